This is an optimization exercise on Yosys and OpenROAD, whose aim is small area and a short achievable clock period, not a production implementation. Only simulation tests tie the RTL to the original design; equivalence was not proved. Order is by start time. A run may have started before the one above it ended, and the first run may already hold edits. The series may have gaps, and a smaller design here may also do less where the tests do not look.

### flow/run.sh
#!/bin/bash
# synth_recipe.tcl (not shown) runs the flow's synth.tcl, then flattens the netlist and writes it again
# the make line also repeats each setting of config.mk as NAME=value (left out here)
make -C /OpenROAD-flow-scripts/flow DESIGN_CONFIG=/design/flow/config.mk WORK_HOME=/design/flow/orfs CLKGATE_MAP_FILE= SYNTH_SCRIPT=/design/flow/synth_recipe.tcl finish
### flow/config.mk
export PLATFORM = sky130hd
export DESIGN_NAME = router
export DESIGN_NICKNAME = router
export VERILOG_FILES = /design/flow/design.v
export SDC_FILE = /design/flow/constraint.sdc
export NUM_CORES = 4
export LEC_CHECK = 0
export CAP_MARGIN = 20
export CORE_MARGIN = 2
export CORE_UTILIZATION = 50
export PLACE_DENSITY = 0.6
export SLEW_MARGIN = 20
### flow/constraint.sdc
create_clock -name core_clock -period 5.0 [get_ports {clk}]
set_input_delay 1.0000 -clock core_clock [delete_from_list [all_inputs] [get_ports {clk}]]
set_output_delay 1.0000 -clock core_clock [all_outputs]
set_load 0.01 [all_outputs]
### flow/design.v
module router (
    input logic clk,
    input logic rst_n,
    input logic [3:0]  req_i,       
    input logic [31:0] data_n_i,
    input logic [31:0] data_s_i,
    input logic [31:0] data_e_i,
    input logic [31:0] data_w_i,
    input logic        yumi_i,     
    output logic [31:0] data_o,
    output logic        valid_o,
    output logic        busy_o
);
    logic [31:0] buffer [0:63];      
    logic [5:0]  write_ptr, read_ptr; 
    logic [6:0]  count;              
    logic write_en;
    logic read_en;
    assign write_en = (|req_i) && (count < 64);
    assign read_en  = (count > 0) && yumi_i;
    always_ff @(posedge clk or negedge rst_n) begin
        if (!rst_n) begin
            write_ptr <= 0;
            read_ptr  <= 0;
            count     <= 0;
            busy_o    <= 0;
            valid_o   <= 0;
            data_o    <= 0;
        end else begin
            if (write_en) begin
                if (req_i[0])      buffer[write_ptr] <= data_n_i;
                else if (req_i[1]) buffer[write_ptr] <= data_s_i;
                else if (req_i[2]) buffer[write_ptr] <= data_e_i;
                else if (req_i[3]) buffer[write_ptr] <= data_w_i;
                write_ptr <= write_ptr + 1;
            end
            if (read_en) begin
                data_o    <= buffer[read_ptr];
                valid_o   <= 1;
                read_ptr  <= read_ptr + 1;
            end else begin
                valid_o <= 0;
            end
            if (write_en && !read_en) begin
                count <= count + 1;           
            end 
            else if (!write_en && read_en) begin
                count <= count - 1;           
            end
            if (count >= 60) busy_o <= 1; 
            else             busy_o <= 0;
        end
    end
endmodule
==> results of run 1 <==
## cell usage after synthesis (53+ instances only)
library cell	number	area share
nand2_1	191	0.0092
mux2i_1	78	0.010
o21ai_0	58	0.0037
edfxtp_1	2048	0.79
a21oi_1	95	0.0061
and3_1	57	0.0046
nand4_1	167	0.013
buf_2	53	0.0034
clkbuf_1	209	0.010
nor2_1	164	0.0079
a22oi_1	802	0.077
dfrtp_1	53	0.017
## how the worst max path moves through the flow
stage / from / to / depth (start not counted)
after global placement: req_i[3] / buffer[60][17]$_DFFE_PP_ / 7
final: read_ptr[2]$_DFFE_PN0P_ / data_o[4]$_DFFE_PN0P_ / 9
after detailed placement: req_i[3] / buffer[14][10]$_DFFE_PP_ / 7
after CTS: read_ptr[2]$_DFFE_PN0P_ / data_o[28]$_DFFE_PN0P_ / 9
after floorplan: req_i[2] / buffer[0][23]$_DFFE_PP_ / 6
after global routing: read_ptr[4]$_DFFE_PN0P_ / data_o[11]$_DFFE_PN0P_ / 9
## state kept, by name, indices dropped and copies added (netlist names)
| signal | flops |
|---|---|
| count | 7 |
| buffer | 2048 |
| read_ptr | 6 |
| write_ptr | 6 |
| valid_o | 1 |
| busy_o | 1 |
| data_o | 32 |
## layer usage
| layer | vias up | wire length, µm | share of wire | global-route usage |
|---|---|---|---|---|
| li1 | 19058 | - | - | - |
| met1 | 24333 | 99000 | 0.36 | 0.465 |
| met2 | 3642 | 121000 | 0.45 | 0.513 |
| met3 | 794 | 35000 | 0.13 | 0.0873 |
| met4 | 2 | 16600 | 0.061 | 0.174 |
| met5 | - | 13 | 0.000048 | 0 |
## cell families (layout without fill, tap and decap cells)
kind of cell,Yosys count,count (layout),share of synthesized area
xor gates and xnor gates,16,16,0.00180
DFF,2101,2101,0.807
AOI/OAI and AO/OA,1144,1144,0.108
buffers and inverters,317,790,0.0163
other,0,8,0
adders and majority gates,16,16,0.00267
and+or+nand+nor,808,808,0.0539
muxes,79,79,0.0102
## per-stage QoR
step           hold WS [ps]  instance area (µm²)  setup TNS [ps]  setup WS (ps)
2_1_floorplan           488                77900         -103570           -203
3_3_place_gp            520                84000               0            643
3_5_place_dp            539                84100               0            596
4_1_cts                99.3                90600               0            762
5_1_grt                 124                90600               0            381
6_report                117                90600               0            563
## area by class of cell
class                           count  area [µm²]  area share
Timing Repair Buffer              392        3900      0.0430
Multi-Input combinational cell   2063       14800       0.163
Antenna cell                        8        20.0    0.000221
Sequential cell                  2101       62800       0.693
Tap cell                         2044        2560      0.0282
Clock inverter                    113        1030      0.0113
Inverter                           19        71.3    0.000787
Clock buffer                      266        5480      0.0605
==> results.yml, run 1 <==
clock_tree:
  clk_transition_reported_paths_ps: 60
  cts_tree: "yes"
  htree_levels: 4
  cts_sinks: 2101
  clkLatencyLatePin_ps: 850
  cts_resized: 0
  cts-root-buf: "clkbuf_16"
  cts_max_path_buffers: 3
  cts_setup_buffers: 0
  hold_buffers: 0
  tritoncts.num_buffers: 203
layout:
  finalNonFillerCells: 7006
  final_common_cell: "edfxtp_1"
  utilization: 0.587
  nFillCells: 11491
  drive_above_1_share: 0.137
  area_delta_synth_final_pct: 16.4
  final_cell_mix: "2048 x edfxtp_1, 802 x a22oi_1, 206 x clkbuf_16"
  finalNetCount: 4931
critical_path:
  crit_family: "simple AND/OR/NAND/NOR gates"
  worstPathCellList: "buf_4 > mux2_2 > nor3b_1 > o221ai_1 > a2111oi_0 > nand3_2 > nand2_1 > buf_4 > o221ai_1"
  path_buf_inv: 2
  rrSetupSlack_ps: 560
  start_kind: "flop"
  worstSetupPathType: "reg2reg"
  worstRegToRegCells: 9
  rr_endpoint: "data_o[4]$_DFFE_PN0P_"
  r2r-start: "read_ptr[2]$_DFFE_PN0P_"
  arrival_ps: 5120
  worst_ep_required_time_ps: 5690
  cp_slowest_cell: "dfrtp_1"
  cp_slowest_stage_delay_ps: 800
  cp-end-kind: "flop"
  crit_fanout: 26
sta:
  tightestPinTransition_ps: 1270
  finalHoldViolations: 0
  rsz0062_at_grt: "no"
  fin_crit_sh: 0.887
  period_minus_slack_ps: 4440
  setup_violations: 0
  finClkSkew_ps: 23.8
  drv_slew: 0
  maxSlewHeadroom: 0.128
  fmax_ghz: 0.225
place:
  hpwl_um: 162000
  port_buffers: 168
  routabilityCongestion: 0.946
  dp.cells: 6618
global_routing:
  grt_pass1_vias: 45297
  antenna_found_initial: 6
  overflow: 0
  grt_max_degree: 65
  grt_usage: 0.342
  grt_pass1_wl_um: 370000
routing:
  routedWlPerCell_um: 38.8
  drt_iter0_drc: 8005
  wirelength_um: 272000
  drc: 0
  final_antenna_net_count: 0
  dr.pass1.iters: 12
  viasPerCell: 6.83
  via_count: 47829
job:
  maxCapViolCount: 0
synthesis:
  ys_warn_count: 2
  synth-async-reset-ratio: 0.0252
  avgSynthCellArea_um2: 17.4
  ys_seq_area_frac: 0.807
  synth_top_flop_cell: "edfxtp_1"
  netlist-cell-type-count: 60
  syn_inst: 4481
  ys_seq_elements: 2101
  synth-edff-count: 2048
  syn_area_um2: 77900
die:
  die_w_um: 399
  num_rows: 144
  die_area_um2: 159000
  initial_core_util: 0.504
  core_area_um2: 154000
  die-height_um: 399
  io_pins: 169
min_path:
  hold_path.class: "in2async"
run_status:
  outcome: "finished clean"
Power of run 1 is not shown: the default activity estimate is doubtful for this run.
==> run 2: changes to the inputs <==
==> flow/design.v (replaced) <==
module router (
    input logic clk,
    input logic rst_n,
    input logic [3:0]  req_i,
    input logic [31:0] data_n_i,
    input logic [31:0] data_s_i,
    input logic [31:0] data_e_i,
    input logic [31:0] data_w_i,
    input logic        yumi_i,
    output logic [31:0] data_o,
    output logic        valid_o,
    output logic        busy_o
);
    logic [31:0] buffer [0:63];
    logic [63:0] rsel;         
    logic [5:0]  write_ptr;
    logic [6:0]  count;
    logic        empty;        
    logic full, write_en, read_en;
    logic [31:0] din, rdata;
    assign full     = count[6];
    assign write_en = (|req_i) && !full;
    assign read_en  = yumi_i && !empty;
    always_comb begin
        if (req_i[0])      din = data_n_i;
        else if (req_i[1]) din = data_s_i;
        else if (req_i[2]) din = data_e_i;
        else               din = data_w_i;
    end
    always_ff @(posedge clk) begin
        if (!full) buffer[write_ptr] <= din;
    end
    logic [31:0] lvl0 [0:63];
    logic [31:0] lvl1 [0:15];
    logic [31:0] lvl2 [0:3];
    always_comb begin
        for (int i = 0; i < 64; i++) lvl0[i] = {32{rsel[i]}} & buffer[i];
        for (int i = 0; i < 16; i++) lvl1[i] = lvl0[4*i] | lvl0[4*i+1] | lvl0[4*i+2] | lvl0[4*i+3];
        for (int i = 0; i < 4; i++)  lvl2[i] = lvl1[4*i] | lvl1[4*i+1] | lvl1[4*i+2] | lvl1[4*i+3];
        rdata = lvl2[0] | lvl2[1] | lvl2[2] | lvl2[3];
    end
    always_ff @(posedge clk) data_o <= rdata;
    logic [6:0] count_next;
    always_comb begin
        if (write_en && !read_en)      count_next = count + 7'd1;
        else if (!write_en && read_en) count_next = count - 7'd1;
        else                           count_next = count;
    end
    always_ff @(posedge clk or negedge rst_n) begin
        if (!rst_n) begin
            rsel      <= 64'd1;
            write_ptr <= 6'd0;
            count     <= 7'd0;
            empty     <= 1'b1;
            valid_o   <= 1'b0;
            busy_o    <= 1'b0;
        end else begin
            valid_o <= read_en;
            busy_o  <= (count >= 7'd60);
            if (read_en)  rsel <= {rsel[62:0], rsel[63]};
            if (write_en) write_ptr <= write_ptr + 6'd1;
            count <= count_next;
            empty <= (count_next == 7'd0);
        end
    end
endmodule
--- a/flow/config.mk
+++ b/flow/config.mk
@@ -5,8 +5,11 @@
 export SDC_FILE = /design/flow/constraint.sdc
 export NUM_CORES = 4
 export LEC_CHECK = 0
+export ABC_CLOCK_PERIOD_IN_PS = 2300
 export CAP_MARGIN = 20
 export CORE_MARGIN = 2
-export CORE_UTILIZATION = 50
-export PLACE_DENSITY = 0.6
+export CORE_UTILIZATION = 60
+export PLACE_DENSITY = 0.7
+export SETUP_SLACK_MARGIN = 2.7
 export SLEW_MARGIN = 20
+export TNS_END_PERCENT = 100
==> run 2 against run 1 <==
Compared with the run above:
- via count is 16% higher
- largest cell class unchanged
- highest routed layer unchanged
- hold slack gained 61 ps
- sequential share of layout area decreased by 1.2 points
- die area is 17% lower
- worst setup slack improved by 1900 ps
- sequential cell count increased by 59
- core utilization up 15 points
- global-route usage increased by 16 points
- maximum frequency is 77% higher
- first-iteration DRC count up 66%
==> results.yml, run 2 <==
run_status:
  outcome: "finished clean"
routing:
  final_antenna_net_count: 0
  routedWlPerCell_um: 51.3
  drt_iter0_drc: 13310
  dr.pass1.iters: 10
  drc: 0
  wirelength_um: 342000
  via_count: 55404
  viasPerCell: 8.31
sta:
  finalHoldViolations: 0
  fin_crit_sh: 0.501
  tns_ps: 0
  drv_slew: 0
  setup_violations: 0
  tightestPinTransition_ps: 911
  finClkSkew_ps: 36.4
  fmax_ghz: 0.399
  period_minus_slack_ps: 2500
  rsz0062_at_grt: "yes"
  maxSlewHeadroom: 0.392
synthesis:
  synth-edff-count: 2048
  yosysMostFrequentCell: "edfxtp_1"
  synth_top_flop_cell: "edfxtp_1"
  yosysTopAreaCellShare: 0.791
  syn_inst: 4143
  ys_seq_elements: 2160
  avgSynthCellArea_um2: 18.8
  synth_largest_area_cell: "edfxtp_1"
  ys_seq_area_frac: 0.826
  syn_area_um2: 77700
  ys_warn_count: 4
  synth-async-reset-ratio: 0.0370
  netlist-cell-type-count: 43
  ys_top_cells_by_area: "edfxtp_1 79%, a221oi_1 5.8%, a22o_1 5.8%"
  synth_common_cells: "2048 x edfxtp_1, 512 x a221oi_1, 512 x a22o_1, 264 x clkbuf_1, 236 x nand2_1"
critical_path:
  r2r-start: "rsel[2]$_DFFE_PN0P_"
  critPathLaunch: "valid_o$_DFF_PN0_"
  crit_fanout: 1
  arrival_ps: 1500
  cp-end-kind: "output pin"
  crit_family: "flip-flops"
  path_buf_inv: 1
  cp_slowest_stage_delay_ps: 480
  start_kind: "flop"
  worstPathCellList: "buf_6"
  worst_ep_required_time_ps: 4000
  cp_num_cells: 1
  cp_slowest_cell: "dfrtp_2"
  worstRegToRegCells: 5
  worstSetupPathType: "reg2out"
die:
  die_area_um2: 132000
  io_pins: 169
  die_w_um: 364
  die-height_um: 364
  initial_core_util: 0.602
  core_area_um2: 129000
  num_rows: 132
clock_tree:
  hold_buffers: 0
  clk_transition_reported_paths_ps: 70
  htree_levels: 4
  cts_tree: "yes"
  cts_sinks: 2160
  cts_max_path_buffers: 3
  cts-root-buf: "clkbuf_16"
  tritoncts.num_buffers: 200
  clkLatencyLatePin_ps: 880
global_routing:
  grt_pass1_wl_um: 432000
  overflow: 0
  grt_pass1_vias: 49617
  antenna_found_initial: 24
  grt_max_degree: 66
  grt_usage: 0.503
layout:
  largestRegisters: "buffer x2048, rsel x64, data_o x32"
  seq_area_um2: 64400
  area_delta_synth_final_pct: 21.7
  drive_above_1_share: 0.229
  regMostFlops: "buffer"
  nFillCells: 7112
  largest_reg_flops: 2048
  final_common_cell: "edfxtp_1"
  finalNetCount: 4868
  multi_input_area_um2: 14100
  final_cell_mix: "2048 x edfxtp_1, 512 x a22o_1, 463 x a221oi_1"
min_path:
  hold_path.class: "in2async"
place:
  routabilityCongestion: 0.885
  port_buffers: 168
  hpwl_um: 162000
job:
  maxCapViolCount: 0
run 2: stage by stage:
step,utilization,hold slack (ps),instances,cell area (µm²),setup WS (ps)
2_1_floorplan,-,508,4143,78200,2180
3_3_place_gp,0.646,537,5956,83300,1470
3_5_place_dp,0.646,550,5958,83400,1450
4_1_cts,0.722,162,6590,93100,2370
5_1_grt,0.733,202,6650,94500,2500
6_report,0.733,178,6669,94500,2500
run 2: final timing paths:
| check | slack, ps | endpoint |
|---|---|---|
| min in group core_clock | 580 | count[4]$_DFF_PN0_ |
| setup / recovery | 2500 | valid_o |
| max in group asynchronous | 3690 | rsel[60]$_DFFE_PN0P_ |
| setup reg to reg | 2520 | data_o[21]$_DFF_P_ |
| hold / removal | 180 | count[0]$_DFF_PN0_ |
| hold reg to reg | 580 | count[4]$_DFF_PN0_ |
run 2: cell families (layout without fill, tap and decap cells):
kind of cell	after synthesis	in the layout	share of synthesized area
DFF	2160	2160	0.826
AOI/OAI and AO/OA	1100	1119	0.121
and+or+nand+nor	533	533	0.0329
buffers and inverters	302	1045	0.0147
muxes	34	34	0.00440
xor gates and xnor gates	10	10	0.00113
adders and majority gates	4	4	0.000644
other	0	22	0
run 2: layout make-up:
class / instances / share of cell area
sequential: 2160 / 0.681
multi-input combinational: 1700 / 0.149
timing repair buffer: 663 / 0.0787
clock buffer: 277 / 0.0584
tap: 1742 / 0.0231
clock inverter: 101 / 0.00891
antenna: 22 / 0.000582
inverter: 4 / 0.000212
run 2: what timing repair did:
| action | CTS | global route |
|---|---|---|
| setup buffers | 248 | 37 |
| gates cloned | 6 | 19 |
| gates resized for setup | 374 | 151 |
| endpoints found under the setup margin | 3140 | 2114 |
| pin swaps | 55 | 33 |
run 2: per-layer routing:
layer | wire length [µm] | GRT usage | vias up | part of all wire
li1 | - | - | 18766 | -
met1 | 95800 | 0.607 | 26395 | 0.28
met4 | 37400 | 0.365 | 49 | 0.11
met3 | 76400 | 0.296 | 2392 | 0.22
met5 | 1720 | 0.0203 | - | 0.0050
met2 | 131000 | 0.664 | 7802 | 0.38
Power of run 2 is not shown: the default activity estimate is doubtful for this run.
==> run 3: changes to the inputs <==
--- a/flow/design.v
+++ b/flow/design.v
@@ -13,7 +13,8 @@
 );
     logic [31:0] buffer [0:63];
     logic [63:0] rsel;         
-    logic [5:0]  write_ptr;
+    logic [7:0]  wlo, whi;     
+    logic [7:0]  wlo_g;        
     logic [6:0]  count;
     logic        empty;        
     logic full, write_en, read_en;
@@ -28,7 +29,9 @@
         else               din = data_w_i;
     end
     always_ff @(posedge clk) begin
-        if (!full) buffer[write_ptr] <= din;
+        for (int h = 0; h < 8; h++)
+            for (int l = 0; l < 8; l++)
+                if (whi[h] && wlo_g[l]) buffer[8*h+l] <= din;
     end
     logic [31:0] lvl0 [0:63];
     logic [31:0] lvl1 [0:15];
@@ -46,19 +49,25 @@
         else if (!write_en && read_en) count_next = count - 7'd1;
         else                           count_next = count;
     end
+    logic [7:0] wlo_next;
+    assign wlo_next = write_en ? {wlo[6:0], wlo[7]} : wlo;
     always_ff @(posedge clk or negedge rst_n) begin
         if (!rst_n) begin
-            rsel      <= 64'd1;
-            write_ptr <= 6'd0;
-            count     <= 7'd0;
-            empty     <= 1'b1;
-            valid_o   <= 1'b0;
-            busy_o    <= 1'b0;
+            rsel    <= 64'd1;
+            wlo     <= 8'd1;
+            wlo_g   <= 8'd1;
+            whi     <= 8'd1;
+            count   <= 7'd0;
+            empty   <= 1'b1;
+            valid_o <= 1'b0;
+            busy_o  <= 1'b0;
         end else begin
             valid_o <= read_en;
             busy_o  <= (count >= 7'd60);
-            if (read_en)  rsel <= {rsel[62:0], rsel[63]};
-            if (write_en) write_ptr <= write_ptr + 6'd1;
+            if (read_en) rsel <= {rsel[62:0], rsel[63]};
+            wlo   <= wlo_next;
+            wlo_g <= count_next[6] ? 8'd0 : wlo_next;
+            if (write_en && wlo[7]) whi <= {whi[6:0], whi[7]};
             count <= count_next;
             empty <= (count_next == 7'd0);
         end
--- a/flow/config.mk
+++ b/flow/config.mk
@@ -9,6 +9,8 @@
 export CAP_MARGIN = 20
 export CORE_MARGIN = 2
 export CORE_UTILIZATION = 60
+export CTS_CLUSTER_DIAMETER = 80
+export CTS_CLUSTER_SIZE = 25
 export PLACE_DENSITY = 0.7
 export SETUP_SLACK_MARGIN = 2.7
 export SLEW_MARGIN = 20
==> run 3 against run 2 <==
Compared with the run above:
- hold slack better by 150 ps
- critical path depth is 1 higher
- non-clock buffer count shrank 153
- sequential share of layout area increased by 4.6 points
==> results.yml, run 3 <==
clock_tree:
  clk_transition_reported_paths_ps: 100
  tritoncts.num_buffers: 99
  cts-root-buf: "clkbuf_16"
  cts_max_path_buffers: 3
  cts_tree: "yes"
  cts_sinks: 2178
  htree_levels: 3
  clkLatencyLatePin_ps: 780
place:
  hpwl_um: 166000
  pre_cts_ws_ps: 1370
  routabilityCongestion: 0.912
  port_buffers: 168
  placed_area_um2: 83200
die:
  initial_core_util: 0.605
  die_area_um2: 134000
  io_pins: 169
  num_rows: 132
  core_area_um2: 130000
  die-height_um: 366
  die_w_um: 366
routing:
  drc: 0
  drt_iter0_drc: 13470
  viasPerCell: 8.36
  dr.pass1.iters: 9
  routedWlPerCell_um: 52.5
  via_count: 53075
  final_antenna_net_count: 0
  wirelength_um: 333000
critical_path:
  crit_fanout: 19
  rr_endpoint: "buffer[9][9]$_DFFE_PP_"
  rrSetupSlack_ps: 2540
  worstSetupPathType: "reg2reg"
  worst_ep_required_time_ps: 5400
  cp-end-kind: "flop"
  start_kind: "flop"
  r2r-start: "whi[1]$_DFFE_PN0P_"
  arrival_ps: 2860
  worstRegToRegCells: 2
global_routing:
  grt_usage: 0.482
  grt_max_degree: 68
  overflow: 0
  grt_pass1_vias: 47296
  antenna_found_initial: 26
  grt_pass1_wl_um: 424000
layout:
  largest_reg_flops: 2048
  multi_input_area_um2: 14000
  largestRegisters: "buffer x2048, rsel x64, data_o x32"
  finalNetCount: 4638
  seq_area_um2: 64800
  utilization: 0.687
  area_delta_synth_final_pct: 13.5
  postLayoutCellArea_um2: 89200
  drive_above_1_share: 0.176
  nFillCells: 8205
  final_cell_mix: "2048 x edfxtp_1, 512 x a22o_1, 469 x a221oi_1"
  regMostFlops: "buffer"
  final_common_cell: "edfxtp_1"
sta:
  finalHoldViolations: 0
  tightestPinTransition_ps: 1240
  fmax_ghz: 0.406
  period_minus_slack_ps: 2460
  fin_ws_ps: 2540
  rsz0062_at_grt: "yes"
  tns_ps: 0
  finClkSkew_ps: 45.8
  maxSlewHeadroom: 0.172
  fin_crit_sh: 0.493
  drv_slew: 0
  setup_violations: 0
synthesis:
  synth_top_flop_cell: "edfxtp_1"
  yosysTopAreaCellShare: 0.783
  yosysMostFrequentCell: "edfxtp_1"
  ys_seq_elements: 2178
  avgSynthCellArea_um2: 18.9
  synth-edff-count: 2048
  syn_inst: 4157
  synth_common_cells: "2048 x edfxtp_1, 512 x a221oi_1, 512 x a22o_1, 225 x nand2_1, 170 x clkbuf_1"
  netlist-cell-type-count: 50
  ys_top_cells_by_area: "edfxtp_1 78%, a221oi_1 5.7%, a22o_1 5.7%"
  synth-async-reset-ratio: 0.0450
  syn_area_um2: 78600
  synth_largest_area_cell: "edfxtp_1"
  ys_warn_count: 5
  ys_seq_area_frac: 0.822
run_status:
  outcome: "finished clean"
job:
  maxCapViolCount: 0
min_path:
  hold_path.class: "in2async"
## run 3: changes by cell type in the layout (fill, tap and decap cells not counted), sizes merged, moves of 14 or more
cell and delta:
buf -158, clkbuf -117, clkinv -72, and2 +64
nor2 -64, dfrtp +15, mux2 +14
## run 3: stage by stage
stage | std cells | hold slack, ps
after floorplan | 4157 | 484
after global placement | 5948 | 503
after detailed placement | 5956 | 509
after CTS | 6275 | 382
after global routing | 6324 | 431
final | 6347 | 327
## run 3: final cells by class
type | count | share of cell area
Timing Repair Buffer | 510 | 0.0588
Sequential cell | 2178 | 0.727
Clock inverter | 16 | 0.00161
Clock buffer | 165 | 0.0310
Tap cell | 1742 | 0.0244
Antenna cell | 25 | 0.000701
Inverter | 4 | 0.000168
Multi-Input combinational cell | 1707 | 0.157
## run 3: cell families after synthesis
group,Yosys count,share of synthesized area
AOI/OAI and AO/OA,1105,0.120
xor gates and xnor gates,5,0.000557
adders and majority gates,3,0.000478
buffers and inverters,298,0.0162
DFF,2178,0.822
muxes,47,0.00661
and+or+nand+nor,521,0.0341
## run 3: how the worst max path moves through the flow
stage	startpoint	endpoint	slack, ps	cells after the start
after floorplan	req_i[2]	buffer[0][10]$_DFFE_PP_	2490	6
after CTS	valid_o$_DFF_PN0_	valid_o	2440	1
after global routing	req_i[2]	buffer[37][31]$_DFFE_PP_	2560	6
after detailed placement	req_i[2]	buffer[38][29]$_DFFE_PP_	1370	6
final	whi[1]$_DFFE_PN0P_	buffer[9][9]$_DFFE_PP_	2540	2
after global placement	req_i[2]	buffer[9][6]$_DFFE_PP_	1410	6
## run 3: critical path: stages, from the launching register on
cell and delay [ps]:
dfrtp_1 560, and2_2 890, buf_4 550
## run 3: layer usage
layer	routed length, µm	GRT usage
met3	72400	0.247
met2	132000	0.645
met4	32600	0.354
met5	1000	0.0146
met1	95400	0.599
## run 3: timing repair
| item | in CTS | in global routing |
|---|---|---|
| setup endpoints to repair | 2254 | 962 |
| gates cloned | 13 | 14 |
| pin swaps | 18 | 23 |
| hold buffers | 0 | 0 |
| setup buffers | 125 | 33 |
| resized for setup | 355 | 97 |
Power of run 3 is not shown: the default activity estimate is doubtful for this run.
==> run 4: changes to the inputs <==
--- a/flow/design.v
+++ b/flow/design.v
@@ -33,15 +33,23 @@
             for (int l = 0; l < 8; l++)
                 if (whi[h] && wlo_g[l]) buffer[8*h+l] <= din;
     end
-    logic [31:0] lvl0 [0:63];
-    logic [31:0] lvl1 [0:15];
-    logic [31:0] lvl2 [0:3];
-    always_comb begin
-        for (int i = 0; i < 64; i++) lvl0[i] = {32{rsel[i]}} & buffer[i];
-        for (int i = 0; i < 16; i++) lvl1[i] = lvl0[4*i] | lvl0[4*i+1] | lvl0[4*i+2] | lvl0[4*i+3];
-        for (int i = 0; i < 4; i++)  lvl2[i] = lvl1[4*i] | lvl1[4*i+1] | lvl1[4*i+2] | lvl1[4*i+3];
-        rdata = lvl2[0] | lvl2[1] | lvl2[2] | lvl2[3];
+    logic [31:0] grp_n [0:21];
+    for (genvar k = 0; k < 21; k++) begin : g_grp
+        router_rd_grp3 u_grp (.d0(buffer[3*k]), .d1(buffer[3*k+1]), .d2(buffer[3*k+2]),
+                              .s0(rsel[3*k]), .s1(rsel[3*k+1]), .s2(rsel[3*k+2]),
+                              .y_n(grp_n[k]));
     end
+    assign grp_n[21] = ~({32{rsel[63]}} & buffer[63]);
+    logic [31:0] or9 [0:7];
+    logic [31:0] or27_n [0:2];
+    for (genvar k = 0; k < 7; k++) begin : g_or9
+        router_nand3 u_nand (.a(grp_n[3*k]), .b(grp_n[3*k+1]), .c(grp_n[3*k+2]), .y(or9[k]));
+    end
+    assign or9[7] = ~grp_n[21];
+    router_nor3 u_nor0 (.a(or9[0]), .b(or9[1]), .c(or9[2]), .y(or27_n[0]));
+    router_nor3 u_nor1 (.a(or9[3]), .b(or9[4]), .c(or9[5]), .y(or27_n[1]));
+    router_nor3 u_nor2 (.a(or9[6]), .b(or9[7]), .c(32'd0),  .y(or27_n[2]));
+    router_nand3 u_nand_last (.a(or27_n[0]), .b(or27_n[1]), .c(or27_n[2]), .y(rdata));
     always_ff @(posedge clk) data_o <= rdata;
     logic [6:0] count_next;
     always_comb begin
@@ -73,3 +81,22 @@
         end
     end
 endmodule
+module router_rd_grp3 (
+    input  logic [31:0] d0, d1, d2,
+    input  logic        s0, s1, s2,
+    output logic [31:0] y_n
+);
+    assign y_n = ~(({32{s0}} & d0) | ({32{s1}} & d1) | ({32{s2}} & d2));
+endmodule
+module router_nand3 (
+    input  logic [31:0] a, b, c,
+    output logic [31:0] y
+);
+    assign y = ~(a & b & c);
+endmodule
+module router_nor3 (
+    input  logic [31:0] a, b, c,
+    output logic [31:0] y
+);
+    assign y = ~(a | b | c);
+endmodule
--- a/flow/config.mk
+++ b/flow/config.mk
@@ -14,4 +14,6 @@
 export PLACE_DENSITY = 0.7
 export SETUP_SLACK_MARGIN = 2.7
 export SLEW_MARGIN = 20
+export SYNTH_HIERARCHICAL = 1
+export SYNTH_MINIMUM_KEEP_SIZE = 0
 export TNS_END_PERCENT = 100
==> run 4 against run 3 <==
Compared with the run above:
- maximum frequency up 1.2%
- sequential cell count is the same
- critical path depth rose by 4
==> results.yml, run 4 <==
run_status:
  outcome: "finished clean"
place:
  routabilityCongestion: 0.831
  hpwl_um: 128000
  port_buffers: 168
sta:
  rsz0062_at_grt: "yes"
  finClkSkew_ps: 45.7
  fmax_ghz: 0.410
  fin_crit_sh: 0.487
  drv_slew: 0
  tightestPinTransition_ps: 1120
  setup_violations: 0
  finalHoldViolations: 0
  tns_ps: 0
  period_minus_slack_ps: 2440
  maxSlewHeadroom: 0.256
synthesis:
  synth-edff-count: 2048
  netlist-cell-type-count: 46
  synth_top_flop_cell: "edfxtp_1"
  ys_warn_count: 14
  ys_seq_elements: 2178
  ys_seq_area_frac: 0.825
  syn_inst: 3958
  synth_common_cells: "2048 x edfxtp_1, 672 x a222oi_1, 257 x nand3_1, 227 x nand2_1, 127 x buf_6"
  avgSynthCellArea_um2: 19.8
  synth-async-reset-ratio: 0.0450
  ys_top_cells_by_area: "edfxtp_1 79%, a222oi_1 8.6%, dfrtp_1 3.0%"
  syn_area_um2: 78300
  yosysMostFrequentCell: "edfxtp_1"
  synth_largest_area_cell: "edfxtp_1"
  yosysTopAreaCellShare: 0.786
layout:
  largestRegisters: "buffer x2048, rsel x64, data_o x32"
  final_common_cell: "edfxtp_1"
  nFillCells: 8313
  final_cell_mix: "2048 x edfxtp_1, 672 x a222oi_1, 231 x nand3_1, 231 x buf_4, 227 x nand2_1"
  drive_above_1_share: 0.183
  largest_reg_flops: 2048
  regMostFlops: "buffer"
  area_delta_synth_final_pct: 12.1
  finalNetCount: 4499
die:
  die-height_um: 365
  die_w_um: 365
  core_area_um2: 129000
  io_pins: 169
  initial_core_util: 0.605
  num_rows: 132
  die_area_um2: 133000
global_routing:
  grt_max_degree: 65
  grt_pass1_vias: 43108
  grt_pass1_wl_um: 335000
  grt_usage: 0.368
  antenna_found_initial: 8
  overflow: 0
clock_tree:
  clkLatencyLatePin_ps: 760
  tritoncts.num_buffers: 99
  cts-root-buf: "clkbuf_16"
  htree_levels: 3
  clk_transition_reported_paths_ps: 100
  cts_sinks: 2178
  cts_max_path_buffers: 3
  cts_tree: "yes"
routing:
  routedWlPerCell_um: 40.2
  drc: 0
  dr.pass1.iters: 13
  via_count: 46612
  viasPerCell: 7.52
  wirelength_um: 249000
  drt_iter0_drc: 11086
  final_antenna_net_count: 0
critical_path:
  cp-end-kind: "flop"
  start_kind: "flop"
  cp_slowest_cell: "nor3_4"
  path_buf_inv: 2
  cp_slowest_stage_delay_ps: 650
  arrival_ps: 3030
  worst_ep_required_time_ps: 5590
  crit_fanout: 14
  crit_family: "simple AND/OR/NAND/NOR gates"
  cp_common_cell: "buf_4"
  worstPathCellList: "buf_4 > buf_4 > a222oi_1 > nand3_1 > nor3_4 > nand3_2"
  worstSetupPathType: "reg2reg"
job:
  maxCapViolCount: 0
min_path:
  hold_path.class: "in2async"
run 4: changes by cell type after synthesis, sizes merged, moves of 9 or more:
cell	delta
a222oi	+672
a22o	-512
a221oi	-511
nand3	+252
clkbuf	-137
nand4	-130
nor3	+95
buf	+72
and2	+40
or4	-32
nor2b	-9
run 4: cell type report:
| type | instances | area, µm² | share of cell area |
|---|---|---|---|
| repair buffers | 480 | 4670 | 0.0532 |
| well taps | 1742 | 2180 | 0.0248 |
| multi-input cells | 1596 | 13100 | 0.149 |
| clock inverters | 14 | 165 | 0.00188 |
| inverters | 6 | 35.0 | 0.000399 |
| diodes | 8 | 20.0 | 0.000228 |
| flip-flops and latches | 2178 | 64800 | 0.738 |
| clock buffers | 174 | 2850 | 0.0325 |
run 4: worst reg2reg max path: cells and delay by family, from the launching register on:
kind / cells / cell delay, ps
buffers and inverters: 2 / 460
AND/OR/NAND/NOR: 3 / 1050
flip-flops: 1 / 490
AO/OA/AOI/OAI: 1 / 280
run 4: modules after synthesis, one instance, submodules excluded:
module,cells,times used
router_nand3,32,8
router,2745,1
router_nor3,32,3
router_rd_grp3,41,21
run 4: what timing repair did:
action                      CTS  global route
gates resized for setup     295            70
setup endpoints to repair  1447          1034
pin swaps                    51            75
buffers inserted             65            62
hold buffers                  0             0
cloned                       16             8
run 4: stage by stage:
step           worst slack, ps  utilization  hold WS (ps)  instance area (µm²)  cells
2_1_floorplan             2340            -           482                78900   3989
3_3_place_gp              1330        0.635           471                82300   5850
3_5_place_dp              1270        0.635           495                82300   5850
4_1_cts                   2570        0.669           199                86700   6119
5_1_grt                   2630        0.678           226                87800   6190
6_report                  2560        0.678           194                87800   6198
run 4: worst paths after layout:
check	start	slack (ps)	end	cells past startpoint
worst max-delay path	rsel[8]$_DFFE_PN0P_	2560	data_o[26]$_DFF_P_	6
worst min register to register	rsel[56]$_DFFE_PN0P_	520	rsel[56]$_DFFE_PN0P_	2
worst max register to register	rsel[8]$_DFFE_PN0P_	2560	data_o[26]$_DFF_P_	6
min in group core_clock	rsel[56]$_DFFE_PN0P_	520	rsel[56]$_DFFE_PN0P_	2
max in group asynchronous	rst_n	3770	rsel[45]$_DFFE_PN0P_	2
worst min-delay path	rst_n	190	busy_o$_DFF_PN0_	1
run 4: cell families after synthesis:
group / Yosys count / synth area share
flip-flops: 2178 / 0.825
AO/OA/AOI/OAI: 752 / 0.0916
other: 1 / 0.0000479
AND/OR/NAND/NOR: 737 / 0.0514
XOR/XNOR: 5 / 0.000559
multiplexers: 47 / 0.00625
adder cells (fa/ha/maj): 3 / 0.000480
buffers and inverters: 235 / 0.0245
run 4: layer usage:
| layer | GRT usage | routed length [µm] | vias to the layer above |
|---|---|---|---|
| li1 | - | - | 17913 |
| met1 | 0.503 | 79500 | 23336 |
| met2 | 0.537 | 108000 | 4720 |
| met3 | 0.122 | 46500 | 635 |
| met4 | 0.183 | 14700 | 8 |
| met5 | 0 | 230 | - |
Power of run 4 is not shown: the default activity estimate is doubtful for this run.
==> run 5: changes to the inputs <==
--- a/flow/design.v
+++ b/flow/design.v
@@ -48,7 +48,7 @@
     assign or9[7] = ~grp_n[21];
     router_nor3 u_nor0 (.a(or9[0]), .b(or9[1]), .c(or9[2]), .y(or27_n[0]));
     router_nor3 u_nor1 (.a(or9[3]), .b(or9[4]), .c(or9[5]), .y(or27_n[1]));
-    router_nor3 u_nor2 (.a(or9[6]), .b(or9[7]), .c(32'd0),  .y(or27_n[2]));
+    router_nor2 u_nor2 (.a(or9[6]), .b(or9[7]), .y(or27_n[2]));
     router_nand3 u_nand_last (.a(or27_n[0]), .b(or27_n[1]), .c(or27_n[2]), .y(rdata));
     always_ff @(posedge clk) data_o <= rdata;
     logic [6:0] count_next;
@@ -77,7 +77,7 @@
             wlo_g <= count_next[6] ? 8'd0 : wlo_next;
             if (write_en && wlo[7]) whi <= {whi[6:0], whi[7]};
             count <= count_next;
-            empty <= (count_next == 7'd0);
+            empty <= (empty && !write_en) || (count == 7'd1 && read_en && !write_en);
         end
     end
 endmodule
@@ -100,3 +100,9 @@
 );
     assign y = ~(a | b | c);
 endmodule
+module router_nor2 (
+    input  logic [31:0] a, b,
+    output logic [31:0] y
+);
+    assign y = ~(a | b);
+endmodule
==> run 5 against run 4 <==
Compared with the run above:
- area after synthesis down 0.24%
- synthesized cell count is 3.2% lower
- maximum frequency shrank 0.33%
- global-route usage decreased by 3.7 points
- clock-buffer cell count decreased by 17
- via count down 6.3%
- sequential cell count stayed put
- critical endpoint is now data_o[27]$_DFF_P_
- highest routed layer unchanged
==> results.yml, run 5 <==
run_status:
  outcome: "finished clean"
layout:
  drive_above_1_share: 0.182
  final_cell_mix: "2048 x edfxtp_1, 672 x a222oi_1, 213 x nand3_1"
  area_delta_synth_final_pct: 11.0
  largest_reg_flops: 2048
  final_common_cell: "edfxtp_1"
  nFillCells: 8212
  largestRegisters: "buffer x2048, rsel x64, data_o x32"
  regMostFlops: "buffer"
  finalNetCount: 4263
global_routing:
  grt_use_met3: 0.0797
  use_met1: 0.465
  use_met2: 0.515
  grt_max_degree: 65
  grt_usage: 0.331
  antenna_found_initial: 12
  global_route.peak_usage_layer: "met2"
  grt_pass1_vias: 40908
  overflow: 0
  grt_pass1_wl_um: 307000
min_path:
  hold_path.class: "in2async"
critical_path:
  cp_slowest_stage_delay_ps: 570
  start_kind: "flop"
  cp-end-kind: "flop"
  worstSetupPathType: "reg2reg"
  worst_ep_required_time_ps: 5600
  arrival_ps: 3040
  cp_slowest_cell: "nor3_4"
  crit_fanout: 6
  worstPathCellList: "buf_6 > a222oi_1 > nand3_2 > nor3_4 > nand3_2"
  cp_common_cell: "nand3_2"
sta:
  fmax_ghz: 0.409
  maxSlewHeadroom: 0.217
  tns_ps: 0
  period_minus_slack_ps: 2440
  fin_crit_sh: 0.489
  finClkSkew_ps: 52.6
  rsz0062_at_grt: "yes"
  drv_slew: 0
  finalHoldViolations: 0
  tightestPinTransition_ps: 1170
  setup_violations: 0
routing:
  drc: 0
  via_count: 43656
  final_antenna_net_count: 0
  routedWlPerCell_um: 37.8
  dr.pass1.iters: 10
  viasPerCell: 7.35
  drt_iter0_drc: 9368
  wirelength_um: 224000
die:
  io_pins: 169
  initial_core_util: 0.604
  die_w_um: 365
  die_area_um2: 133000
  num_rows: 132
  core_area_um2: 129000
  die-height_um: 365
synthesis:
  yosysTopAreaCellShare: 0.788
  synth_common_cells: "2048 x edfxtp_1, 672 x a222oi_1, 259 x nand3_1, 127 x buf_6, 96 x and2_1"
  synth_top_flop_cell: "edfxtp_1"
  ys_seq_area_frac: 0.827
  netlist-cell-type-count: 42
  synth-async-reset-ratio: 0.0450
  syn_area_um2: 78100
  synth_largest_area_cell: "edfxtp_1"
  ys_top_cells_by_area: "edfxtp_1 79%, a222oi_1 8.6%, dfrtp_1 3.0%"
  ys_seq_elements: 2178
  yosysMostFrequentCell: "edfxtp_1"
  synth-edff-count: 2048
  avgSynthCellArea_um2: 20.4
  ys_warn_count: 14
  syn_inst: 3831
clock_tree:
  cts-root-buf: "clkbuf_16"
  tritoncts.num_buffers: 99
  clk_transition_reported_paths_ps: 100
  cts_max_path_buffers: 3
  cts_tree: "yes"
  cts_sinks: 2178
  clkLatencyLatePin_ps: 750
  htree_levels: 3
  hold_buffers: 0
place:
  routabilityCongestion: 0.816
  port_buffers: 168
  hpwl_um: 115000
job:
  maxCapViolCount: 0
run 5: changes by cell type in the layout (fill, tap and decap cells not counted), sizes merged, moves of 31 or more:
cell,delta
conb,-32
nor2,+33
buf,-88
nor3,-31
mux2,+63
nand2,-189
run 5: worst paths after layout:
kind	startpoint	end	slack [ps]	depth (start not counted)
setup / recovery	rsel[42]$_DFFE_PN0P_	data_o[27]$_DFF_P_	2560	5
max in group asynchronous	rst_n	rsel[12]$_DFFE_PN0P_	3790	2
hold / removal	rst_n	count[3]$_DFFE_PN0P_	200	1
hold reg to reg	wlo[0]$_DFF_PN1_	wlo[0]$_DFF_PN1_	510	2
setup reg to reg	rsel[42]$_DFFE_PN0P_	data_o[27]$_DFF_P_	2560	5
min in group core_clock	wlo[0]$_DFF_PN1_	wlo[0]$_DFF_PN1_	510	2
run 5: area by class of cell:
type                       count  area [µm²]  share of cell area
antenna                        2        5.00           0.0000578
clock buffer                 157        2820              0.0326
clock inverter                15         171             0.00198
inverter                       7        42.5            0.000491
multi-input combinational   1442       13000               0.150
sequential                  2178       64700               0.747
tap                         1742        2180              0.0252
timing repair buffer         395        3760              0.0434
run 5: worst max-delay path, delay by kind of cell (launching register included):
family          cells  cell delay, ps
simple gates        3            1120
compound gates      1             470
buf+inv             1             150
flops               1             540
run 5: cells by family after synthesis:
logic type	synth area share
xor+xnor	0.000353
fa+ha+maj	0.000801
buf+inv	0.0242
flops	0.827
simple gates	0.0398
compound gates	0.0920
mux	0.0156
run 5: metrics by stage:
step                setup WS, ps  utilization  hold slack (ps)  instances  area, µm²
global route                2620        0.670              239       5936      86600
CTS                         2570        0.663              204       5878      85800
finish                      2560        0.670              200       5938      86600
detailed placement          1150        0.631              481       5647      81600
floorplan                   2470            -              459       3831      78600
global placement            1210        0.631              476       5645      81500
run 5: per-module statistics from Yosys (local to each module, per instance):
module / copies in the design / flip-flops and latches / cells inside / cell area [µm²]
router: 1 / 2178 / 2618 / 67600
router_rd_grp3: 21 / 0 / 41 / 403
router_nor3: 2 / 0 / 32 / 320
router_nand3: 8 / 0 / 32 / 160
router_nor2: 1 / 0 / 32 / 120
run 5: per-layer routing:
metal / vias to the layer above / wire [µm]
met5: - / 39
li1: 17338 / -
met1: 22372 / 75900
met3: 380 / 35800
met2: 3560 / 104000
met4: 6 / 8780
run 5: what timing repair did:
action	in CTS	in global routing
cloned	13	3
setup buffers	46	55
hold endpoints to repair	0	0
gates resized for setup	281	68
endpoints found under the setup margin	1582	714
pin swaps	44	77
Power of run 5 is not shown: the default activity estimate is doubtful for this run.
==> run 6: changes to the inputs <==
--- a/flow/design.v
+++ b/flow/design.v
@@ -41,15 +41,15 @@
     end
     assign grp_n[21] = ~({32{rsel[63]}} & buffer[63]);
     logic [31:0] or9 [0:7];
-    logic [31:0] or27_n [0:2];
+    logic [31:0] or18_n [0:3];
     for (genvar k = 0; k < 7; k++) begin : g_or9
         router_nand3 u_nand (.a(grp_n[3*k]), .b(grp_n[3*k+1]), .c(grp_n[3*k+2]), .y(or9[k]));
     end
     assign or9[7] = ~grp_n[21];
-    router_nor3 u_nor0 (.a(or9[0]), .b(or9[1]), .c(or9[2]), .y(or27_n[0]));
-    router_nor3 u_nor1 (.a(or9[3]), .b(or9[4]), .c(or9[5]), .y(or27_n[1]));
-    router_nor2 u_nor2 (.a(or9[6]), .b(or9[7]), .y(or27_n[2]));
-    router_nand3 u_nand_last (.a(or27_n[0]), .b(or27_n[1]), .c(or27_n[2]), .y(rdata));
+    for (genvar k = 0; k < 4; k++) begin : g_or18
+        router_nor2 u_nor (.a(or9[2*k]), .b(or9[2*k+1]), .y(or18_n[k]));
+    end
+    router_nand4 u_nand_last (.a(or18_n[0]), .b(or18_n[1]), .c(or18_n[2]), .d(or18_n[3]), .y(rdata));
     always_ff @(posedge clk) data_o <= rdata;
     logic [6:0] count_next;
     always_comb begin
@@ -94,11 +94,11 @@
 );
     assign y = ~(a & b & c);
 endmodule
-module router_nor3 (
-    input  logic [31:0] a, b, c,
+module router_nand4 (
+    input  logic [31:0] a, b, c, d,
     output logic [31:0] y
 );
-    assign y = ~(a | b | c);
+    assign y = ~(a & b & c & d);
 endmodule
 module router_nor2 (
     input  logic [31:0] a, b,
==> run 6 against run 5 <==
Compared with the run above:
- non-clock buffer count is 16 lower
- synthesized cell count up 0.84%
- largest cell class unchanged
- core utilization is 0.38 points lower
- clock-buffer cell count increased by 10
- global-route usage up 1.1 points
- highest routed layer unchanged
==> results.yml, run 6 <==
die:
  die-height_um: 364
  die_area_um2: 133000
  initial_core_util: 0.603
  core_area_um2: 129000
  die_w_um: 364
  io_pins: 169
  num_rows: 132
global_routing:
  grt_max_degree: 70
  antenna_found_initial: 20
  grt_pass1_vias: 40971
  grt_usage: 0.343
  grt_pass1_wl_um: 314000
  overflow: 0
clock_tree:
  cts_sinks: 2178
  clkLatencyLatePin_ps: 740
  tritoncts.num_buffers: 97
  cts-root-buf: "clkbuf_16"
  cts_max_path_buffers: 3
  clk_transition_reported_paths_ps: 100
  cts_tree: "yes"
  hold_buffers: 0
  htree_levels: 3
synthesis:
  synth_largest_area_cell: "edfxtp_1"
  synth-edff-count: 2048
  netlist-cell-type-count: 41
  synth_xor_xnor_area_share: 0.000354
  synthSimpleGateAreaFrac: 0.0368
  synth_top_family_by_area: "compound AO/OA/AOI/OAI gates"
  yosysMostFrequentCell: "edfxtp_1"
  muxShareOfSynthArea: 0.0157
  avgSynthCellArea_um2: 20.2
  ys_warn_count: 14
  syn_area_um2: 77900
  synth_common_cells: "2048 x edfxtp_1, 672 x a222oi_1, 227 x nand3_1, 164 x nor2_1, 127 x buf_6"
  yosysTopAreaCellShare: 0.790
  ys_seq_area_frac: 0.830
  ys_top_cells_by_area: "edfxtp_1 79%, a222oi_1 8.6%, dfrtp_1 3.0%"
  synth_compound_area_frac: 0.0923
  synth_top_flop_cell: "edfxtp_1"
  synth-async-reset-ratio: 0.0450
  syn_inst: 3863
  synth_adder_area_share: 0.000804
  ys_seq_elements: 2178
sta:
  finalHoldViolations: 0
  finClkSkew_ps: 34.2
  maxSlewHeadroom: 0.223
  fmax_ghz: 0.416
  fin_crit_sh: 0.481
  setup_violations: 0
  tns_ps: 0
  drv_slew: 0
  rsz0062_at_grt: "yes"
  period_minus_slack_ps: 2410
  tightestPinTransition_ps: 1170
critical_path:
  start_kind: "flop"
  crit_fanout: 34
  worst_ep_required_time_ps: 5500
  cp-end-kind: "flop"
  arrival_ps: 2910
  worstRegToRegCells: 5
  worstSetupPathType: "reg2reg"
job:
  maxCapViolCount: 0
place:
  hpwl_um: 121000
  routabilityCongestion: 0.853
  port_buffers: 168
layout:
  final_common_cell: "edfxtp_1"
  drive_above_1_share: 0.168
  final_cell_mix: "2048 x edfxtp_1, 672 x a222oi_1, 223 x nand3_1"
  largest_reg_flops: 2048
  largestRegisters: "buffer x2048, rsel x64, data_o x32"
  nFillCells: 8464
  finalNetCount: 4283
  regMostFlops: "buffer"
  area_delta_synth_final_pct: 10.5
min_path:
  hold_path.class: "in2async"
routing:
  drt_iter0_drc: 9635
  wirelength_um: 232000
  drc: 0
  viasPerCell: 7.39
  final_antenna_net_count: 0
  via_count: 44025
  dr.pass1.iters: 10
  routedWlPerCell_um: 39.0
run_status:
  outcome: "finished clean"
run 6: what timing repair did:
action	CTS	global route
setup endpoints to repair	2058	1019
resized for setup	292	64
buffers inserted	39	43
hold endpoints to repair	0	0
cloned	18	5
pin swaps	41	42
run 6: layout make-up:
class                           instances  area [µm²]  share of cell area
Clock buffer                          167        2820              0.0327
Clock inverter                          5        62.6            0.000727
Sequential cell                      2178       64700               0.752
Multi-Input combinational cell       1480       12600               0.146
Tap cell                             1742        2180              0.0253
Timing Repair Buffer                  379        3630              0.0422
Inverter                                7        33.8            0.000393
Antenna cell                            3        7.51           0.0000872
run 6: cells by family after synthesis:
kind of cell | Yosys count
buf+inv | 227
compound gates | 756
xor+xnor | 1
mux | 112
fa+ha+maj | 5
simple gates | 584
flops | 2178
run 6: critical path, stage by stage, from the launching register on:
cell and delay (ps):
dfrtp_2 400, buf_4 310, a222oi_1 430, nand3_1 250, nor2_1 400, nand4_1 370
run 6: stage by stage:
step           utilization  hold WS [ps]  std cells  worst slack [ps]  cell area [µm²]
5_1_grt              0.666           357       5958              2640            86000
4_1_cts              0.660           325       5910              2610            85300
3_3_place_gp         0.630           492       5678              1300            81300
6_report             0.666           313       5961              2590            86000
2_1_floorplan            -           459       3863              2470            78400
3_5_place_dp         0.630           489       5681              1250            81400
run 6: worst paths after layout:
path                                        end  slack (ps)            startpoint
setup / recovery             data_o[28]$_DFF_P_        2590  rsel[22]$_DFFE_PN0P_
hold / removal                valid_o$_DFF_PN0_         310                 rst_n
setup reg to reg             data_o[28]$_DFF_P_        2590  rsel[22]$_DFFE_PN0P_
hold reg to reg                wlo[0]$_DFF_PN1_         510      wlo[0]$_DFF_PN1_
max in group asynchronous  rsel[34]$_DFFE_PN0P_        3580                 rst_n
min in group core_clock        wlo[0]$_DFF_PN1_         510      wlo[0]$_DFF_PN1_
run 6: routing by layer:
layer	up-vias	GRT usage	routed length, µm
met4	24	0.164	12800
met3	459	0.101	38000
li1	17401	-	-
met5	-	0	153
met1	22348	0.468	77100
met2	3793	0.512	104000
run 6: Yosys stat by module (local to each module, per instance):
module / times used / flip-flops and latches / cells
router_rd_grp3: 21 / 0 / 41
router_nand3: 7 / 0 / 32
router_nor2: 4 / 0 / 32
router_nand4: 1 / 0 / 32
router: 1 / 2178 / 2618
Power of run 6 is not shown: the default activity estimate is doubtful for this run.
==> run 7: changes to the inputs <==
--- a/flow/design.v
+++ b/flow/design.v
@@ -22,12 +22,13 @@
     assign full     = count[6];
     assign write_en = (|req_i) && !full;
     assign read_en  = yumi_i && !empty;
-    always_comb begin
-        if (req_i[0])      din = data_n_i;
-        else if (req_i[1]) din = data_s_i;
-        else if (req_i[2]) din = data_e_i;
-        else               din = data_w_i;
-    end
+    logic sel_n, sel_s, sel_e, sel_w;
+    assign sel_n = req_i[0];
+    assign sel_s = !req_i[0] && req_i[1];
+    assign sel_e = !req_i[0] && !req_i[1] && req_i[2];
+    assign sel_w = !req_i[0] && !req_i[1] && !req_i[2];
+    router_sel4 u_din (.a(data_n_i), .b(data_s_i), .c(data_e_i), .d(data_w_i),
+                       .sa(sel_n), .sb(sel_s), .sc(sel_e), .sd(sel_w), .y(din));
     always_ff @(posedge clk) begin
         for (int h = 0; h < 8; h++)
             for (int l = 0; l < 8; l++)
@@ -106,3 +107,10 @@
 );
     assign y = ~(a | b);
 endmodule
+module router_sel4 (
+    input  logic [31:0] a, b, c, d,
+    input  logic        sa, sb, sc, sd,
+    output logic [31:0] y
+);
+    assign y = ({32{sa}} & a) | ({32{sb}} & b) | ({32{sc}} & c) | ({32{sd}} & d);
+endmodule
==> flow/flow/run.sh (new file) <==
#!/bin/bash
# The standard layout (standard.sh, unchanged synthesis and steps), with one difference:
# the port buffers that global placement inserts are plain sky130_fd_sc_hd__buf_1 cells
# instead of the default choice (clkdlybuf4s50_1 delay cells).
# The whole make output goes to standard.log; ORFS's per-step logs stay under orfs/logs.
set -euo pipefail
cd "$(dirname "$0")/.."
export BUFFER_PORTS_ARGS="-buffer_cell sky130_fd_sc_hd__buf_1"
bash standard.sh > standard.log 2>&1
==> flow/standard.sh (new file) <==
#!/bin/bash
# synth_recipe.tcl (not shown) runs the flow's synth.tcl, then flattens the netlist and writes it again
# the make line also repeats each setting of config.mk as NAME=value (left out here)
make -C /OpenROAD-flow-scripts/flow DESIGN_CONFIG=/design/flow/config.mk WORK_HOME=/design/flow/orfs CLKGATE_MAP_FILE= SYNTH_SCRIPT=/design/flow/synth_recipe.tcl "${@:-finish}"
removed: flow/run.sh
==> run 7 against run 6 <==
Compared with the run above:
- global-route usage fell by 3.2 points
- hold slack improved by 120 ps
- critical path depth did not move
- synthesized cell count fell by 1.7%
- maximum frequency rose by 0.17%
- die area fell by 0.32%
- worst setup slack improved by 4.0 ps
- sequential share of layout area rose by 2.3 points
- routed wire length fell by 11%
- core utilization fell by 1.5 points
- area after synthesis fell by 0.33%
==> results.yml, run 7 <==
sta:
  fin_crit_sh: 0.480
  fmax_ghz: 0.416
  drv_slew: 0
  setup_violations: 0
  period_minus_slack_ps: 2400
  tns_ps: 0
  rsz0062_at_grt: "yes"
  finClkSkew_ps: 34.5
  maxSlewHeadroom: 0.227
  finalHoldViolations: 0
  tightestPinTransition_ps: 1160
synthesis:
  synth-edff-count: 2048
  ys_warn_count: 14
  synth-async-reset-ratio: 0.0450
  syn_inst: 3796
  ys_seq_elements: 2178
  syn_area_um2: 77600
  yosysTopAreaCellShare: 0.793
  ys_seq_area_frac: 0.832
  avgSynthCellArea_um2: 20.4
  synth_largest_area_cell: "edfxtp_1"
  synth_top_flop_cell: "edfxtp_1"
  synth_common_cells: "2048 x edfxtp_1, 672 x a222oi_1, 227 x nand3_1, 132 x nor2_1, 129 x buf_6"
  netlist-cell-type-count: 42
  yosysMostFrequentCell: "edfxtp_1"
  ys_top_cells_by_area: "edfxtp_1 79%, a222oi_1 8.7%, dfrtp_1 3.0%"
place:
  routabilityCongestion: 0.838
  hpwl_um: 110000
  port_buffers: 168
layout:
  drive_above_1_share: 0.127
  utilization: 0.652
  final_common_cell: "edfxtp_1"
  final_cell_mix: "2048 x edfxtp_1, 672 x a222oi_1, 206 x nand3_1"
  largest_reg_flops: 2048
  largestRegisters: "buffer x2048, rsel x64, data_o x32"
  finalNetCount: 4069
  regMostFlops: "buffer"
  area_delta_synth_final_pct: 7.50
clock_tree:
  cts-root-buf: "clkbuf_16"
  clkLatencyLatePin_ps: 740
  cts_max_path_buffers: 3
  htree_levels: 3
  cts_sinks: 2178
  hold_buffers: 0
  tritoncts.num_buffers: 97
  clk_transition_reported_paths_ps: 100
  cts_tree: "yes"
global_routing:
  grt_pass1_vias: 38669
  overflow: 0
  grt_max_degree: 65
  grt_pass1_wl_um: 288000
  grt_usage: 0.311
  antenna_found_initial: 7
critical_path:
  crit_fanout: 19
  start_kind: "flop"
  worstRegToRegCells: 5
  cp-end-kind: "flop"
  worst_ep_required_time_ps: 5550
  critPathLaunch: "rsel[6]$_DFFE_PN0P_"
  arrival_ps: 2960
  worstSetupPathType: "reg2reg"
  rrSetupSlack_ps: 2600
  r2r-start: "rsel[6]$_DFFE_PN0P_"
  rr_endpoint: "data_o[19]$_DFF_P_"
  endpoint: "data_o[19]$_DFF_P_"
routing:
  drc: 0
  wirelength_um: 207000
  viasPerCell: 7.33
  final_antenna_net_count: 0
  drt_iter0_drc: 8744
  via_count: 42121
  dr.pass1.iters: 9
  routedWlPerCell_um: 36.1
run_status:
  outcome: "finished clean"
die:
  io_pins: 169
  initial_core_util: 0.606
  die_w_um: 364
  die_area_um2: 132000
  num_rows: 131
  die-height_um: 364
  core_area_um2: 128000
min_path:
  hold_path.class: "in2async"
job:
  maxCapViolCount: 0
-- run 7: routing by layer --
metal / GRT usage / routed length, µm / up-vias
met5: 0 / 0 / -
met2: 0.472 / 94900 / 3455
met4: 0.0997 / 6940 / 0
li1: - / - / 16911
met3: 0.0714 / 31900 / 267
met1: 0.455 / 73700 / 21488
-- run 7: stage by stage --
| stage | cells | cell area (µm²) | worst slack, ps | hold slack [ps] |
|---|---|---|---|---|
| 3_5_place_dp | 5540 | 79400 | 1410 | 494 |
| 6_report | 5750 | 83400 | 2600 | 432 |
| 4_1_cts | 5728 | 82700 | 2690 | 442 |
| 2_1_floorplan | 3796 | 77900 | 2550 | 459 |
| 3_3_place_gp | 5540 | 79400 | 1540 | 492 |
| 5_1_grt | 5744 | 83400 | 2620 | 497 |
-- run 7: what timing repair did --
action                     in CTS  in global routing
setup endpoints to repair    2124               1944
pin swaps                       6                 17
buffers inserted                4                 10
cloned                          1                  1
gates resized for setup       101                 93
-- run 7: per-module statistics from Yosys, one instance, submodules excluded --
module	flops+latches	copies in the design	area, µm²
router_nand4	0	1	200
router_rd_grp3	0	21	403
router_nand3	0	7	160
router	2178	1	66700
router_sel4	0	1	679
router_nor2	0	4	120
-- run 7: worst min path at each step --
| stage | start | endpoint | cells after the start |
|---|---|---|---|
| finish | rst_n | busy_o$_DFF_PN0_ | 1 |
| global route | rst_n | count[1]$_DFFE_PN0P_ | 1 |
| CTS | rst_n | count[4]$_DFFE_PN0P_ | 1 |
| detailed placement | wlo[0]$_DFF_PN1_ | wlo[0]$_DFF_PN1_ | 2 |
| global placement | wlo[6]$_DFF_PN0_ | wlo[6]$_DFF_PN0_ | 2 |
| floorplan | wlo[0]$_DFF_PN1_ | wlo[0]$_DFF_PN1_ | 2 |
-- run 7: layout make-up --
cell class | instances | area [µm²]
sequential | 2178 | 64700
tap | 1729 | 2160
inverter | 7 | 36.3
clock buffer | 178 | 2820
fill | 8320 | 44600
multi-input combinational | 1399 | 12200
antenna | 8 | 20.0
clock inverter | 5 | 72.6
timing repair buffer | 246 | 1460
-- run 7: kinds of logic (layout without fill, tap and decap cells) --
| group | Yosys count | count (layout) | share of synthesized area |
|---|---|---|---|
| compound gates | 756 | 756 | 0.0947 |
| mux | 80 | 80 | 0.0116 |
| simple gates | 555 | 556 | 0.0357 |
| buf+inv | 221 | 436 | 0.0244 |
| other cells | 0 | 8 | 0 |
| fa+ha+maj | 5 | 5 | 0.000806 |
| xor+xnor | 1 | 2 | 0.000355 |
| flops | 2178 | 2178 | 0.832 |
-- run 7: critical path, cell delays in order (launching register included) --
cell and delay [ps]:
dfrtp_2 550, buf_4 290, a222oi_1 530, nand3_2 280, nor2_2 310, nand4_1 240
Power of run 7 is not shown: the default activity estimate is doubtful for this run.
==> run 8: changes to the inputs <==
--- a/flow/design.v
+++ b/flow/design.v
@@ -18,7 +18,7 @@
     logic [6:0]  count;
     logic        empty;        
     logic full, write_en, read_en;
-    logic [31:0] din, rdata;
+    logic [31:0] rdata;
     assign full     = count[6];
     assign write_en = (|req_i) && !full;
     assign read_en  = yumi_i && !empty;
@@ -27,12 +27,15 @@
     assign sel_s = !req_i[0] && req_i[1];
     assign sel_e = !req_i[0] && !req_i[1] && req_i[2];
     assign sel_w = !req_i[0] && !req_i[1] && !req_i[2];
-    router_sel4 u_din (.a(data_n_i), .b(data_s_i), .c(data_e_i), .d(data_w_i),
-                       .sa(sel_n), .sb(sel_s), .sc(sel_e), .sd(sel_w), .y(din));
+    logic [31:0] din_lo, din_hi;
+    router_sel4 u_din_lo (.a(data_n_i), .b(data_s_i), .c(data_e_i), .d(data_w_i),
+                          .sa(sel_n), .sb(sel_s), .sc(sel_e), .sd(sel_w), .y(din_lo));
+    router_sel4 u_din_hi (.a(data_n_i), .b(data_s_i), .c(data_e_i), .d(data_w_i),
+                          .sa(sel_n), .sb(sel_s), .sc(sel_e), .sd(sel_w), .y(din_hi));
     always_ff @(posedge clk) begin
         for (int h = 0; h < 8; h++)
             for (int l = 0; l < 8; l++)
-                if (whi[h] && wlo_g[l]) buffer[8*h+l] <= din;
+                if (whi[h] && wlo_g[l]) buffer[8*h+l] <= (h < 4) ? din_lo : din_hi;
     end
     logic [31:0] grp_n [0:21];
     for (genvar k = 0; k < 21; k++) begin : g_grp
==> run 8 against run 7 <==
Compared with the run above:
- the layout now fails its checks (antenna violations)
- worst setup slack worse by 24 ps
- area after synthesis is 0.88% higher
- clock skew is 2.2 ps lower
- critical path type unchanged
- global-route usage increased by 4.7 points
- largest cell class unchanged
- sequential share of layout area down 0.51 points
- sequential cell count stayed put
- clock-buffer cell count fell by 2
- die area up 0.87%
- core utilization decreased by 0.27 points
- via count rose by 6.9%
- register-to-register slack worse by 20 ps
- hold slack worse by 54 ps
==> results.yml, run 8 <==
routing:
  dr.pass1.iters: 11
  drc: 0
  via_count: 45031
  routedWlPerCell_um: 40.7
  viasPerCell: 7.57
  final_antenna_net_count: 1
  drt_iter0_drc: 9914
  wirelength_um: 242000
clock_tree:
  clkLatencyLatePin_ps: 730
  htree_levels: 3
  cts_max_path_buffers: 3
  cts_sinks: 2178
  cts-root-buf: "clkbuf_16"
  clk_transition_reported_paths_ps: 100
  hold_buffers: 0
  cts_tree: "yes"
  tritoncts.num_buffers: 97
critical_path:
  worst_ep_required_time_ps: 5550
  worstSetupPathType: "reg2reg"
  critPathLaunch: "rsel[54]$_DFFE_PN0P_"
  crit_fanout: 19
  worstRegToRegCells: 5
  cp-end-kind: "flop"
  start_kind: "flop"
  r2r-start: "rsel[54]$_DFFE_PN0P_"
  rr_endpoint: "data_o[16]$_DFF_P_"
  rrSetupSlack_ps: 2570
  arrival_ps: 2980
die:
  io_pins: 169
  num_rows: 132
  initial_core_util: 0.605
  die_w_um: 365
  die_area_um2: 133000
  die-height_um: 365
  core_area_um2: 129000
sta:
  finalHoldViolations: 0
  drv_slew: 0
  rsz0062_at_grt: "yes"
  fmax_ghz: 0.412
  finClkSkew_ps: 32.3
  setup_violations: 0
  tightestPinTransition_ps: 964
  maxSlewHeadroom: 0.357
  period_minus_slack_ps: 2430
  fin_crit_sh: 0.485
  tns_ps: 0
synthesis:
  ys_warn_count: 14
  ys_seq_elements: 2178
  ys_seq_area_frac: 0.825
  synth_common_cells: "2048 x edfxtp_1, 672 x a222oi_1, 227 x nand3_1, 132 x buf_6, 132 x nor2_1"
  ys_top_cells_by_area: "edfxtp_1 79%, a222oi_1 8.6%, dfrtp_1 3.0%"
  synth_top_flop_cell: "edfxtp_1"
  yosysTopAreaCellShare: 0.786
  avgSynthCellArea_um2: 20.1
  yosysMostFrequentCell: "edfxtp_1"
  synth-edff-count: 2048
  syn_area_um2: 78300
  synth_largest_area_cell: "edfxtp_1"
  syn_inst: 3904
  netlist-cell-type-count: 42
  synth-async-reset-ratio: 0.0450
layout:
  utilization: 0.649
  largestRegisters: "buffer x2048, rsel x64, data_o x32"
  largest_reg_flops: 2048
  seq_area_um2: 64700
  regMostFlops: "buffer"
  finalNonFillerCells: 5949
  final_common_cell: "edfxtp_1"
  final_cell_mix: "2048 x edfxtp_1, 672 x a222oi_1, 224 x nand3_1"
  finalNetCount: 4245
  drive_above_1_share: 0.142
  nFillCells: 8661
  area_delta_synth_final_pct: 7.35
  multi_input_area_um2: 12200
global_routing:
  grt_pass1_wl_um: 325000
  grt_usage: 0.358
  antenna_found_initial: 20
  grt_pass1_vias: 41826
  grt_max_degree: 65
  overflow: 0
place:
  hpwl_um: 138000
  routabilityCongestion: 0.930
  port_buffers: 168
  dp.cells: 5728
min_path:
  hold_path.class: "in2async"
run_status:
  outcome: "complete, but fails checks"
  check.faults: "antenna violations"
job:
  maxCapViolCount: 0
==> run 8: changes by cell type after synthesis <==
cell     delta
a22oi_1    +64
buf_2       +9
buf_6       +3
nand2_1    +32
==> run 8: metal layers <==
| layer | part of all wire | wire length, µm | GRT usage |
|---|---|---|---|
| met5 | 0.00084 | 204 | 0.0109 |
| met4 | 0.067 | 16100 | 0.192 |
| met3 | 0.15 | 35600 | 0.0942 |
| met2 | 0.47 | 114000 | 0.575 |
| met1 | 0.31 | 76100 | 0.449 |
==> run 8: Yosys stat by module (local to each module, per instance) <==
module          flops+latches  area, µm²
router                   2178      66700
router_nor2                 0        120
router_nand3                0        160
router_nand4                0        200
router_sel4                 0        679
router_rd_grp3              0        403
==> run 8: final cells by class <==
cell class              instances  area share
flip-flops and latches       2178       0.770
multi-input cells            1495       0.146
clock buffers                 176      0.0332
well taps                    1742      0.0259
repair buffers                326      0.0234
diodes                         21    0.000625
clock inverters                 4    0.000596
inverters                       7    0.000357
==> run 8: worst max-delay path, cell delays in order, from the launching register on <==
cell and delay, ps:
dfrtp_2 620, buf_4 370, a222oi_1 400, nand3_1 140, nor2_1 420, nand4_1 260
==> run 8: worst max-delay path by stage <==
stage,depth (start not counted),endpoint,slack [ps]
after floorplan,7,wlo_g[1]$_DFF_PN0_,2550
after global placement,8,wlo_g[4]$_DFF_PN0_,1450
after detailed placement,4,buffer[56][31]$_DFFE_PP_,1380
after CTS,1,data_o[17],2700
after global routing,5,data_o[0]$_DFF_P_,2690
final,5,data_o[16]$_DFF_P_,2570
==> run 8: what timing repair did <==
| action | CTS | global route |
|---|---|---|
| pin swaps | 4 | 15 |
| setup endpoints to repair | 2133 | 182 |
| setup buffers | 9 | 7 |
| gates cloned | 2 | 2 |
| gates resized for setup | 76 | 48 |
==> run 8: stage by stage <==
| step | setup WS [ps] | instance area (µm²) | hold slack [ps] |
|---|---|---|---|
| 2_1_floorplan | 2550 | 78500 | 459 |
| 3_3_place_gp | 1450 | 80600 | 489 |
| 3_5_place_dp | 1380 | 80600 | 484 |
| 4_1_cts | 2700 | 83700 | 395 |
| 5_1_grt | 2690 | 84000 | 458 |
| 6_report | 2570 | 84000 | 378 |
==> run 8: logic make-up after synthesis <==
logic type | synth area share
flip-flops | 0.825
XOR/XNOR | 0.000352
multiplexers | 0.0115
AND/OR/NAND/NOR | 0.0369
adder cells (fa/ha/maj) | 0.000799
AO/OA/AOI/OAI | 0.100
buffers and inverters | 0.0252
Power of run 8 is not shown: the default activity estimate is doubtful for this run.
==> run 9: changes to the inputs <==
--- a/flow/design.v
+++ b/flow/design.v
@@ -37,23 +37,21 @@
             for (int l = 0; l < 8; l++)
                 if (whi[h] && wlo_g[l]) buffer[8*h+l] <= (h < 4) ? din_lo : din_hi;
     end
-    logic [31:0] grp_n [0:21];
-    for (genvar k = 0; k < 21; k++) begin : g_grp
-        router_rd_grp3 u_grp (.d0(buffer[3*k]), .d1(buffer[3*k+1]), .d2(buffer[3*k+2]),
-                              .s0(rsel[3*k]), .s1(rsel[3*k+1]), .s2(rsel[3*k+2]),
-                              .y_n(grp_n[k]));
+    logic [31:0] grp_n [0:31];
+    logic [31:0] or8 [0:7];
+    logic [31:0] or16_n [0:3];
+    for (genvar k = 0; k < 32; k++) begin : g_grp
+        router_rd_grp2 u_grp (.d0(buffer[2*k]), .d1(buffer[2*k+1]),
+                              .s0(rsel[2*k]), .s1(rsel[2*k+1]), .y_n(grp_n[k]));
     end
-    assign grp_n[21] = ~({32{rsel[63]}} & buffer[63]);
-    logic [31:0] or9 [0:7];
-    logic [31:0] or18_n [0:3];
-    for (genvar k = 0; k < 7; k++) begin : g_or9
-        router_nand3 u_nand (.a(grp_n[3*k]), .b(grp_n[3*k+1]), .c(grp_n[3*k+2]), .y(or9[k]));
+    for (genvar k = 0; k < 8; k++) begin : g_or8
+        router_nand4 u_nand (.a(grp_n[4*k]), .b(grp_n[4*k+1]), .c(grp_n[4*k+2]), .d(grp_n[4*k+3]),
+                             .y(or8[k]));
     end
-    assign or9[7] = ~grp_n[21];
-    for (genvar k = 0; k < 4; k++) begin : g_or18
-        router_nor2 u_nor (.a(or9[2*k]), .b(or9[2*k+1]), .y(or18_n[k]));
+    for (genvar k = 0; k < 4; k++) begin : g_or16
+        router_nor2 u_nor (.a(or8[2*k]), .b(or8[2*k+1]), .y(or16_n[k]));
     end
-    router_nand4 u_nand_last (.a(or18_n[0]), .b(or18_n[1]), .c(or18_n[2]), .d(or18_n[3]), .y(rdata));
+    router_nand4 u_nand_last (.a(or16_n[0]), .b(or16_n[1]), .c(or16_n[2]), .d(or16_n[3]), .y(rdata));
     always_ff @(posedge clk) data_o <= rdata;
     logic [6:0] count_next;
     always_comb begin
@@ -61,6 +59,8 @@
         else if (!write_en && read_en) count_next = count - 7'd1;
         else                           count_next = count;
     end
+    logic full_next;
+    assign full_next = full ? !read_en : (count == 7'd63) && write_en && !read_en;
     logic [7:0] wlo_next;
     assign wlo_next = write_en ? {wlo[6:0], wlo[7]} : wlo;
     always_ff @(posedge clk or negedge rst_n) begin
@@ -78,25 +78,19 @@
             busy_o  <= (count >= 7'd60);
             if (read_en) rsel <= {rsel[62:0], rsel[63]};
             wlo   <= wlo_next;
-            wlo_g <= count_next[6] ? 8'd0 : wlo_next;
+            wlo_g <= full_next ? 8'd0 : wlo_next;
             if (write_en && wlo[7]) whi <= {whi[6:0], whi[7]};
             count <= count_next;
             empty <= (empty && !write_en) || (count == 7'd1 && read_en && !write_en);
         end
     end
 endmodule
-module router_rd_grp3 (
-    input  logic [31:0] d0, d1, d2,
-    input  logic        s0, s1, s2,
+module router_rd_grp2 (
+    input  logic [31:0] d0, d1,
+    input  logic        s0, s1,
     output logic [31:0] y_n
 );
-    assign y_n = ~(({32{s0}} & d0) | ({32{s1}} & d1) | ({32{s2}} & d2));
-endmodule
-module router_nand3 (
-    input  logic [31:0] a, b, c,
-    output logic [31:0] y
-);
-    assign y = ~(a & b & c);
+    assign y_n = ~(({32{s0}} & d0) | ({32{s1}} & d1));
 endmodule
 module router_nand4 (
     input  logic [31:0] a, b, c, d,
==> run 9 against run 8 <==
Compared with the run above:
- clock skew up 6.6 ps
- register-to-register slack better by 50 ps
- critical path type unchanged
- non-clock buffer count down 7
- the run now finishes clean
- critical path depth unchanged
- routed wire length up 4.8%
- synthesized cell count up 12%
- core utilization about the same
- maximum frequency up 2.3%
- design area up 1.4%
- global-route usage up 1.4 points
- first-iteration DRC count down 12%
- die area up 1.3%
==> results.yml, run 9 <==
layout:
  finalNetCount: 4697
  multi_input_area_um2: 13600
  regMostFlops: "buffer"
  nFillCells: 8798
  largestRegisters: "buffer x2048, rsel x64, data_o x32"
  final_common_cell: "edfxtp_1"
  final_cell_mix: "2048 x edfxtp_1, 1153 x a22oi_1, 290 x nand4_1"
  drive_above_1_share: 0.110
  utilization: 0.649
  seq_area_um2: 64700
  largest_reg_flops: 2048
  area_delta_synth_final_pct: 7.44
synthesis:
  yosysTopAreaCellShare: 0.775
  ys_warn_count: 12
  avgSynthCellArea_um2: 18.2
  synth_adder_area_share: 0.000789
  syn_area_um2: 79300
  muxShareOfSynthArea: 0.00254
  synth_largest_area_cell: "edfxtp_1"
  syn_inst: 4369
  synth_top_family_by_area: "compound AO/OA/AOI/OAI gates"
  ys_seq_elements: 2178
  synth_top_flop_cell: "edfxtp_1"
  synth_common_cells: "2048 x edfxtp_1, 1153 x a22oi_1, 290 x nand4_1, 257 x nand2_1, 130 x nor2_1"
  synthSimpleGateAreaFrac: 0.0480
  ys_top_cells_by_area: "edfxtp_1 78%, a22oi_1 11%, dfrtp_1 2.9%"
  synth_xor_xnor_area_share: 0.000773
  synth_compound_area_frac: 0.111
  netlist-cell-type-count: 41
  yosysMostFrequentCell: "edfxtp_1"
  synth-edff-count: 2048
  synth-async-reset-ratio: 0.0450
  ys_seq_area_frac: 0.815
routing:
  drt_iter0_drc: 8763
  wl_met3_um: 42800
  routedWlPerCell_um: 39.6
  final_antenna_net_count: 0
  top_layer_used: "met5"
  via_count: 47858
  wl_met1_um: 84500
  drc: 0
  dr.pass1.iters: 6
  met2_length_um: 112000
  wirelength_um: 254000
  viasPerCell: 7.48
global_routing:
  grt_max_degree: 65
  antenna_found_initial: 18
  overflow: 0
  grt_pass1_wl_um: 346000
  grt_pass1_vias: 44479
  grt_usage: 0.372
die:
  num_rows: 133
  core_area_um2: 131000
  die_w_um: 368
  die-height_um: 368
  io_pins: 169
  die_area_um2: 135000
  initial_core_util: 0.604
clock_tree:
  clkLatencyLatePin_ps: 740
  cts_sinks: 2178
  cts_tree: "yes"
  htree_levels: 3
  hold_buffers: 0
  tritoncts.num_buffers: 98
  clk_transition_reported_paths_ps: 100
  cts_max_path_buffers: 3
  cts-root-buf: "clkbuf_16"
sta:
  period_minus_slack_ps: 2370
  tightestPinTransition_ps: 1040
  fin_crit_sh: 0.474
  setup_violations: 0
  fin_ws_ps: 2630
  tns_ps: 0
  finalHoldViolations: 0
  maxSlewHeadroom: 0.306
  holdWs_ps: 400
  rsz0062_at_grt: "no"
  finClkSkew_ps: 38.8
  drv_slew: 0
  fmax_ghz: 0.422
critical_path:
  cp_common_cell: "nand4_1"
  path_buf_inv: 1
  rrSetupSlack_ps: 2630
  worstSetupPathType: "reg2reg"
  start_kind: "flop"
  worst_ep_required_time_ps: 5460
  cp-end-kind: "flop"
  crit_family: "simple AND/OR/NAND/NOR gates"
  crit_fanout: 14
  cp_slowest_stage_delay_ps: 660
  arrival_ps: 2830
  r2r-start: "rsel[8]$_DFFE_PN0P_"
  worstPathCellList: "buf_4 > a22oi_1 > nand4_1 > nor2_4 > nand4_1"
  rr_endpoint: "data_o[1]$_DFF_P_"
  worstRegToRegCells: 5
  cp_slowest_cell: "dfrtp_4"
place:
  routabilityCongestion: 0.902
  hpwl_um: 139000
  pre_cts_ws_ps: 1650
  port_buffers: 168
min_path:
  hold_path.class: "in2async"
run_status:
  outcome: "finished clean"
job:
  maxCapViolCount: 0
[run 9: worst max-delay path by stage]
| stage | from | end | slack (ps) | cells past startpoint |
|---|---|---|---|---|
| 2_1_floorplan | req_i[2] | count[5]$_DFFE_PN0P_ | 2270 | 7 |
| 3_3_place_gp | yumi_i | wlo_g[4]$_DFF_PN0_ | 1700 | 5 |
| 3_5_place_dp | req_i[2] | buffer[56][31]$_DFFE_PP_ | 1650 | 5 |
| 4_1_cts | valid_o$_DFF_PN0_ | valid_o | 2680 | 1 |
| 5_1_grt | req_i[1] | buffer[10][15]$_DFFE_PP_ | 2700 | 5 |
| 6_report | rsel[8]$_DFFE_PN0P_ | data_o[1]$_DFF_P_ | 2630 | 5 |
[run 9: Yosys stat by module, one instance, submodules excluded]
| module | area, µm² | flip-flops and latches |
|---|---|---|
| router | 66400 | 2178 |
| router_nand4 | 200 | 0 |
| router_nor2 | 120 | 0 |
| router_rd_grp2 | 289 | 0 |
| router_sel4 | 679 | 0 |
[run 9: through the flow]
stage	cells	cell area, µm²
detailed placement	6208	81800
global placement	6208	81800
CTS	6389	84900
floorplan	4369	79500
global route	6389	85200
finish	6395	85200
[run 9: timing repair]
| action | 4_1_cts | 5_1_grt |
|---|---|---|
| resized for setup | 62 | 85 |
| setup endpoints to repair | 575 | 1236 |
| gates cloned | 2 | 0 |
| buffers inserted | 2 | 0 |
| pin swaps | 2 | 1 |
[run 9: area by class of cell]
class | instances | share of cell area
diodes | 6 | 0.000176
clock buffers | 170 | 0.0334
clock inverters | 7 | 0.00101
inverters | 4 | 0.000206
multi-input cells | 1956 | 0.159
flip-flops and latches | 2178 | 0.759
well taps | 1755 | 0.0258
repair buffers | 319 | 0.0214
[run 9: kinds of logic after synthesis]
logic type | count (synthesis)
AOI/OAI and AO/OA | 1167
muxes | 18
DFF | 2178
buffers and inverters | 237
adders and majority gates | 5
and+or+nand+nor | 757
xor gates and xnor gates | 7
[run 9: metal layers]
| metal | GRT usage | vias up |
|---|---|---|
| met5 | 0 | - |
| met4 | 0.170 | 20 |
| met3 | 0.123 | 835 |
| met2 | 0.549 | 4379 |
| met1 | 0.507 | 24200 |
| li1 | - | 18424 |
Power of run 9 is not shown: the default activity estimate is doubtful for this run.
==> run 10: changes to the inputs <==
==> flow/flow/run.sh (replaced) <==
#!/bin/bash
set -euo pipefail
cd "$(dirname "$0")/.."
export BUFFER_PORTS_ARGS="-buffer_cell sky130_fd_sc_hd__buf_1"
export PRE_GLOBAL_ROUTE_TCL="$PWD/flow/pess_rc.tcl"
bash standard.sh > standard.log 2>&1
==> flow/flow/pess_rc.tcl (new file) <==
# Pessimistic wire parasitics for the timing repair after global routing: the platform's
# layer RC scaled by 1.25, so that repair leaves margin for the detailed route.
set_layer_rc -layer li1 -capacitance [expr {1.25*1.499e-04}] -resistance [expr {1.25*7.176e-02}]
set_layer_rc -layer met1 -capacitance [expr {1.25*1.72375E-04}] -resistance [expr {1.25*8.929e-04}]
set_layer_rc -layer met2 -capacitance [expr {1.25*1.36233E-04}] -resistance [expr {1.25*8.929e-04}]
set_layer_rc -layer met3 -capacitance [expr {1.25*2.14962E-04}] -resistance [expr {1.25*1.567e-04}]
set_layer_rc -layer met4 -capacitance [expr {1.25*1.48128E-04}] -resistance [expr {1.25*1.567e-04}]
set_layer_rc -layer met5 -capacitance [expr {1.25*1.54087E-04}] -resistance [expr {1.25*1.781e-05}]
==> run 10 against run 9 <==
Compared with the run above:
- non-clock buffer count grew 19
- via count is essentially flat
- die area is the same
- final cell count grew 0.28%
- first-iteration DRC count shrank 0.48%
- global-route usage is essentially flat
- register-to-register slack gained 130 ps
- critical path depth shrank 4
- critical path type is now reg2out
==> results.yml, run 10 <==
global_routing:
  overflow: 0
  antenna_found_initial: 18
  grt_pass1_wl_um: 346000
  grt_max_degree: 65
  grt_pass1_vias: 44494
  grt_usage: 0.372
sta:
  period_minus_slack_ps: 2290
  drv_slew: 0
  tns_ps: 0
  tightestPinTransition_ps: 941
  fin_crit_sh: 0.458
  rsz0062_at_grt: "yes"
  setup_violations: 0
  fmax_ghz: 0.437
  finalHoldViolations: 0
  maxSlewHeadroom: 0.373
  finClkSkew_ps: 36.0
clock_tree:
  hold_buffers: 0
  cts_tree: "yes"
  tritoncts.num_buffers: 98
  cts_max_path_buffers: 3
  cts-root-buf: "clkbuf_16"
  clk_transition_reported_paths_ps: 100
  cts_sinks: 2178
  htree_levels: 3
  clkLatencyLatePin_ps: 740
critical_path:
  cp_num_cells: 1
  crit_family: "flip-flops"
  cp_slowest_stage_delay_ps: 430
  r2r-start: "rsel[28]$_DFFE_PN0P_"
  worstSetupPathType: "reg2out"
  worstRegToRegCells: 5
  critPathLaunch: "valid_o$_DFF_PN0_"
  worst_ep_required_time_ps: 4000
  worstPathCellList: "buf_6"
  rr_endpoint: "data_o[1]$_DFF_P_"
  crit_fanout: 1
  arrival_ps: 1290
  start_kind: "flop"
  cp-end-kind: "output pin"
  cp_slowest_cell: "dfrtp_1"
  rrSetupSlack_ps: 2760
  endpoint: "valid_o"
  path_buf_inv: 1
die:
  die_area_um2: 135000
  core_area_um2: 131000
  die_w_um: 368
  io_pins: 169
  num_rows: 133
  die-height_um: 368
  initial_core_util: 0.604
routing:
  viasPerCell: 7.46
  routedWlPerCell_um: 39.5
  wirelength_um: 254000
  final_antenna_net_count: 0
  dr.pass1.iters: 8
  drc: 0
  drt_iter0_drc: 8721
  via_count: 47861
synthesis:
  syn_area_um2: 79300
  ys_warn_count: 12
  synth_largest_area_cell: "edfxtp_1"
  yosysMostFrequentCell: "edfxtp_1"
  synth_common_cells: "2048 x edfxtp_1, 1153 x a22oi_1, 290 x nand4_1, 257 x nand2_1, 130 x nor2_1"
  ys_seq_area_frac: 0.815
  syn_inst: 4369
  synth_top_flop_cell: "edfxtp_1"
  avgSynthCellArea_um2: 18.2
  yosysTopAreaCellShare: 0.775
  synth-async-reset-ratio: 0.0450
  ys_top_cells_by_area: "edfxtp_1 78%, a22oi_1 11%, dfrtp_1 2.9%"
  netlist-cell-type-count: 41
  ys_seq_elements: 2178
  synth-edff-count: 2048
layout:
  nFillCells: 8742
  final_cell_mix: "2048 x edfxtp_1, 1153 x a22oi_1, 290 x nand4_1"
  largest_reg_flops: 2048
  final_common_cell: "edfxtp_1"
  seq_area_um2: 64700
  regMostFlops: "buffer"
  largestRegisters: "buffer x2048, rsel x64, data_o x32"
  area_delta_synth_final_pct: 8.25
  finalNetCount: 4716
  drive_above_1_share: 0.123
  multi_input_area_um2: 13800
run_status:
  outcome: "finished clean"
min_path:
  hold_path.class: "in2async"
place:
  port_buffers: 168
  hpwl_um: 139000
  routabilityCongestion: 0.902
job:
  maxCapViolCount: 0
-- run 10: cell types whose count changed in the layout (fill, tap and decap cells not counted), sizes merged --
| cell | delta |
|---|---|
| buf | +3 |
| clkbuf | +16 |
| diode | -1 |
-- run 10: cell type report --
type                            instances  share of cell area
Sequential cell                      2178               0.754
Multi-Input combinational cell       1956               0.161
Clock buffer                          170              0.0332
Tap cell                             1755              0.0256
Timing Repair Buffer                  338              0.0253
Clock inverter                          7             0.00101
Inverter                                4            0.000204
Antenna cell                            5            0.000146
-- run 10: metal layers --
metal	part of all wire	GRT usage	up-vias
met5	0.0012	0	-
met4	0.052	0.170	24
met3	0.17	0.123	833
met2	0.45	0.549	4415
met1	0.33	0.507	24127
li1	-	-	18462
-- run 10: kinds of logic (layout without fill, tap and decap cells) --
logic type / count (synthesis) / after routing / synth area share
AOI/OAI and AO/OA: 1167 / 1167 / 0.111
xor gates and xnor gates: 7 / 7 / 0.000773
adders and majority gates: 5 / 5 / 0.000789
buffers and inverters: 237 / 519 / 0.0227
DFF: 2178 / 2178 / 0.815
muxes: 18 / 18 / 0.00254
other: 0 / 5 / 0
and+or+nand+nor: 757 / 759 / 0.0480
-- run 10: stage by stage --
stage | instances | utilization | hold slack (ps) | instance area [µm²] | worst slack, ps
finish | 6413 | 0.654 | 287 | 85900 | 2710
global route | 6410 | 0.654 | 296 | 85800 | 2610
CTS | 6389 | 0.646 | 493 | 84900 | 2680
detailed placement | 6208 | 0.623 | 478 | 81800 | 1650
global placement | 6208 | 0.623 | 475 | 81800 | 1700
floorplan | 4369 | - | 454 | 79500 | 2270
-- run 10: how the worst min path moves through the flow --
stage                                      end  slack, ps                  from  cells after the start
after global routing      rsel[46]$_DFFE_PN0P_        300                 rst_n                      1
after detailed placement  count[5]$_DFFE_PN0P_        480  count[5]$_DFFE_PN0P_                      1
final                        valid_o$_DFF_PN0_        290                 rst_n                      1
after global placement    count[5]$_DFFE_PN0P_        480  count[5]$_DFFE_PN0P_                      1
after CTS                 rsel[38]$_DFFE_PN0P_        490                 rst_n                      1
after floorplan           count[5]$_DFFE_PN0P_        450  count[5]$_DFFE_PN0P_                      1
-- run 10: per-module statistics from Yosys, one instance, submodules excluded --
module	cells	flops+latches	times used
router	2521	2178	1
router_nand4	32	0	9
router_nor2	32	0	4
router_rd_grp2	38	0	32
router_sel4	108	0	2
-- run 10: timing repair --
action,4_1_cts,5_1_grt
resized for setup,62,249
cloned,2,0
endpoints found under the setup margin,575,2153
buffers inserted,2,19
pin swaps,2,5
hold endpoints to repair,0,0
Power of run 10 is not shown: the default activity estimate is doubtful for this run.
==> run 11: changes to the inputs <==
--- a/flow/design.v
+++ b/flow/design.v
@@ -53,10 +53,11 @@
     end
     router_nand4 u_nand_last (.a(or16_n[0]), .b(or16_n[1]), .c(or16_n[2]), .d(or16_n[3]), .y(rdata));
     always_ff @(posedge clk) data_o <= rdata;
-    logic [6:0] count_next;
+    logic [6:0] count_inc, count_dec, count_next;
+    router_incdec u_incdec (.c(count), .inc(count_inc), .dec(count_dec));
     always_comb begin
-        if (write_en && !read_en)      count_next = count + 7'd1;
-        else if (!write_en && read_en) count_next = count - 7'd1;
+        if (write_en && !read_en)      count_next = count_inc;
+        else if (!write_en && read_en) count_next = count_dec;
         else                           count_next = count;
     end
     logic full_next;
@@ -111,3 +112,10 @@
 );
     assign y = ({32{sa}} & a) | ({32{sb}} & b) | ({32{sc}} & c) | ({32{sd}} & d);
 endmodule
+module router_incdec (
+    input  logic [6:0] c,
+    output logic [6:0] inc, dec
+);
+    assign inc = c + 7'd1;
+    assign dec = c - 7'd1;
+endmodule
==> run 11 against run 10 <==
Compared with the run above:
- still clean on timing, DRC and antenna
- worst setup slack improved by 33 ps
- maximum frequency is 1.5% higher
- clock-buffer cell count grew 5
- critical path type is now in2reg
- largest cell class unchanged
==> results.yml, run 11 <==
critical_path:
  r2r-start: "rsel[10]$_DFFE_PN0P_"
  worstPathCellList: "clkbuf_4 > nor2b_4 > buf_12 > buf_12 > a22oi_1 > nand2_4"
  rr_endpoint: "data_o[11]$_DFF_P_"
  rrSetupSlack_ps: 2830
  worstRegToRegCells: 6
  worstSetupPathType: "in2reg"
  path_buf_inv: 3
  arrival_ps: 2670
  cp-end-kind: "flop"
  cp_num_cells: 6
  cp_common_cell: "buf_12"
  cp_slowest_stage_delay_ps: 470
  worst_ep_required_time_ps: 5410
  endpoint: "buffer[11][8]$_DFFE_PP_"
  crit_fanout: 32
  cp_slowest_cell: "a22oi_1"
  critPathLaunch: "req_i[0]"
  crit_family: "buffers and inverters"
  start_kind: "input port"
synthesis:
  ys_top_cells_by_area: "edfxtp_1 77%, a22oi_1 11%, dfrtp_1 2.9%"
  synthSimpleGateAreaFrac: 0.0484
  ys_seq_elements: 2178
  netlist-cell-type-count: 37
  synth_top_flop_cell: "edfxtp_1"
  synth_common_cells: "2048 x edfxtp_1, 1152 x a22oi_1, 289 x nand4_1, 267 x nand2_1, 133 x nor2_1"
  muxShareOfSynthArea: 0.00365
  synth_top_family_by_area: "compound AO/OA/AOI/OAI gates"
  ys_seq_area_frac: 0.813
  syn_inst: 4398
  synth_largest_area_cell: "edfxtp_1"
  synth-edff-count: 2048
  yosysMostFrequentCell: "edfxtp_1"
  synth_adder_area_share: 0.000472
  synth_xor_xnor_area_share: 0.00110
  ys_warn_count: 12
  syn_area_um2: 79500
  yosysTopAreaCellShare: 0.774
  synth_compound_area_frac: 0.110
  synth-async-reset-ratio: 0.0450
  avgSynthCellArea_um2: 18.1
die:
  io_pins: 169
  core_area_um2: 131000
  initial_core_util: 0.604
  die_w_um: 368
  die_area_um2: 135000
  num_rows: 133
  die-height_um: 368
layout:
  final_cell_mix: "2048 x edfxtp_1, 1146 x a22oi_1, 289 x nand4_1"
  largestRegisters: "buffer x2048, rsel x64, data_o x32"
  area_delta_synth_final_pct: 8.55
  largest_reg_flops: 2048
  finalNetCount: 4763
  drive_above_1_share: 0.128
  regMostFlops: "buffer"
  final_common_cell: "edfxtp_1"
global_routing:
  antenna_found_initial: 16
  grt_max_degree: 45
  overflow: 0
  grt_pass1_vias: 43946
  grt_usage: 0.363
  grt_pass1_wl_um: 339000
routing:
  drt_iter0_drc: 7932
  viasPerCell: 7.35
  dr.pass1.iters: 6
  via_count: 47559
  drc: 0
  routedWlPerCell_um: 38.6
  wirelength_um: 250000
  final_antenna_net_count: 0
min_path:
  hold_path.class: "in2async"
place:
  routabilityCongestion: 0.917
  hpwl_um: 140000
  port_buffers: 168
sta:
  tightestPinTransition_ps: 963
  setup_violations: 0
  tns_ps: 0
  period_minus_slack_ps: 2260
  maxSlewHeadroom: 0.358
  fmax_ghz: 0.443
  fin_crit_sh: 0.451
  finalHoldViolations: 0
  finClkSkew_ps: 26.5
  drv_slew: 0
  rsz0062_at_grt: "yes"
clock_tree:
  hold_buffers: 0
  cts_max_path_buffers: 3
  clk_transition_reported_paths_ps: 100
  cts-root-buf: "clkbuf_16"
  cts_sinks: 2178
  tritoncts.num_buffers: 100
  cts_tree: "yes"
  clkLatencyLatePin_ps: 760
  htree_levels: 3
run_status:
  outcome: "finished clean"
job:
  maxCapViolCount: 0
[run 11: changes by cell type in the layout (fill, tap and decap cells not counted), sizes merged, moves of 4 or more]
| cell | before | now |
|---|---|---|
| xnor2 | 2 | 7 |
| nand2 | 257 | 269 |
| nand3 | 1 | 5 |
| clkinv | 2 | 8 |
| buf | 321 | 334 |
| clkbuf | 187 | 199 |
| o21ai | 1 | 7 |
| mux2i | 1 | 8 |
[run 11: per-stage QoR]
step	worst slack [ps]	instances	utilization	cell area [µm²]	hold WS [ps]
global placement	1520	6258	0.624	82100	513
finish	2740	6471	0.656	86200	219
CTS	2710	6454	0.649	85400	213
global route	2630	6468	0.656	86200	214
floorplan	2700	4398	-	79600	491
detailed placement	1450	6258	0.624	82100	526
[run 11: modules after synthesis (local to each module, per instance)]
| module | cell area [µm²] | copies in the design | cells | flops+latches |
|---|---|---|---|---|
| router_nor2 | 120 | 4 | 32 | 0 |
| router_rd_grp2 | 289 | 32 | 38 | 0 |
| router_sel4 | 679 | 2 | 108 | 0 |
| router_incdec | 199 | 1 | 29 | 0 |
| router | 66400 | 1 | 2521 | 2178 |
| router_nand4 | 200 | 9 | 32 | 0 |
[run 11: cell families (layout without fill, tap and decap cells)]
family	Yosys count	after routing
flip-flops	2178	2178
XOR/XNOR	10	10
adder cells (fa/ha/maj)	3	3
other	0	3
AND/OR/NAND/NOR	774	776
AO/OA/AOI/OAI	1169	1169
buffers and inverters	240	553
multiplexers	24	24
[run 11: what timing repair did]
| action | 4_1_cts | 5_1_grt |
|---|---|---|
| buffers inserted | 6 | 11 |
| gates resized for setup | 50 | 226 |
| setup endpoints to repair | 2006 | 1965 |
| cloned | 0 | 2 |
| pin swaps | 2 | 15 |
[run 11: how the worst min path moves through the flow]
stage / from / end / slack, ps
final: rst_n / count[4]$_DFFE_PN0P_ / 220
after global routing: rst_n / count[4]$_DFFE_PN0P_ / 210
after CTS: rst_n / count[4]$_DFFE_PN0P_ / 210
after detailed placement: wlo[1]$_DFF_PN0_ / wlo_g[2]$_DFF_PN0_ / 530
after global placement: empty$_DFF_PN1_ / empty$_DFF_PN1_ / 510
after floorplan: rsel[0]$_DFFE_PN1P_ / rsel[0]$_DFFE_PN1P_ / 490
[run 11: routing by layer]
metal | vias up | share of wire | GRT usage
li1 | 18596 | - | -
met1 | 24146 | 0.33 | 0.482
met2 | 3953 | 0.46 | 0.556
met3 | 846 | 0.15 | 0.106
met4 | 18 | 0.056 | 0.173
met5 | - | 0.00046 | 0
[run 11: cell type report]
type | instances | area (µm²)
Timing Repair Buffer | 358 | 2320
Clock inverter | 15 | 183
Tap cell | 1755 | 2200
Antenna cell | 3 | 7.51
Multi-Input combinational cell | 1982 | 13900
Fill cell | 8868 | 45200
Inverter | 5 | 23.8
Clock buffer | 175 | 2900
Sequential cell | 2178 | 64700
Power of run 11 is not shown: the default activity estimate is doubtful for this run.

static timing again, ports no longer ideal:
No port has a modelled driver above. Below, the same layouts with a new extraction and two added sets of constraints.
Step 1: set_driving_cell puts a clkbuf_16 on clk and a buf_2 on each other input, an assumption about the parent block.
Step 2, shift: input delay + t, output delay - t, t = (earliest + latest rising clock arrival at the registers) / 2. This alone moves slack from input paths to output paths.
Three values: no drivers, after step 1, after step 2; two values: the first two.
run | t (ns) | setup WS [ns] | slew at the worst register clock pin (ns) | worst data-port slew with drivers (ns)
run 1 | 0.911 | 0.563 / 0.563 / 0.495 | 0.07 / 0.07 | 0.07
run 2 | 0.948 | 2.497 / 2.409 / 1.720 | 0.08 / 0.08 | 0.06
run 3 | 0.851 | 2.535 / 2.469 / 1.755 | 0.11 / 0.11 | 0.25
run 4 | 0.823 | 2.564 / 2.564 / 1.873 | 0.11 / 0.11 | 0.17
run 5 | 0.804 | 2.555 / 2.555 / 1.956 | 0.10 / 0.10 | 0.07
run 6 | 0.805 | 2.594 / 2.594 / 1.918 | 0.10 / 0.10 | 0.20
run 7 | 0.806 | 2.598 / 2.598 / 1.971 | 0.10 / 0.10 | 0.09
run 8 | 0.802 | 2.574 / 2.574 / 1.883 | 0.11 / 0.11 | 0.24
run 9 | 0.808 | 2.628 / 2.628 / 1.885 | 0.10 / 0.10 | 0.11
run 10 | 0.808 | 2.710 / 2.629 / 1.944 | 0.10 / 0.10 | 0.11
run 11 | 0.831 | 2.743 / 2.615 / 1.785 | 0.10 / 0.10 | 0.20
The setup slack of run 11, which loses most, moves by -0.128 ns with the drivers and by -0.958 ns with both steps.
